What follows belongs to an exercise in optimizing a design on an open flow for small area and a short achievable clock period; a production flow would make more cautious choices. The RTL was checked by simulation tests, not by an equivalence proof against the original design. Order is by start time. A run may have started before the one above it ended, and the first run may already hold edits. Not every run is shown, and edits may drop behaviour that the tests do not exercise. Power and IR drop assume default switching activity.

==> design/flow/design.v <==
module adder8bit(input [7:0] a, input [7:0] b, input c0, input Binv,
					  output [7:0] Sum, output Carry);
wire [1:0] P;
wire [1:0] G;
wire Carry1;
wire Carry2;
adder4bit A40(.a(a[3:0]), .b(b[3:0]), .CI(c0), .Binv(Binv), .result(Sum[3:0]), .P_out(P[0]), .G_out(G[0]));
CarryIn1 C1(.g0(G[0]), .p0(P[0]), .c0(c0), .c1(Carry1));
adder4bit A41(.a(a[7:4]), .b(b[7:4]), .CI(Carry1), .Binv(Binv), .result(Sum[7:4]), .P_out(P[1]), .G_out(G[1]));
CarryIn2 C2(.g(G[1:0]), .p(P[1:0]), .c0(c0), .c2(Carry2));
assign Carry = Carry2;
endmodule
module adder4bit(input [3:0] a, input [3:0] b, input CI, input Binv,
					  output [3:0]result, output P_out, output G_out);
wire [3:0] bInv;					  
wire [3:0] net_g;
wire [3:0] net_p;
wire c1, c2, c3, c4;
wire [3:0] net_result;
wire netP, netG;
assign bInv = (Binv) ? ~b : b;
_generate _G0(.ai(a[0]), .bi(bInv[0]), .gi(net_g[0]));
_generate _G1(.ai(a[1]), .bi(bInv[1]), .gi(net_g[1]));
_generate _G2(.ai(a[2]), .bi(bInv[2]), .gi(net_g[2]));
_generate _G3(.ai(a[3]), .bi(bInv[3]), .gi(net_g[3]));
_propagate _P0(.ai(a[0]), .bi(bInv[0]), .pi(net_p[0]));
_propagate _P1(.ai(a[1]), .bi(bInv[1]), .pi(net_p[1]));
_propagate _P2(.ai(a[2]), .bi(bInv[2]), .pi(net_p[2]));
_propagate _P3(.ai(a[3]), .bi(bInv[3]), .pi(net_p[3]));
CarryIn1 _CI1(.g0(net_g[0]), .p0(net_p[0]), .c0(CI), .c1(c1));
CarryIn2 _CI2(.g(net_g[1:0]), .p(net_p[1:0]), .c0(CI), .c2(c2));
CarryIn3 _CI3(.g(net_g[2:0]), .p(net_p[2:0]), .c0(CI), .c3(c3));
Propagate P0(.p(net_p[3:0]), .P(netP));
Generate G0(.g(net_g[3:0]), .p(net_p[3:0]), .G(netG));
adder1bit A10(.a(a[0]), .b(bInv[0]), .ci(CI), .result(net_result[0]));
adder1bit A11(.a(a[1]), .b(bInv[1]), .ci(c1), .result(net_result[1]));
adder1bit A12(.a(a[2]), .b(bInv[2]), .ci(c2), .result(net_result[2]));
adder1bit A13(.a(a[3]), .b(bInv[3]), .ci(c3), .result(net_result[3]));
assign result = net_result; assign P_out = netP; assign G_out = netG;
endmodule
module _generate(input ai, input bi, output gi);
	assign gi = ai & bi;
endmodule
module _propagate(input ai, input bi, output pi);
	assign pi = ai | bi;
endmodule
module CarryIn1(input g0, input p0, input c0, output c1);
	assign c1 = g0 | (p0 & c0);
endmodule
module CarryIn2(input [1:0] g, input [1:0] p, input c0, output c2);
	assign c2 = g[1] | (p[1] & g[0]) | (p[1] & p[0] & c0);
endmodule
module CarryIn3(input [2:0] g, input [2:0] p, input c0, output c3);
	assign c3 = g[2] | (p[2] & g[1]) | (p[2] & p[1] & g[0]) | (p[2] & p[1] & p[0] & c0);
endmodule
module CarryIn4(input [3:0] g, input [3:0] p, input c0, output c4);
	assign c4 = g[3] | (p[3] & g[2]) | (p[3] & p[2] & g[1]) | (p[3] & p[2] & p[1] & g[0]) | (p[3] & p[2] & p[1] & p[0] & c0);
endmodule
module Propagate(input [3:0] p, output P);
	assign P = p[3] & p[2] & p[1] & p[0];
endmodule
module Generate(input [3:0] g, input [3:0] p, output G);
	assign G = g[3] | (p[3] & g[2]) | (p[3] & p[2] & g[1]) | (p[3] & p[2] & p[1] & g[0]);
endmodule
module adder1bit(input a, input b,  
					  input ci,
					  output result);
	assign result = a ^ b ^ ci;
endmodule
module Multiply(input [7:0] a_in, input [7:0] b_in, output [15:0] product);
wire [7:0] net00, net01, net10, net11, net20, net21, net30, net31;
wire [7:0] net40, net41, net50, net51, net60, net61, net70, net71;
wire check;
assign check = a_in[7] ^ b_in[7];
wire [7:0] a1, b1; 
wire [7:0] a2, b2; 
wire check_a, check_b;
wire [7:0] a, b;
assign a1 = ~a_in;
assign b1 = ~b_in;
assign check_a = a_in[7];
assign check_b = b_in[7];
adder8bit IN_TC0(.a(a1), .b(8'b00000001), .c0(1'b0), .Binv(1'b0), .Sum(a2), .Carry());
adder8bit IN_TC1(.a(b1), .b(8'b00000001), .c0(1'b0), .Binv(1'b0), .Sum(b2), .Carry());
assign a = (check_a) ? (a2) : a_in;
assign b = (check_b) ? (b2) : b_in;
assign net00[0] = a[0] & b[0];
assign net00[1] = a[1] & b[0];
assign net00[2] = a[2] & b[0];
assign net00[3] = a[3] & b[0];
assign net00[4] = a[4] & b[0];
assign net00[5] = a[5] & b[0];
assign net00[6] = a[6] & b[0];
assign net00[7] = a[7] & b[0];
assign net01[0] = a[7] & b[1];
assign net01[1] = a[7] & b[2];
assign net01[2] = a[7] & b[3];
assign net01[3] = a[7] & b[4];
assign net01[4] = a[7] & b[5];
assign net01[5] = a[7] & b[6];
assign net01[6] = a[7] & b[7];
assign net01[7] = 1'b0;
assign net10[0] = 1'b0;
assign net10[1] = a[0] & b[1];
assign net10[2] = a[1] & b[1];
assign net10[3] = a[2] & b[1];
assign net10[4] = a[3] & b[1];
assign net10[5] = a[4] & b[1];
assign net10[6] = a[5] & b[1];
assign net10[7] = a[6] & b[1];
assign net11[0] = a[6] & b[2];
assign net11[1] = a[6] & b[3];
assign net11[2] = a[6] & b[4];
assign net11[3] = a[6] & b[5];
assign net11[4] = a[6] & b[6];
assign net11[5] = a[6] & b[7];
assign net11[6] = 1'b0;
assign net11[7] = 1'b0;
assign net20[0] = 1'b0;
assign net20[1] = 1'b0;
assign net20[2] = a[0] & b[2];
assign net20[3] = a[1] & b[2];
assign net20[4] = a[2] & b[2];
assign net20[5] = a[3] & b[2];
assign net20[6] = a[4] & b[2];
assign net20[7] = a[5] & b[2];
assign net21[0] = a[5] & b[3];
assign net21[1] = a[5] & b[4];
assign net21[2] = a[5] & b[5];
assign net21[3] = a[5] & b[6];
assign net21[4] = a[5] & b[7];
assign net21[5] = 1'b0;
assign net21[6] = 1'b0;
assign net21[7] = 1'b0;
assign net30[0] = 1'b0;
assign net30[1] = 1'b0;
assign net30[2] = 1'b0;
assign net30[3] = a[0] & b[3];
assign net30[4] = a[1] & b[3];
assign net30[5] = a[2] & b[3];
assign net30[6] = a[3] & b[3];
assign net30[7] = a[4] & b[3];
assign net31[0] = a[4] & b[4];
assign net31[1] = a[4] & b[5];
assign net31[2] = a[4] & b[6];
assign net31[3] = a[4] & b[7];
assign net31[4] = 1'b0;
assign net31[5] = 1'b0;
assign net31[6] = 1'b0;
assign net31[7] = 1'b0;
assign net40[0] = 1'b0;
assign net40[1] = 1'b0;
assign net40[2] = 1'b0;
assign net40[3] = 1'b0;
assign net40[4] = a[0] & b[4];
assign net40[5] = a[1] & b[4];
assign net40[6] = a[2] & b[4];
assign net40[7] = a[3] & b[4];
assign net41[0] = a[3] & b[5];
assign net41[1] = a[3] & b[6];
assign net41[2] = a[3] & b[7];
assign net41[3] = 1'b0;
assign net41[4] = 1'b0;
assign net41[5] = 1'b0;
assign net41[6] = 1'b0;
assign net41[7] = 1'b0;
assign net50[0] = 1'b0;
assign net50[1] = 1'b0;
assign net50[2] = 1'b0;
assign net50[3] = 1'b0;
assign net50[4] = 1'b0;
assign net50[5] = a[0] & b[5];
assign net50[6] = a[1] & b[5];
assign net50[7] = a[2] & b[5];
assign net51[0] = a[2] & b[6];
assign net51[1] = a[2] & b[7];
assign net51[2] = 1'b0;
assign net51[3] = 1'b0;
assign net51[4] = 1'b0;
assign net51[5] = 1'b0;
assign net51[6] = 1'b0;
assign net51[7] = 1'b0;
assign net60[0] = 1'b0;
assign net60[1] = 1'b0;
assign net60[2] = 1'b0;
assign net60[3] = 1'b0;
assign net60[4] = 1'b0;
assign net60[5] = 1'b0;
assign net60[6] = a[0] & b[6];
assign net60[7] = a[1] & b[6];
assign net61[0] = a[1] & b[7];
assign net61[1] = 1'b0;
assign net61[2] = 1'b0;
assign net61[3] = 1'b0;
assign net61[4] = 1'b0;
assign net61[5] = 1'b0;
assign net61[6] = 1'b0;
assign net61[7] = 1'b0;
assign net70[0] = 1'b0;
assign net70[1] = 1'b0;
assign net70[2] = 1'b0;
assign net70[3] = 1'b0;
assign net70[4] = 1'b0;
assign net70[5] = 1'b0;
assign net70[6] = 1'b0;
assign net70[7] = a[0] & b[7];
assign net71[0] = 1'b0;
assign net71[1] = 1'b0;
assign net71[2] = 1'b0;
assign net71[3] = 1'b0;
assign net71[4] = 1'b0;
assign net71[5] = 1'b0;
assign net71[6] = 1'b0;
assign net71[7] = 1'b0;
wire [7:0] add0Result, add1Result, add2Result, add3Result, add4Result, add5Result, add6Result, add7Result;
wire [7:0] add8Result, add9Result, add10Result, add11Result, add12Result, add13Result;
wire carry0, carry1, carry2, carry3, carry4, carry5, carry6;
adder8bit ADD0(.a(net00), .b(net10), .c0(1'b0), .Binv(1'b0), .Sum(add0Result), .Carry(carry0));
adder8bit ADD1(.a(net20), .b(net30), .c0(1'b0), .Binv(1'b0), .Sum(add1Result), .Carry(carry1));
adder8bit ADD2(.a(net40), .b(net50), .c0(1'b0), .Binv(1'b0), .Sum(add2Result), .Carry(carry2));
adder8bit ADD3(.a(net60), .b(net70), .c0(1'b0), .Binv(1'b0), .Sum(add3Result), .Carry(carry3));
adder8bit ADD4(.a(net01), .b(net11), .c0(carry0), .Binv(1'b0), .Sum(add4Result), .Carry());
adder8bit ADD5(.a(net21), .b(net31), .c0(carry1), .Binv(1'b0), .Sum(add5Result), .Carry());
adder8bit ADD6(.a(net41), .b(net51), .c0(carry2), .Binv(1'b0), .Sum(add6Result), .Carry());
adder8bit ADD7(.a(net61), .b(net71), .c0(carry3), .Binv(1'b0), .Sum(add7Result), .Carry());
adder8bit ADD8(.a(add0Result), .b(add1Result), .c0(1'b0), .Binv(1'b0), .Sum(add8Result), .Carry(carry4));
adder8bit ADD9(.a(add2Result), .b(add3Result), .c0(1'b0), .Binv(1'b0), .Sum(add9Result), .Carry(carry5));
adder8bit ADD10(.a(add4Result), .b(add5Result), .c0(carry4), .Binv(1'b0), .Sum(add10Result), .Carry());
adder8bit ADD11(.a(add6Result), .b(add7Result), .c0(carry5), .Binv(1'b0), .Sum(add11Result), .Carry());
adder8bit ADD12(.a(add8Result), .b(add9Result), .c0(1'b0), .Binv(1'b0), .Sum(add12Result), .Carry(carry6));
adder8bit ADD13(.a(add10Result), .b(add11Result), .c0(carry6), .Binv(1'b0), .Sum(add13Result), .Carry());
wire [7:0] add12Result_1, add12Result_2;
wire [7:0] add13Result_1, add13Result_2;
wire carry7;
assign add12Result_1 = ~add12Result;
assign add13Result_1 = ~add13Result;
adder8bit OUT_TC0(.a(add12Result_1), .b(8'b00000001), .c0(1'b0), .Binv(1'b0), .Sum(add12Result_2), .Carry(carry7));
adder8bit OUT_TC1(.a(add13Result_1), .b(8'b0), .c0(carry7), .Binv(1'b0), .Sum(add13Result_2), .Carry());
assign product[7:0] = (check) ? add12Result_2 : add12Result;
assign product[15:8] = (check) ? add13Result_2 : add13Result;
endmodule
module Overflow(input Binv, input c0, input a, input b, input Sum, output OF);
wire a1, b1, Binv1, c01;
assign a1 = ~a; assign b1 = ~b; assign Binv1 = ~Binv; assign c01 = ~c0;
assign OF = (Sum & ((a1 & b1 & c01 & Binv1) | (a1 & b & c0 & Binv))) | (~Sum & ((a & b & c01 & Binv1) | (a & b1 & c0 & Binv)));
endmodule
module rotate_left(input [7:0] a, input [2:0] b, output [7:0] r);
assign r[7:0] = (b == 3'd0) ? a :
					 (b == 3'd1) ? {a[6:0], a[7]} :
			       (b == 3'd2) ? {a[5:0], a[7:6]} :
			       (b == 3'd3) ? {a[4:0], a[7:5]} :
			       (b == 3'd4) ? {a[3:0], a[7:4]} :
			       (b == 3'd5) ? {a[2:0], a[7:3]} :
			       (b == 3'd6) ? {a[1:0], a[7:2]} : {a[0], a[7:1]};
endmodule
module rotate_right(input [7:0] a, input [2:0] b, output [7:0] r);
assign r[7:0] = (b == 3'd0) ? a :
					 (b == 3'd1) ? {a[0], a[7:1]} :
					 (b == 3'd2) ? {a[1:0], a[7:2]} :
					 (b == 3'd3) ? {a[2:0], a[7:3]} :
					 (b == 3'd4) ? {a[3:0], a[7:4]} :
					 (b == 3'd5) ? {a[4:0], a[7:5]} :
					 (b == 3'd6) ? {a[5:0], a[7:6]} : {a[6:0], a[7]};
endmodule
module shift_left_arithmetic(input [7:0] a, input [7:0] b, output [7:0] r);
assign r[7:0] = (b == 8'd0) ? a : 
					 (b == 8'd1) ? {a[7], a[5:0], 1'b0} :
					 (b == 8'd2) ? {a[7], a[4:0], 2'b0} :
					 (b == 8'd3) ? {a[7], a[3:0], 3'b0} :
					 (b == 8'd4) ? {a[7], a[2:0], 4'b0} :
					 (b == 8'd5) ? {a[7], a[1:0], 5'b0} :
					 (b == 8'd6) ? {a[7], a[0], 6'b0} : {a[7], 7'b0};
endmodule
module shift_left_logic(input [7:0] a, input [7:0] b, output [7:0] r);
assign r[7:0] = (b == 8'd0) ? a : 
					 (b == 8'd1) ? {a[6:0], 1'b0} :
					 (b == 8'd2) ? {a[5:0], 2'b0} :
					 (b == 8'd3) ? {a[4:0], 3'b0} :
					 (b == 8'd4) ? {a[3:0], 4'b0} :
					 (b == 8'd5) ? {a[2:0], 5'b0} :
					 (b == 8'd6) ? {a[1:0], 6'b0} : 
					 (b == 8'd7) ? {a[0], 7'b0} : 8'b0;
endmodule
module shift_right_arithmetic(input [7:0] a, input [7:0] b, output [7:0] r);
assign r[7:0] = (b == 8'd0) ? a : 
					 (b == 8'd1) ? {a[7], a[7:1]} :
					 (b == 8'd2) ? {a[7], a[7], a[7:2]} :
					 (b == 8'd3) ? {a[7], a[7], a[7], a[7:3]} :
					 (b == 8'd4) ? {a[7], a[7], a[7], a[7], a[7:4]} :
					 (b == 8'd5) ? {a[7], a[7], a[7], a[7], a[7], a[7:5]} :
					 (b == 8'd6) ? {a[7], a[7], a[7], a[7], a[7], a[7], a[7:6]} : {a[7], a[7], a[7], a[7], a[7], a[7], a[7], a[7]};
endmodule
module shift_right_logic(input [7:0] a, input [7:0] b, output [7:0] r);
assign r[7:0] = (b == 8'd0) ? a : 
					 (b == 8'd1) ? {1'b0, a[7:1]} :
					 (b == 8'd2) ? {2'b0, a[7:2]} :
					 (b == 8'd3) ? {3'b0, a[7:3]} :
					 (b == 8'd4) ? {4'b0, a[7:4]} :
					 (b == 8'd5) ? {5'b0, a[7:5]} :
					 (b == 8'd6) ? {6'b0, a[7:6]} : 
					 (b == 8'd7) ? {7'b0, a[7]} : 8'b0;
endmodule
module ALU8bit(input clk, input [3:0] Op,
					input [7:0] a, input [7:0] b,
					output reg [7:0] result, output reg [15:0] product,
					output OF, output zero, output slt);
wire [7:0] invResult, andResult, orResult; 
wire [7:0] sll, srl, sla, sra, rl, rr;
wire [7:0] arithmetic; wire [15:0] netProduct;
wire Binv, c0, CarryOut;
assign Binv = (Op == 4'b1010) ? 1'b1 : 1'b0;
assign c0 = (Op == 4'b1010) ? 1'b1 : 1'b0;
assign invResult = ~a;
assign andResult = a & b;
assign orResult = a | b;
shift_left_logic SLL(.a(a), .b(b), .r(sll));
shift_right_logic SRL(.a(a), .b(b), .r(srl));
shift_left_arithmetic SLA(.a(a), .b(b), .r(sla));
shift_right_arithmetic SRA(.a(a), .b(b), .r(sra));
rotate_left RL(.a(a), .b(b[2:0]), .r(rl));
rotate_right RR(.a(a), .b(b[2:0]), .r(rr));
adder8bit A80(.a(a), .b(b), .c0(c0), .Binv(Binv), .Sum(arithmetic), .Carry(CarryOut));
Multiply M0(.a_in(a), .b_in(b), .product(netProduct));
Overflow OV(.Binv(Binv), .c0(c0), .a(a[7]), .b(b[7]), .Sum(arithmetic[7]), .OF(OF));
assign zero = ((result == 8'b0) && (!OF)) ? 1'b1 : 1'b0;
assign slt = result[7] & Binv & c0 & (~OF);
always @(posedge clk) begin
	case(Op)
		4'b0000:begin  
			result <= invResult;
			product <= 16'b0;
		end
		4'b0001:begin  
			result <= andResult;
			product <= 16'b0;
		end
		4'b0010:begin  
			result <= orResult;
			product <= 16'b0;
		end
		4'b0011:begin  
			result <= sll;
			product <= 16'b0;
		end
		4'b0100:begin  
			result <= srl;
			product <= 16'b0;
		end
		4'b0101:begin  
			result <= sla;
			product <= 16'b0;
		end
		4'b0110:begin  
			result <= sra;
			product <= 16'b0;
		end
		4'b0111:begin  
			result <= rl;
			product <= 16'b0;
		end
		4'b1000:begin  
			result <= rr;
			product <= 16'b0;
		end
		4'b1001:begin  
			result <= arithmetic;
			product <= 16'b0;
		end
		4'b1010:begin  
			result <= arithmetic;
			product <= 16'b0;
		end
		4'b1011:begin  
			product <= netProduct;
			result <= 8'b0;
		end
		default:begin  
			result <= 8'b0;
			product <= 16'b0;
		end
	endcase
end
endmodule
==> design/flow/run.sh <==
#!/bin/bash
# synth_recipe.tcl (not shown) runs the flow's synth.tcl, then flattens the netlist and writes it again
# the make line also repeats each setting of config.mk as NAME=value (left out here)
make -C /OpenROAD-flow-scripts/flow DESIGN_CONFIG=/design/flow/config.mk WORK_HOME=/design/flow/orfs CLKGATE_MAP_FILE= SYNTH_SCRIPT=/design/flow/synth_recipe.tcl finish
==> design/flow/config.mk <==
export PLATFORM = sky130hd
export DESIGN_NAME = ALU8bit
export DESIGN_NICKNAME = ALU8bit
export VERILOG_FILES = /design/flow/design.v
export SDC_FILE = /design/flow/constraint.sdc
export NUM_CORES = 4
export LEC_CHECK = 0
export CAP_MARGIN = 20
export CORE_MARGIN = 2
export CORE_UTILIZATION = 40
export SLEW_MARGIN = 20
==> design/flow/constraint.sdc <==
create_clock -name core_clock -period 8.0 [get_ports {clk}]
set_input_delay 1.6000 -clock core_clock [delete_from_list [all_inputs] [get_ports {clk}]]
set_output_delay 1.6000 -clock core_clock [all_outputs]
set_load 0.01 [all_outputs]
==> flow_summary.json, run 1 <==
{
  "placed_area_um2": 8728,
  "routedWlPerCell_um": 17.18,
  "async_reset_ff_frac": 0,
  "num_vias": 7723,
  "synth_edf_count": 0,
  "hold_viol": 0,
  "synth_top_area_cell": "ha_1",
  "drv_cap": 0,
  "period_minus_slack_ns": 7.648,
  "syn_area_um2": 7352,
  "path_clk_slew_ns": 0.06,
  "h-tree-depth": 1,
  "dieArea_um2": 19480,
  "crit_arrival_ns": 7.80,
  "ys_warn_count": 1,
  "nets": 1323,
  "antenna_found_initial": 1,
  "pre_cts_slack_ns": -0.4700,
  "ant_nets": 0,
  "place_congestion": 0.9918,
  "ys_ff_latch": 24,
  "syn_inst": 1045,
  "yosysSeqAreaShare": 0.06535,
  "cts-root-buf": "clkbuf_16",
  "grt_pass1_vias": 7356,
  "initial_core_util": 0.4079,
  "critPathRequiredTime_ns": 8.15,
  "critical-path-slowest-cell": "fa_2",
  "drc": 0,
  "num_antenna_cells": 0,
  "drt_first_iter_violations": 667,
  "p_int_mw": 0.7561,
  "drv_slew": 0,
  "switchingPower_mw": 0.6554,
  "syn_to_final_growth_pct": 22.92,
  "final_util": 0.5014,
  "ir_drop_v": 0.0001627,
  "dp.cells": 1378,
  "p_sw_frac": 0.4643,
  "dr.pass1.iters": 5,
  "power_frac_comb": 0.805,
  "design_area_um2": 9037,
  "regArea_um2": 480.5,
  "final-instance-count-excl-fill": 1384,
  "layout_setup_ws_ns": 0.3516,
  "cts_buffers": 3,
  "max_slew_margin": 0.3645,
  "grt_pass1_wl_um": 37780,
  "status": "complete, no violations",
  "clock_path_buffers": 2,
  "seqPwrFrac": 0.096,
  "p_per_area_nw_per_um2": 156.2,
  "die_w_um": 139.6,
  "clkSinkCount": 24,
  "vias_per_cell": 5.580,
  "syn_area_per_cell_um2": 7.035,
  "io_buffers": 47,
  "multi_input_area_um2": 6302,
  "num_rows": 49,
  "wl_um": 23770,
  "path_max_fanout": 4,
  "grtUsageTotal": 0.2364,
  "finalCritPeriodShare": 0.9560,
  "fillers": 1832,
  "timing.fmax_ghz": 0.1307,
  "setup_viol": 0,
  "worst_pin_slew_ns": 0.9513,
  "core_um2": 18020,
  "synthDistinctLibCells": 84,
  "cts_tree": "built",
  "grt_max_degree": 25,
  "synth_area_leaders": "ha_1 (22%), inv_1 (6.8%), dfxtp_1 (6.5%), a21oi_1 (5.9%), nor2_1 (5.7%)",
  "hpwl_um": 19080,
  "io_pins": 48,
  "yosys.area.top_type_share": 0.2178,
  "cp_slowest_stage_delay_ns": 0.55,
  "grt_overflow": 0,
  "start_kind": "input port",
  "hp-class": "input port to flop",
  "die_h_um": 139.6,
  "worstSetupPathType": "input port to flop",
  "p_clk_frac": 0.099,
  "drive_gt1_frac": 0.1636,
  "cp-end-kind": "flop",
  "leakagePower_nw": 4.487,
  "ys.flop_type": "dfxtp_1"
}
[cells by family (layout without fill, tap and decap cells)]
kind of cell / count (synthesis) / in the layout / synth area share
DFF: 24 / 24 / 0.06535
AOI/OAI and AO/OA: 263 / 263 / 0.2400
other: 2 / 3 / 0.001021
adders and majority gates: 147 / 147 / 0.2682
muxes: 9 / 9 / 0.01242
and+or+nand+nor: 330 / 330 / 0.2187
buffers and inverters: 194 / 303 / 0.1019
xor gates and xnor gates: 76 / 76 / 0.09241
[cells in the mapped netlist (6+ instances only)]
cell,count
a21o_1,11
a31oi_1,6
or2_2,8
nand3_1,13
o21ai_0,36
nand2b_1,22
nor2b_1,12
a21oi_1,87
mux2i_1,8
xnor2_1,42
inv_1,133
o221ai_1,22
nor2_1,111
a221oi_1,8
nor4_1,7
o22ai_1,6
nor3_1,11
o21bai_1,10
clkbuf_1,42
xor2_1,33
buf_1,6
or3_1,7
nand2_1,102
a211oi_1,11
and3_1,7
a211o_1,7
dfxtp_1,24
o211ai_1,7
fa_1,18
ha_1,128
[power by group through the flow]
| stage | sequential (mW) | combinational (mW) | clock [mW] |
|---|---|---|---|
| 6_report | 0.136 | 1.14 | 0.140 |
| 2_1_floorplan | 0.144 | 0.697 | 0 |
| 3_5_place_dp | 0.139 | 1.08 | 0 |
| 5_1_grt | 0.137 | 1.26 | 0.147 |
| 4_1_cts | 0.136 | 1.10 | 0.142 |
| 3_3_place_gp | 0.139 | 1.07 | 0 |
[cell type report]
cell class,count,area share
Clock buffer,3,0.008307
Inverter,138,0.05746
Timing Repair Buffer,161,0.1487
Sequential cell,24,0.05316
Multi-Input combinational cell,828,0.6974
Tap cell,229,0.03170
Clock inverter,1,0.003323
[worst max-delay path: cells and delay by family]
kind                     cells  cell delay, ns
AND/OR/NAND/NOR             11            1.53
XOR/XNOR                     1            0.16
adder cells (fa/ha/maj)      7            2.25
buffers and inverters        6            0.65
AO/OA/AOI/OAI                8            1.58
[layout by cell type (no fill, tap or decap), drive strengths merged, types with 22 or more instances in the layout]
master | netlist | final
o21ai | 41 | 41
nand2b | 22 | 22
a21oi | 87 | 87
dfxtp | 24 | 24
xnor2 | 42 | 42
xor2 | 33 | 33
ha | 128 | 128
clkdlybuf4s50 | 0 | 37
nand2 | 103 | 103
inv | 134 | 134
o221ai | 22 | 22
buf | 14 | 114
nor2 | 111 | 111
[per-stage QoR]
| step | total power [mW] | setup TNS, ns | hold slack [ns] |
|---|---|---|---|
| floorplan | 0.8419 | 0 | 1.845 |
| global placement | 1.208 | -0.5595 | 2.338 |
| detailed placement | 1.221 | -1.012 | 2.335 |
| CTS | 1.376 | 0 | 2.177 |
| global route | 1.546 | -0.03165 | 2.033 |
| finish | 1.412 | 0 | 2.033 |
[metal layers]
layer,GRT usage,wire [um],up-vias
met5,0,0,-
met4,0.04053,419,0
met3,0.02822,1856,43
met2,0.4087,11140,324
met1,0.3215,10360,3595
li1,-,-,3761
[state kept, by name (all words and copies together), names as in the netlist]
signal   count
result       8
product     16
[final timing paths]
| kind | start | to | slack, ns | cells after the start |
|---|---|---|---|---|
| worst max-delay path | b[0] | product[15] | 0.35 | 33 |
| worst min-delay path | a[0] | result[0] | 2.03 | 4 |
[what timing repair did]
item | 4_1_cts | 5_1_grt
setup buffers | 0 | 2
hold buffers | 0 | 0
pin swaps | 5 | 21
endpoints found under the setup margin | 2 | 4
gates resized for setup | 16 | 43
==> run 2, diff against run 1 <==
==> design/flow/design.v (replaced) <==
module mul8s(input [7:0] a, input [7:0] b, output [15:0] p);
wire pp_0_0 = a[0] & b[0];
wire pp_0_1 = a[1] & b[0];
wire pp_0_2 = a[2] & b[0];
wire pp_0_3 = a[3] & b[0];
wire pp_0_4 = a[4] & b[0];
wire pp_0_5 = a[5] & b[0];
wire pp_0_6 = a[6] & b[0];
wire pp_0_7 = ~(a[7] & b[0]);
wire pp_1_0 = a[0] & b[1];
wire pp_1_1 = a[1] & b[1];
wire pp_1_2 = a[2] & b[1];
wire pp_1_3 = a[3] & b[1];
wire pp_1_4 = a[4] & b[1];
wire pp_1_5 = a[5] & b[1];
wire pp_1_6 = a[6] & b[1];
wire pp_1_7 = ~(a[7] & b[1]);
wire pp_2_0 = a[0] & b[2];
wire pp_2_1 = a[1] & b[2];
wire pp_2_2 = a[2] & b[2];
wire pp_2_3 = a[3] & b[2];
wire pp_2_4 = a[4] & b[2];
wire pp_2_5 = a[5] & b[2];
wire pp_2_6 = a[6] & b[2];
wire pp_2_7 = ~(a[7] & b[2]);
wire pp_3_0 = a[0] & b[3];
wire pp_3_1 = a[1] & b[3];
wire pp_3_2 = a[2] & b[3];
wire pp_3_3 = a[3] & b[3];
wire pp_3_4 = a[4] & b[3];
wire pp_3_5 = a[5] & b[3];
wire pp_3_6 = a[6] & b[3];
wire pp_3_7 = ~(a[7] & b[3]);
wire pp_4_0 = a[0] & b[4];
wire pp_4_1 = a[1] & b[4];
wire pp_4_2 = a[2] & b[4];
wire pp_4_3 = a[3] & b[4];
wire pp_4_4 = a[4] & b[4];
wire pp_4_5 = a[5] & b[4];
wire pp_4_6 = a[6] & b[4];
wire pp_4_7 = ~(a[7] & b[4]);
wire pp_5_0 = a[0] & b[5];
wire pp_5_1 = a[1] & b[5];
wire pp_5_2 = a[2] & b[5];
wire pp_5_3 = a[3] & b[5];
wire pp_5_4 = a[4] & b[5];
wire pp_5_5 = a[5] & b[5];
wire pp_5_6 = a[6] & b[5];
wire pp_5_7 = ~(a[7] & b[5]);
wire pp_6_0 = a[0] & b[6];
wire pp_6_1 = a[1] & b[6];
wire pp_6_2 = a[2] & b[6];
wire pp_6_3 = a[3] & b[6];
wire pp_6_4 = a[4] & b[6];
wire pp_6_5 = a[5] & b[6];
wire pp_6_6 = a[6] & b[6];
wire pp_6_7 = ~(a[7] & b[6]);
wire pp_7_0 = ~(a[0] & b[7]);
wire pp_7_1 = ~(a[1] & b[7]);
wire pp_7_2 = ~(a[2] & b[7]);
wire pp_7_3 = ~(a[3] & b[7]);
wire pp_7_4 = ~(a[4] & b[7]);
wire pp_7_5 = ~(a[5] & b[7]);
wire pp_7_6 = ~(a[6] & b[7]);
wire pp_7_7 = a[7] & b[7];
wire s1, c2;
assign {c2, s1} = pp_0_6 + pp_1_5;
wire s3, c4;
assign {c4, s3} = pp_0_7 + pp_1_6 + pp_2_5;
wire s5, c6;
assign {c6, s5} = pp_3_4 + pp_4_3;
wire s7, c8;
assign {c8, s7} = pp_1_7 + pp_2_6 + pp_3_5;
wire s9, c10;
assign {c10, s9} = pp_4_4 + pp_5_3 + pp_6_2;
wire s11, c12;
assign {c12, s11} = pp_2_7 + pp_3_6 + pp_4_5;
wire s13, c14;
assign {c14, s13} = pp_0_4 + pp_1_3;
wire s15, c16;
assign {c16, s15} = pp_0_5 + pp_1_4 + pp_2_3;
wire s17, c18;
assign {c18, s17} = pp_3_2 + pp_4_1;
wire s19, c20;
assign {c20, s19} = s1 + pp_2_4 + pp_3_3;
wire s21, c22;
assign {c22, s21} = pp_4_2 + pp_5_1 + pp_6_0;
wire s23, c24;
assign {c24, s23} = c2 + s3 + s5;
wire s25, c26;
assign {c26, s25} = pp_5_2 + pp_6_1 + pp_7_0;
wire s27, c28;
assign {c28, s27} = c4 + c6 + s7;
wire s29, c30;
assign {c30, s29} = s9 + pp_7_1 + 1'b1;
wire s31, c32;
assign {c32, s31} = c8 + c10 + s11;
wire s33, c34;
assign {c34, s33} = pp_5_4 + pp_6_3 + pp_7_2;
wire s35, c36;
assign {c36, s35} = c12 + pp_3_7 + pp_4_6;
wire s37, c38;
assign {c38, s37} = pp_5_5 + pp_6_4 + pp_7_3;
wire s39, c40;
assign {c40, s39} = pp_4_7 + pp_5_6 + pp_6_5;
wire s41, c42;
assign {c42, s41} = pp_0_3 + pp_1_2;
wire s43, c44;
assign {c44, s43} = s13 + pp_2_2 + pp_3_1;
wire s45, c46;
assign {c46, s45} = c14 + s15 + s17;
wire s47, c48;
assign {c48, s47} = c16 + c18 + s19;
wire s49, c50;
assign {c50, s49} = c20 + c22 + s23;
wire s51, c52;
assign {c52, s51} = c24 + c26 + s27;
wire s53, c54;
assign {c54, s53} = c28 + c30 + s31;
wire s55, c56;
assign {c56, s55} = c32 + c34 + s35;
wire s57, c58;
assign {c58, s57} = c36 + c38 + s39;
wire s59, c60;
assign {c60, s59} = c40 + pp_5_7 + pp_6_6;
wire s61, c62;
assign {c62, s61} = pp_0_2 + pp_1_1;
wire s63, c64;
assign {c64, s63} = s41 + pp_2_1 + pp_3_0;
wire s65, c66;
assign {c66, s65} = c42 + s43 + pp_4_0;
wire s67, c68;
assign {c68, s67} = c44 + s45 + pp_5_0;
wire s69, c70;
assign {c70, s69} = c46 + s47 + s21;
wire s71, c72;
assign {c72, s71} = c48 + s49 + s25;
wire s73, c74;
assign {c74, s73} = c50 + s51 + s29;
wire s75, c76;
assign {c76, s75} = c52 + s53 + s33;
wire s77, c78;
assign {c78, s77} = c54 + s55 + s37;
wire s79, c80;
assign {c80, s79} = c56 + s57 + pp_7_4;
wire s81, c82;
assign {c82, s81} = c58 + s59 + pp_7_5;
wire s83, c84;
assign {c84, s83} = c60 + pp_6_7 + pp_7_6;
wire [15:0] x = {1'b1, c84, c82, c80, c78, c76, c74, c72, c70, c68, c66, c64, c62, s61, pp_0_1, pp_0_0};
wire [15:0] y = {1'b0, pp_7_7, s83, s81, s79, s77, s75, s73, s71, s69, s67, s65, s63, pp_2_0, pp_1_0, 1'b0};
assign p = x + y;
endmodule
module ALU8bit(input clk, input [3:0] Op,
               input [7:0] a, input [7:0] b,
               output reg [7:0] result, output reg [15:0] product,
               output OF, output zero, output slt);
wire sub = (Op == 4'd10);
function carry7(input [6:0] g, input [6:0] p);
  reg g10, p10, g32, p32, g54, p54, g30, g64, p64;
  begin
    g10 = g[1] | (p[1] & g[0]);
    g32 = g[3] | (p[3] & g[2]); p32 = p[3] & p[2];
    g54 = g[5] | (p[5] & g[4]); p54 = p[5] & p[4];
    g30 = g32 | (p32 & g10);
    g64 = g[6] | (p[6] & g54);  p64 = p[6] & p54;
    carry7 = g64 | (p64 & g30);
  end
endfunction
wire [6:0] bn = ~b[6:0];
wire c7a = carry7(a[6:0] & b[6:0], a[6:0] | b[6:0]);
wire c7s = carry7({a[6:1] & bn[6:1], a[0] | bn[0]}, a[6:0] | bn);
wire c7  = sub ? c7s : c7a;
wire b7x = b[7] ^ sub;
assign OF = c7 ? (~a[7] & ~b7x) : (a[7] & b7x);
assign zero = (result == 8'd0) & ~OF;
assign slt  = result[7] & sub & ~OF;
wire [7:0] arith = a + (b ^ {8{sub}}) + {7'd0, sub};
wire [2:0] s   = b[2:0];
wire big       = |b[7:3];
wire right     = (Op == 4'd4) | (Op == 4'd6) | (Op == 4'd8);
wire rot_op    = (Op == 4'd7) | (Op == 4'd8);
wire [2:0] L   = right ? (3'd0 - s) : s;
wire [7:0] r1  = L[0] ? {a[6:0], a[7]}    : a;
wire [7:0] r2  = L[1] ? {r1[5:0], r1[7:6]} : r1;
wire [7:0] rot = L[2] ? {r2[3:0], r2[7:4]} : r2;
wire [7:0] t;
genvar i;
generate for (i = 0; i < 8; i = i + 1) begin : g_t
  assign t[i] = (i >= s);
end endgenerate
wire [7:0] trev = {t[0], t[1], t[2], t[3], t[4], t[5], t[6], t[7]};
wire [7:0] keep = rot_op ? 8'hff : big ? 8'h00 : (right ? trev : t);
wire fill = (Op == 4'd6) & a[7];
wire [7:0] shres = (rot & keep) | ({8{fill}} & ~keep);
wire [15:0] mul;
mul8s M0(.a(a), .b(b), .p(mul));
always @(posedge clk) begin
  case (Op)
    4'd0: result <= ~a;
    4'd1: result <= a & b;
    4'd2: result <= a | b;
    4'd3, 4'd4, 4'd6, 4'd7, 4'd8: result <= shres;
    4'd5: result <= {a[7], shres[6:0]};
    4'd9, 4'd10: result <= arith;
    default: result <= 8'd0;
  endcase
  product <= (Op == 4'd11) ? mul : 16'd0;
end
endmodule
==> design/flow/flow/run.sh (new file) <==
#!/bin/bash
# Own layout flow: the standard ORFS flow (standard.sh), run unchanged for
# synthesis, then for the layout with these changes to how it is made:
#  - port buffers are sky130_fd_sc_hd__buf_1 (ORFS otherwise picks a delay cell);
#  - clock tree built from small clock buffers, without dummy loads.
# Each make call writes its full output to its own log file in this folder.
set -euo pipefail
bash standard.sh synth > flow_synth.log 2>&1
bash standard.sh \
  "BUFFER_PORTS_ARGS=-buffer_cell sky130_fd_sc_hd__buf_1" \
  "CTS_ARGS=-sink_clustering_enable -repair_clock_nets -dont_use_dummy_load -buf_list {sky130_fd_sc_hd__clkbuf_2 sky130_fd_sc_hd__clkbuf_4 sky130_fd_sc_hd__clkbuf_8}" \
  finish > flow_layout.log 2>&1
==> design/flow/standard.sh (new file) <==
#!/bin/bash
# synth_recipe.tcl (not shown) runs the flow's synth.tcl, then flattens the netlist and writes it again
# the make line also repeats each setting of config.mk as NAME=value (left out here)
make -C /OpenROAD-flow-scripts/flow DESIGN_CONFIG=/design/flow/config.mk WORK_HOME=/design/flow/orfs CLKGATE_MAP_FILE= SYNTH_SCRIPT=/design/flow/synth_recipe.tcl "${@:-finish}"
--- a/design/flow/config.mk
+++ b/design/flow/config.mk
@@ -9,3 +9,4 @@
 export CORE_MARGIN = 2
-export CORE_UTILIZATION = 40
+export CORE_UTILIZATION = 70
+export SETUP_SLACK_MARGIN = 2
 export SLEW_MARGIN = 20
removed: design/flow/run.sh
==> flow_summary.json, run 2 <==
{
  "num_vias": 3923,
  "core_um2": 5608,
  "finalCritPeriodShare": 0.7152,
  "drt_first_iter_violations": 403,
  "grt_pass1_vias": 3724,
  "final-instance-count-excl-fill": 619,
  "syn_area_per_cell_um2": 7.940,
  "yosysSeqAreaShare": 0.1164,
  "drive_gt1_frac": 0.05119,
  "cp_top_family": "buffers and inverters",
  "fin_tns_setup_ns": 0,
  "syn_to_final_growth_pct": 5.848,
  "grt_pass1_wl_um": 17930,
  "grt_max_degree": 28,
  "synth_area_leaders": "fa_1 (18%), dfxtp_1 (12%), ha_1 (11%), nand2_1 (5.6%), inv_1 (5.5%)",
  "start_kind": "input port",
  "io_pins": 48,
  "synthDistinctLibCells": 56,
  "synth-xor-area-share": 0.05939,
  "p_clk_frac": 0.103,
  "drv_slew": 0,
  "crit_buf_inv": 3,
  "routedWlPerCell_um": 17.53,
  "setup_viol": 0,
  "period_minus_slack_ns": 5.722,
  "hold_viol": 0,
  "status": "complete, no violations",
  "critical-path-slowest-cell": "buf_1",
  "worst_pin_slew_ns": 0.8452,
  "grt_overflow": 0,
  "place_congestion": 0.9595,
  "yosys.area.top_type_share": 0.1794,
  "hp-class": "input port to flop",
  "clock_path_buffers": 2,
  "initial_core_util": 0.7363,
  "io_buffers": 47,
  "p_int_mw": 0.4003,
  "cp-end-kind": "primary output",
  "ir_drop_v": 0.0002628,
  "vias_per_cell": 6.338,
  "final_common_cell": "nand2_1",
  "dieArea_um2": 6529,
  "synth_compound_area_frac": 0.1918,
  "synth_top_area_cell": "fa_1",
  "hpwl_um": 8272,
  "synth-simple-area-share": 0.1836,
  "seqPwrFrac": 0.175,
  "wl_um": 10850,
  "die_h_um": 80.80,
  "ys_warn_count": 1,
  "crit_chain": "buf_1, inv_1, ha_1, nor2_1, o21ai_0, a21oi_1, o2111ai_1, a31oi_1, mux2_2, nor2_1, buf_1",
  "synth_edf_count": 0,
  "synthMostInstantiatedCell": "nand2_1",
  "ys.flop_type": "dfxtp_1",
  "crit_arrival_ns": 4.12,
  "syn_inst": 520,
  "dp.cells": 616,
  "power_frac_comb": 0.722,
  "path_clk_slew_ns": 0.10,
  "timing.fmax_ghz": 0.1748,
  "synth_fa_ha_area_frac": 0.2909,
  "netlist_top_cells_count": "nand2_1 (62), inv_1 (61), nor2_1 (45), fa_1 (37), ha_1 (36)",
  "cts-root-buf": "clkbuf_8",
  "ys_ff_latch": 24,
  "drc": 0,
  "drv_cap": 0,
  "path_max_fanout": 14,
  "cts_hold_buf": 0,
  "clkSinkCount": 24,
  "fillers": 431,
  "ant_nets": 0,
  "num_antenna_cells": 0,
  "critPathRequiredTime_ns": 6.40,
  "grtUsageTotal": 0.3555,
  "cts_buffers": 3,
  "nets": 643,
  "async_reset_ff_frac": 0,
  "num_rows": 27,
  "cp_slowest_stage_delay_ns": 0.50,
  "reg_top3": "product: 16 flops, result: 8 flops",
  "max_slew_margin": 0.4285,
  "h-tree-depth": 1,
  "dr.pass1.iters": 7,
  "antenna_found_initial": 0,
  "leakagePower_nw": 1.999,
  "syn_area_um2": 4129,
  "rsz0062_at_grt": "no",
  "worstSetupPathType": "input port to primary output",
  "cts_tree": "built",
  "p_per_area_nw_per_um2": 177.8,
  "regMostFlops": "product",
  "synth_mux_area_frac": 0.07030,
  "largest_register_ffs": 16,
  "die_w_um": 80.80,
  "synth_top_family_by_area": "adder cells",
  "switchingPower_mw": 0.3768,
  "p_sw_frac": 0.4849,
  "final_cell_mix": "nand2_1 (62), inv_1 (61), nor2_1 (45)",
  "post_cts_buffers": 0
}
-- run 2: through the flow --
step	worst slack [ns]	power, mW	util	instance area [um^2]	hold slack, ns
floorplan	2.420	0.5768	-	4129	1.896
global placement	1.860	0.6690	0.7706	4322	1.986
detailed placement	1.570	0.6916	0.7706	4322	1.984
CTS	2.018	0.7687	0.7782	4364	1.918
global route	2.069	0.8552	0.7793	4370	1.968
finish	2.278	0.7771	0.7793	4370	1.927
-- run 2: worst min-delay path, cell delays in order --
cell     delay (ns)
buf_1          0.23
o22ai_1        0.21
a211o_1        0.13
-- run 2: worst paths after layout --
path	from	to	slack (ns)	cells past startpoint
min	Op[3]	result[7]	1.93	3
max	a[0]	zero	2.28	11
-- run 2: cell families after synthesis --
family                     Yosys count
muxes                               17
xor gates and xnor gates            28
DFF                                 24
AOI/OAI and AO/OA                  121
adders and majority gates           74
buffers and inverters               92
and+or+nand+nor                    164
-- run 2: layout make-up --
cell class | instances | area, um^2 | area share
sequential | 24 | 480.5 | 0.1099
clock buffer | 3 | 41.29 | 0.009447
inverter | 63 | 239.0 | 0.05468
timing repair buffer | 53 | 225.2 | 0.05153
multi-input combinational | 404 | 3294 | 0.7538
tap | 72 | 90.09 | 0.02061
-- run 2: repair_timing --
action / CTS / global route
hold endpoints to repair: 0 / 0
gates resized for setup: 1 / 5
endpoints found under the setup margin: 4 / 7
-- run 2: power groups by stage --
stage,Combinational (mW),Sequential (mW),Clock (mW)
after floorplan,0.433,0.144,0
after global routing,0.635,0.137,0.0833
after detailed placement,0.553,0.138,0
after global placement,0.531,0.138,0
final,0.561,0.136,0.0801
after CTS,0.555,0.136,0.0776
-- run 2: layer usage --
layer / vias to the layer above / share of wire / track usage
li1: 1820 / - / -
met1: 1844 / 0.42 / 0.4907
met2: 221 / 0.45 / 0.5678
met3: 38 / 0.10 / 0.07556
met4: 0 / 0.028 / 0.1000
met5: - / 0 / 0
==> run 3, diff against run 2 <==
--- a/design/flow/design.v
+++ b/design/flow/design.v
@@ -149,6 +149,376 @@
 assign {c84, s83} = c60 + pp_6_7 + pp_7_6;
-wire [15:0] x = {1'b1, c84, c82, c80, c78, c76, c74, c72, c70, c68, c66, c64, c62, s61, pp_0_1, pp_0_0};
-wire [15:0] y = {1'b0, pp_7_7, s83, s81, s79, s77, s75, s73, s71, s69, s67, s65, s63, pp_2_0, pp_1_0, 1'b0};
-assign p = x + y;
+assign p[0] = pp_0_0;
+wire mw1;
+c_nand2 mu1 (.a(pp_0_1), .b(pp_1_0), .y(mw1));
+wire mw2;
+c_nor2 mu2 (.a(pp_0_1), .b(pp_1_0), .y(mw2));
+wire mw3;
+c_xor2 mu3 (.a(pp_0_1), .b(pp_1_0), .y(mw3));
+wire mw4;
+c_nand2 mu4 (.a(s61), .b(pp_2_0), .y(mw4));
+wire mw5;
+c_nor2 mu5 (.a(s61), .b(pp_2_0), .y(mw5));
+wire mw6;
+c_xor2 mu6 (.a(s61), .b(pp_2_0), .y(mw6));
+wire mw7;
+c_nand2 mu7 (.a(c62), .b(s63), .y(mw7));
+wire mw8;
+c_nor2 mu8 (.a(c62), .b(s63), .y(mw8));
+wire mw9;
+c_xor2 mu9 (.a(c62), .b(s63), .y(mw9));
+wire mw10;
+c_nand2 mu10 (.a(c64), .b(s65), .y(mw10));
+wire mw11;
+c_nor2 mu11 (.a(c64), .b(s65), .y(mw11));
+wire mw12;
+c_xor2 mu12 (.a(c64), .b(s65), .y(mw12));
+wire mw13;
+c_nand2 mu13 (.a(c66), .b(s67), .y(mw13));
+wire mw14;
+c_nor2 mu14 (.a(c66), .b(s67), .y(mw14));
+wire mw15;
+c_xor2 mu15 (.a(c66), .b(s67), .y(mw15));
+wire mw16;
+c_nand2 mu16 (.a(c68), .b(s69), .y(mw16));
+wire mw17;
+c_nor2 mu17 (.a(c68), .b(s69), .y(mw17));
+wire mw18;
+c_xor2 mu18 (.a(c68), .b(s69), .y(mw18));
+wire mw19;
+c_nand2 mu19 (.a(c70), .b(s71), .y(mw19));
+wire mw20;
+c_nor2 mu20 (.a(c70), .b(s71), .y(mw20));
+wire mw21;
+c_xor2 mu21 (.a(c70), .b(s71), .y(mw21));
+wire mw22;
+c_nand2 mu22 (.a(c72), .b(s73), .y(mw22));
+wire mw23;
+c_nor2 mu23 (.a(c72), .b(s73), .y(mw23));
+wire mw24;
+c_xor2 mu24 (.a(c72), .b(s73), .y(mw24));
+wire mw25;
+c_nand2 mu25 (.a(c74), .b(s75), .y(mw25));
+wire mw26;
+c_nor2 mu26 (.a(c74), .b(s75), .y(mw26));
+wire mw27;
+c_xor2 mu27 (.a(c74), .b(s75), .y(mw27));
+wire mw28;
+c_nand2 mu28 (.a(c76), .b(s77), .y(mw28));
+wire mw29;
+c_nor2 mu29 (.a(c76), .b(s77), .y(mw29));
+wire mw30;
+c_xor2 mu30 (.a(c76), .b(s77), .y(mw30));
+wire mw31;
+c_nand2 mu31 (.a(c78), .b(s79), .y(mw31));
+wire mw32;
+c_nor2 mu32 (.a(c78), .b(s79), .y(mw32));
+wire mw33;
+c_xor2 mu33 (.a(c78), .b(s79), .y(mw33));
+wire mw34;
+c_nand2 mu34 (.a(c80), .b(s81), .y(mw34));
+wire mw35;
+c_nor2 mu35 (.a(c80), .b(s81), .y(mw35));
+wire mw36;
+c_xor2 mu36 (.a(c80), .b(s81), .y(mw36));
+wire mw37;
+c_nand2 mu37 (.a(c82), .b(s83), .y(mw37));
+wire mw38;
+c_nor2 mu38 (.a(c82), .b(s83), .y(mw38));
+wire mw39;
+c_xor2 mu39 (.a(c82), .b(s83), .y(mw39));
+wire mw40;
+c_nand2 mu40 (.a(c84), .b(pp_7_7), .y(mw40));
+wire mw41;
+c_nor2 mu41 (.a(c84), .b(pp_7_7), .y(mw41));
+wire mw42;
+c_xor2 mu42 (.a(c84), .b(pp_7_7), .y(mw42));
+wire mw43;
+c_oai21 mu43 (.a1(mw5), .a2(mw1), .b1(mw4), .y(mw43));
+wire mw44;
+c_oai21 mu44 (.a1(mw11), .a2(mw7), .b1(mw10), .y(mw44));
+wire mw45;
+c_nor2 mu45 (.a(mw11), .b(mw8), .y(mw45));
+wire mw46;
+c_oai21 mu46 (.a1(mw17), .a2(mw13), .b1(mw16), .y(mw46));
+wire mw47;
+c_nor2 mu47 (.a(mw17), .b(mw14), .y(mw47));
+wire mw48;
+c_oai21 mu48 (.a1(mw23), .a2(mw19), .b1(mw22), .y(mw48));
+wire mw49;
+c_nor2 mu49 (.a(mw23), .b(mw20), .y(mw49));
+wire mw50;
+c_oai21 mu50 (.a1(mw29), .a2(mw25), .b1(mw28), .y(mw50));
+wire mw51;
+c_nor2 mu51 (.a(mw29), .b(mw26), .y(mw51));
+wire mw52;
+c_oai21 mu52 (.a1(mw35), .a2(mw31), .b1(mw34), .y(mw52));
+wire mw53;
+c_nor2 mu53 (.a(mw35), .b(mw32), .y(mw53));
+wire mw54;
+c_oai21 mu54 (.a1(mw41), .a2(mw37), .b1(mw40), .y(mw54));
+wire mw55;
+c_nor2 mu55 (.a(mw41), .b(mw38), .y(mw55));
+wire mw56;
+c_inv mu56 (.a(mw43), .y(mw56));
+wire mw57;
+c_oai21 mu57 (.a1(mw8), .a2(mw56), .b1(mw7), .y(mw57));
+wire mw58;
+c_aoi21 mu58 (.a1(mw45), .a2(mw43), .b1(mw44), .y(mw58));
+wire mw59;
+c_inv mu59 (.a(mw46), .y(mw59));
+wire mw60;
+c_oai21 mu60 (.a1(mw20), .a2(mw59), .b1(mw19), .y(mw60));
+wire mw61;
+c_inv mu61 (.a(mw47), .y(mw61));
+wire mw62;
+c_nor2 mu62 (.a(mw20), .b(mw61), .y(mw62));
+wire mw63;
+c_aoi21 mu63 (.a1(mw49), .a2(mw46), .b1(mw48), .y(mw63));
+wire mw64;
+c_nand2 mu64 (.a(mw49), .b(mw47), .y(mw64));
+wire mw65;
+c_inv mu65 (.a(mw50), .y(mw65));
+wire mw66;
+c_oai21 mu66 (.a1(mw32), .a2(mw65), .b1(mw31), .y(mw66));
+wire mw67;
+c_inv mu67 (.a(mw51), .y(mw67));
+wire mw68;
+c_nor2 mu68 (.a(mw32), .b(mw67), .y(mw68));
+wire mw69;
+c_aoi21 mu69 (.a1(mw53), .a2(mw50), .b1(mw52), .y(mw69));
+wire mw70;
+c_nand2 mu70 (.a(mw53), .b(mw51), .y(mw70));
+wire mw71;
+c_oai21 mu71 (.a1(mw14), .a2(mw58), .b1(mw13), .y(mw71));
+wire mw72;
+c_inv mu72 (.a(mw58), .y(mw72));
+wire mw73;
+c_aoi21 mu73 (.a1(mw47), .a2(mw72), .b1(mw46), .y(mw73));
+wire mw74;
+c_aoi21 mu74 (.a1(mw62), .a2(mw72), .b1(mw60), .y(mw74));
+wire mw75;
+c_oai21 mu75 (.a1(mw64), .a2(mw58), .b1(mw63), .y(mw75));
+wire mw76;
+c_oai21 mu76 (.a1(mw38), .a2(mw69), .b1(mw37), .y(mw76));
+wire mw77;
+c_nor2 mu77 (.a(mw38), .b(mw70), .y(mw77));
+wire mw78;
+c_inv mu78 (.a(mw69), .y(mw78));
+wire mw79;
+c_aoi21 mu79 (.a1(mw55), .a2(mw78), .b1(mw54), .y(mw79));
+wire mw80;
+c_inv mu80 (.a(mw70), .y(mw80));
+wire mw81;
+c_nand2 mu81 (.a(mw55), .b(mw80), .y(mw81));
+wire mw82;
+c_inv mu82 (.a(mw75), .y(mw82));
+wire mw83;
+c_oai21 mu83 (.a1(mw26), .a2(mw82), .b1(mw25), .y(mw83));
+wire mw84;
+c_aoi21 mu84 (.a1(mw51), .a2(mw75), .b1(mw50), .y(mw84));
+wire mw85;
+c_aoi21 mu85 (.a1(mw68), .a2(mw75), .b1(mw66), .y(mw85));
+wire mw86;
+c_oai21 mu86 (.a1(mw70), .a2(mw82), .b1(mw69), .y(mw86));
+wire mw87;
+c_aoi21 mu87 (.a1(mw77), .a2(mw75), .b1(mw76), .y(mw87));
+wire mw88;
+c_oai21 mu88 (.a1(mw81), .a2(mw82), .b1(mw79), .y(mw88));
+wire mw89;
+c_xnor2 mu89 (.a(mw6), .b(mw1), .y(mw89));
+wire mw90;
+c_xor2 mu90 (.a(mw9), .b(mw43), .y(mw90));
+wire mw91;
+c_xor2 mu91 (.a(mw12), .b(mw57), .y(mw91));
+wire mw92;
+c_xnor2 mu92 (.a(mw15), .b(mw58), .y(mw92));
+wire mw93;
+c_xor2 mu93 (.a(mw18), .b(mw71), .y(mw93));
+wire mw94;
+c_xnor2 mu94 (.a(mw21), .b(mw73), .y(mw94));
+wire mw95;
+c_xnor2 mu95 (.a(mw24), .b(mw74), .y(mw95));
+wire mw96;
+c_xor2 mu96 (.a(mw27), .b(mw75), .y(mw96));
+wire mw97;
+c_xor2 mu97 (.a(mw30), .b(mw83), .y(mw97));
+wire mw98;
+c_xnor2 mu98 (.a(mw33), .b(mw84), .y(mw98));
+wire mw99;
+c_xnor2 mu99 (.a(mw36), .b(mw85), .y(mw99));
+wire mw100;
+c_xor2 mu100 (.a(mw39), .b(mw86), .y(mw100));
+wire mw101;
+c_xnor2 mu101 (.a(mw42), .b(mw87), .y(mw101));
+wire mw102;
+c_inv mu102 (.a(mw88), .y(mw102));
+assign p[1] = mw3;
+assign p[2] = mw89;
+assign p[3] = mw90;
+assign p[4] = mw91;
+assign p[5] = mw92;
+assign p[6] = mw93;
+assign p[7] = mw94;
+assign p[8] = mw95;
+assign p[9] = mw96;
+assign p[10] = mw97;
+assign p[11] = mw98;
+assign p[12] = mw99;
+assign p[13] = mw100;
+assign p[14] = mw101;
+assign p[15] = mw102;
 endmodule
+module alu_flags(input [3:0] Op, input [7:0] a, input [7:0] b, input rz, input r7,
+                 output OF, output zero, output slt);
+wire sub = (Op == 4'd10);
+wire ow1;
+c_nand2 ou1 (.a(a[0]), .b(b[0]), .y(ow1));
+wire ow2;
+c_nand2 ou2 (.a(a[1]), .b(b[1]), .y(ow2));
+wire ow3;
+c_nand2 ou3 (.a(a[2]), .b(b[2]), .y(ow3));
+wire ow4;
+c_nand2 ou4 (.a(a[3]), .b(b[3]), .y(ow4));
+wire ow5;
+c_nand2 ou5 (.a(a[4]), .b(b[4]), .y(ow5));
+wire ow6;
+c_nand2 ou6 (.a(a[5]), .b(b[5]), .y(ow6));
+wire ow7;
+c_nand2 ou7 (.a(a[6]), .b(b[6]), .y(ow7));
+wire ow8;
+c_nor2 ou8 (.a(a[0]), .b(b[0]), .y(ow8));
+wire ow9;
+c_nor2 ou9 (.a(a[1]), .b(b[1]), .y(ow9));
+wire ow10;
+c_nor2 ou10 (.a(a[2]), .b(b[2]), .y(ow10));
+wire ow11;
+c_nor2 ou11 (.a(a[3]), .b(b[3]), .y(ow11));
+wire ow12;
+c_nor2 ou12 (.a(a[4]), .b(b[4]), .y(ow12));
+wire ow13;
+c_nor2 ou13 (.a(a[5]), .b(b[5]), .y(ow13));
+wire ow14;
+c_nor2 ou14 (.a(a[6]), .b(b[6]), .y(ow14));
+wire ow15;
+c_inv ou15 (.a(b[0]), .y(ow15));
+wire ow16;
+c_inv ou16 (.a(b[1]), .y(ow16));
+wire ow17;
+c_inv ou17 (.a(b[2]), .y(ow17));
+wire ow18;
+c_inv ou18 (.a(b[3]), .y(ow18));
+wire ow19;
+c_inv ou19 (.a(b[4]), .y(ow19));
+wire ow20;
+c_inv ou20 (.a(b[5]), .y(ow20));
+wire ow21;
+c_inv ou21 (.a(b[6]), .y(ow21));
+wire ow22;
+c_nand2 ou22 (.a(a[1]), .b(ow16), .y(ow22));
+wire ow23;
+c_nand2 ou23 (.a(a[2]), .b(ow17), .y(ow23));
+wire ow24;
+c_nand2 ou24 (.a(a[3]), .b(ow18), .y(ow24));
+wire ow25;
+c_nand2 ou25 (.a(a[4]), .b(ow19), .y(ow25));
+wire ow26;
+c_nand2 ou26 (.a(a[5]), .b(ow20), .y(ow26));
+wire ow27;
+c_nand2 ou27 (.a(a[6]), .b(ow21), .y(ow27));
+wire ow28;
+c_nor2 ou28 (.a(a[0]), .b(ow15), .y(ow28));
+wire ow29;
+c_nor2 ou29 (.a(a[1]), .b(ow16), .y(ow29));
+wire ow30;
+c_nor2 ou30 (.a(a[2]), .b(ow17), .y(ow30));
+wire ow31;
+c_nor2 ou31 (.a(a[3]), .b(ow18), .y(ow31));
+wire ow32;
+c_nor2 ou32 (.a(a[4]), .b(ow19), .y(ow32));
+wire ow33;
+c_nor2 ou33 (.a(a[5]), .b(ow20), .y(ow33));
+wire ow34;
+c_nor2 ou34 (.a(a[6]), .b(ow21), .y(ow34));
+wire ow35;
+c_oai21 ou35 (.a1(ow9), .a2(ow1), .b1(ow2), .y(ow35));
+wire ow36;
+c_oai21 ou36 (.a1(ow11), .a2(ow3), .b1(ow4), .y(ow36));
+wire ow37;
+c_nor2 ou37 (.a(ow11), .b(ow10), .y(ow37));
+wire ow38;
+c_oai21 ou38 (.a1(ow13), .a2(ow5), .b1(ow6), .y(ow38));
+wire ow39;
+c_nor2 ou39 (.a(ow13), .b(ow12), .y(ow39));
+wire ow40;
+c_inv ou40 (.a(ow35), .y(ow40));
+wire ow41;
+c_oai21 ou41 (.a1(ow10), .a2(ow40), .b1(ow3), .y(ow41));
+wire ow42;
+c_aoi21 ou42 (.a1(ow37), .a2(ow35), .b1(ow36), .y(ow42));
+wire ow43;
+c_inv ou43 (.a(ow38), .y(ow43));
+wire ow44;
+c_oai21 ou44 (.a1(ow14), .a2(ow43), .b1(ow7), .y(ow44));
+wire ow45;
+c_inv ou45 (.a(ow39), .y(ow45));
+wire ow46;
+c_nor2 ou46 (.a(ow14), .b(ow45), .y(ow46));
+wire ow47;
+c_oai21 ou47 (.a1(ow12), .a2(ow42), .b1(ow5), .y(ow47));
+wire ow48;
+c_inv ou48 (.a(ow42), .y(ow48));
+wire ow49;
+c_aoi21 ou49 (.a1(ow39), .a2(ow48), .b1(ow38), .y(ow49));
+wire ow50;
+c_aoi21 ou50 (.a1(ow46), .a2(ow48), .b1(ow44), .y(ow50));
+wire ow51;
+c_oai21 ou51 (.a1(ow29), .a2(ow28), .b1(ow22), .y(ow51));
+wire ow52;
+c_oai21 ou52 (.a1(ow31), .a2(ow23), .b1(ow24), .y(ow52));
+wire ow53;
+c_nor2 ou53 (.a(ow31), .b(ow30), .y(ow53));
+wire ow54;
+c_oai21 ou54 (.a1(ow33), .a2(ow25), .b1(ow26), .y(ow54));
+wire ow55;
+c_nor2 ou55 (.a(ow33), .b(ow32), .y(ow55));
+wire ow56;
+c_inv ou56 (.a(ow51), .y(ow56));
+wire ow57;
+c_oai21 ou57 (.a1(ow30), .a2(ow56), .b1(ow23), .y(ow57));
+wire ow58;
+c_aoi21 ou58 (.a1(ow53), .a2(ow51), .b1(ow52), .y(ow58));
+wire ow59;
+c_inv ou59 (.a(ow54), .y(ow59));
+wire ow60;
+c_oai21 ou60 (.a1(ow34), .a2(ow59), .b1(ow27), .y(ow60));
+wire ow61;
+c_inv ou61 (.a(ow55), .y(ow61));
+wire ow62;
+c_nor2 ou62 (.a(ow34), .b(ow61), .y(ow62));
+wire ow63;
+c_oai21 ou63 (.a1(ow32), .a2(ow58), .b1(ow25), .y(ow63));
+wire ow64;
+c_inv ou64 (.a(ow58), .y(ow64));
+wire ow65;
+c_aoi21 ou65 (.a1(ow55), .a2(ow64), .b1(ow54), .y(ow65));
+wire ow66;
+c_aoi21 ou66 (.a1(ow62), .a2(ow64), .b1(ow60), .y(ow66));
+wire c7 = sub ? ow66 : ow50;   
+wire b7x = b[7] ^ sub;
+wire of1 = ~a[7] & ~b7x;
+wire of0 = a[7] & b7x;
+c_mux2 f_of (.a1(of0), .a0(of1), .s(c7), .y(OF));
+c_mux2 f_zero (.a1(rz & ~of0), .a0(rz & ~of1), .s(c7), .y(zero));
+c_mux2 f_slt (.a1(r7 & sub & ~of0), .a0(r7 & sub & ~of1), .s(c7), .y(slt));
+endmodule
+module c_nand2(input a, input b, output y); assign y = ~(a & b); endmodule
+module c_nor2(input a, input b, output y); assign y = ~(a | b); endmodule
+module c_inv(input a, output y); assign y = ~a; endmodule
+module c_xor2(input a, input b, output y); assign y = a ^ b; endmodule
+module c_xnor2(input a, input b, output y); assign y = ~(a ^ b); endmodule
+module c_aoi21(input a1, input a2, input b1, output y); assign y = ~((a1 & a2) | b1); endmodule
+module c_oai21(input a1, input a2, input b1, output y); assign y = ~((a1 | a2) & b1); endmodule
+module c_nand2b(input an, input b, output y); assign y = ~(~an & b); endmodule
+module c_nor2b(input a, input bn, output y); assign y = ~(a | ~bn); endmodule
+module c_mux2(input a0, input a1, input s, output y); assign y = s ? a1 : a0; endmodule
 module ALU8bit(input clk, input [3:0] Op,
@@ -158,22 +528,6 @@
 wire sub = (Op == 4'd10);
-function carry7(input [6:0] g, input [6:0] p);
-  reg g10, p10, g32, p32, g54, p54, g30, g64, p64;
-  begin
-    g10 = g[1] | (p[1] & g[0]);
-    g32 = g[3] | (p[3] & g[2]); p32 = p[3] & p[2];
-    g54 = g[5] | (p[5] & g[4]); p54 = p[5] & p[4];
-    g30 = g32 | (p32 & g10);
-    g64 = g[6] | (p[6] & g54);  p64 = p[6] & p54;
-    carry7 = g64 | (p64 & g30);
-  end
-endfunction
-wire [6:0] bn = ~b[6:0];
-wire c7a = carry7(a[6:0] & b[6:0], a[6:0] | b[6:0]);
-wire c7s = carry7({a[6:1] & bn[6:1], a[0] | bn[0]}, a[6:0] | bn);
-wire c7  = sub ? c7s : c7a;
-wire b7x = b[7] ^ sub;
-assign OF = c7 ? (~a[7] & ~b7x) : (a[7] & b7x);
-assign zero = (result == 8'd0) & ~OF;
-assign slt  = result[7] & sub & ~OF;
+alu_flags FL(.Op(Op), .a(a), .b(b), .rz(result == 8'd0), .r7(result[7]),
+             .OF(OF), .zero(zero), .slt(slt));
 wire [7:0] arith = a + (b ^ {8{sub}}) + {7'd0, sub};
+wire [7:0] shres;
 wire [2:0] s   = b[2:0];
@@ -194,3 +548,3 @@
 wire fill = (Op == 4'd6) & a[7];
-wire [7:0] shres = (rot & keep) | ({8{fill}} & ~keep);
+assign shres = (rot & keep) | ({8{fill}} & ~keep);
 wire [15:0] mul;
--- a/design/flow/flow/run.sh
+++ b/design/flow/flow/run.sh
@@ -3,3 +3,3 @@
 # synthesis, then for the layout with these changes to how it is made:
-#  - port buffers are sky130_fd_sc_hd__buf_1 (ORFS otherwise picks a delay cell);
+#  - port buffers are sky130_fd_sc_hd__buf_2 (ORFS otherwise picks a delay cell);
 #  - clock tree built from small clock buffers, without dummy loads.
@@ -9,3 +9,3 @@
 bash standard.sh \
-  "BUFFER_PORTS_ARGS=-buffer_cell sky130_fd_sc_hd__buf_1" \
+  "BUFFER_PORTS_ARGS=-buffer_cell sky130_fd_sc_hd__buf_2" \
   "CTS_ARGS=-sink_clustering_enable -repair_clock_nets -dont_use_dummy_load -buf_list {sky130_fd_sc_hd__clkbuf_2 sky130_fd_sc_hd__clkbuf_4 sky130_fd_sc_hd__clkbuf_8}" \
--- a/design/flow/config.mk
+++ b/design/flow/config.mk
@@ -10,3 +10,4 @@
 export CORE_UTILIZATION = 70
-export SETUP_SLACK_MARGIN = 2
+export SETUP_SLACK_MARGIN = 2.8
 export SLEW_MARGIN = 20
+export SYNTH_HIERARCHICAL = 1
==> flow_summary.json, run 3 <==
{
  "finalCritPeriodShare": 0.6232,
  "syn_inst": 595,
  "ys_warn_count": 7,
  "ys.flop_type": "dfxtp_1",
  "synth_top_area_cell": "fa_1",
  "place_congestion": 0.9707,
  "ys_ff_latch": 24,
  "die_h_um": 84.09,
  "grt_pass1_wl_um": 18270,
  "cts_buffers": 3,
  "vias_per_cell": 5.904,
  "grt_overflow": 0,
  "yosysSeqAreaShare": 0.1070,
  "clkSinkCount": 24,
  "hpwl_um": 8005,
  "layout_setup_ws_ns": 3.015,
  "critical-path-slowest-cell": "fa_1",
  "hp-class": "input port to flop",
  "syn_area_per_cell_um2": 7.545,
  "placed_area_um2": 4654,
  "hold_end": "product[0]",
  "worstSetupPathType": "input port to flop",
  "grt_pass1_vias": 4029,
  "path_clk_slew_ns": 0.08,
  "ant_nets": 0,
  "syn_area_um2": 4489,
  "regMostFlops": "product",
  "num_vias": 4109,
  "synth_area_leaders": "fa_1 (16%), dfxtp_1 (11%), and2_1 (8.1%), inv_1 (6.5%), nand2_1 (5.6%)",
  "drt_first_iter_violations": 267,
  "largest_register_ffs": 16,
  "crit_arrival_ns": 5.20,
  "drv_cap": 0,
  "dieArea_um2": 7070,
  "antenna_found_initial": 0,
  "period_minus_slack_ns": 4.985,
  "hold-path-cell-count": 3,
  "drc": 0,
  "worst_path_most_repeated_cell": "fa_1",
  "num_antenna_cells": 0,
  "wl_um": 10670,
  "grtUsageTotal": 0.3141,
  "worst_pin_slew_ns": 0.8777,
  "yosys.area.top_type_share": 0.1605,
  "io_buffers": 47,
  "rsz0062_at_grt": "no",
  "num_rows": 29,
  "p_per_area_nw_per_um2": 167.5,
  "cts_hold_buf": 0,
  "status": "complete, no violations",
  "design_area_um2": 4732,
  "syn_to_final_growth_pct": 5.407,
  "drv_slew": 0,
  "ir_drop_v": 0.0002215,
  "h-tree-depth": 1,
  "leakagePower_nw": 2.244,
  "nets": 698,
  "synth_edf_count": 0,
  "fin_tns_setup_ns": 0,
  "netlist_top_cells_count": "inv_1 (78), nand2_1 (67), and2_1 (58), nor2_1 (57), fa_1 (36)",
  "synthDistinctLibCells": 58,
  "setup_viol": 0,
  "cp_slowest_stage_delay_ns": 0.55,
  "final_cell_mix": "inv_1 (78), nand2_1 (67), and2_1 (58)",
  "cp-end-kind": "flop",
  "crit_chain": "buf_2, and2_1, fa_1, fa_1, fa_1, fa_1, inv_1, nor2_1, nor2_2, a21oi_2, o21ai_4, buf_4, a21oi_2, xnor2_1, and2_1",
  "max_slew_margin": 0.4127,
  "core_um2": 6277,
  "hold_viol": 0,
  "grt_max_degree": 26,
  "cts-root-buf": "clkbuf_8",
  "dr.pass1.iters": 6,
  "initial_core_util": 0.7152,
  "pre_cts_slack_ns": 2.403,
  "die_w_um": 84.09,
  "drive_gt1_frac": 0.1470,
  "power_mw": 0.7924,
  "critPathRequiredTime_ns": 8.22,
  "routedWlPerCell_um": 15.33,
  "synthMostInstantiatedCell": "inv_1",
  "cts_tree": "built",
  "async_reset_ff_frac": 0,
  "reg_top3": "product: 16 flops, result: 8 flops",
  "final_common_cell": "inv_1",
  "clock_path_buffers": 2,
  "path_max_fanout": 21,
  "io_pins": 48,
  "start_kind": "input port",
  "timing.fmax_ghz": 0.2006,
  "worstHoldStart": "b[0]"
}
==> run 3: critical path, delay by kind of cell <==
| kind | cells | cell delay (ns) |
|---|---|---|
| xor+xnor | 1 | 0.12 |
| buf+inv | 3 | 0.45 |
| compound gates | 3 | 0.39 |
| fa+ha+maj | 4 | 1.98 |
| simple gates | 4 | 0.64 |
==> run 3: power breakdown <==
part	switching, mW	internal [mW]
combinational	0.337	0.248
sequential	0.00380	0.131
clock	0.0395	0.0338
total	0.380	0.412
==> run 3: logic make-up (layout without fill, tap and decap cells) <==
kind of cell    count (synthesis)  in the layout  share of synthesized area
mux                            18             18                    0.06159
flops                          24             24                     0.1070
xor+xnor                       40             40                    0.07971
compound gates                132            132                     0.1901
fa+ha+maj                      56             56                     0.2163
simple gates                  216            216                     0.2397
buf+inv                       109            133                     0.1056
==> run 3: final cells by class <==
| cell class | count | area (um^2) |
|---|---|---|
| timing repair buffer | 50 | 262.8 |
| fill | 489 | 1545 |
| sequential | 24 | 480.5 |
| clock buffer | 3 | 41.29 |
| tap | 77 | 96.34 |
| multi-input combinational | 462 | 3551 |
| inverter | 80 | 300.3 |
==> run 3: modules after synthesis, one instance, submodules excluded <==
module	cell area (um^2)	flip-flops and latches	times used
ALU8bit	2120	24	1
alu_flags	86.33	0	1
c_aoi21	8.758	0	13
c_inv	3.754	0	23
c_mux2	15.01	0	3
c_nand2	3.754	0	30
c_nor2	3.754	0	41
c_oai21	5.005	0	24
c_xnor2	8.758	0	7
c_xor2	8.758	0	20
mul8s	1415	0	1
==> run 3: routing by layer <==
metal,GRT usage,vias up,share of wire
met1,0.3913,1905,0.42
li1,-,2003,-
met2,0.5548,164,0.49
met4,0.1378,0,0.033
met5,0,-,0
met3,0.02275,37,0.061
==> run 3: metrics by stage <==
stage,hold WS (ns),util,cells
floorplan,1.904,-,595
global placement,1.993,0.7415,691
detailed placement,1.994,0.7415,691
CTS,1.884,0.7487,694
global route,1.926,0.7538,696
finish,1.881,0.7538,696
==> run 3: timing repair <==
| item | CTS | global route |
|---|---|---|
| resized for setup | 1 | 5 |
| setup endpoints to repair | 3 | 4 |
| pin swaps | 0 | 1 |
| buffers inserted | 0 | 2 |
==> run 3: worst max path at each step <==
stage	from	to	slack [ns]	depth (start not counted)
2_1_floorplan	a[7]	product[13]	2.90	15
3_3_place_gp	b[2]	product[13]	2.59	15
3_5_place_dp	a[7]	product[10]	2.40	15
4_1_cts	b[2]	product[10]	2.87	15
5_1_grt	a[7]	product[12]	2.80	15
6_report	a[7]	product[14]	3.01	15
==> run 4, diff against run 3 <==
--- a/design/flow/design.v
+++ b/design/flow/design.v
@@ -1,2 +1,2 @@
-module mul8s(input [7:0] a, input [7:0] b, output [15:0] p);
+module mul8s(input [7:0] a, input [7:0] b, input en, output [15:0] p);
 wire pp_0_0 = a[0] & b[0];
@@ -149,5 +149,5 @@
 assign {c84, s83} = c60 + pp_6_7 + pp_7_6;
-assign p[0] = pp_0_0;
+assign p[0] = en & pp_0_0;
 wire mw1;
-c_nand2 mu1 (.a(pp_0_1), .b(pp_1_0), .y(mw1));
+c_nand3 mu1 (.a(pp_0_1), .b(pp_1_0), .c(en), .y(mw1));
 wire mw2;
@@ -155,5 +155,5 @@
 wire mw3;
-c_xor2 mu3 (.a(pp_0_1), .b(pp_1_0), .y(mw3));
+c_xora mu3 (.a(pp_0_1), .b(pp_1_0), .e(en), .y(mw3));
 wire mw4;
-c_nand2 mu4 (.a(s61), .b(pp_2_0), .y(mw4));
+c_nand3 mu4 (.a(s61), .b(pp_2_0), .c(en), .y(mw4));
 wire mw5;
@@ -161,5 +161,5 @@
 wire mw6;
-c_xor2 mu6 (.a(s61), .b(pp_2_0), .y(mw6));
+c_xora mu6 (.a(s61), .b(pp_2_0), .e(en), .y(mw6));
 wire mw7;
-c_nand2 mu7 (.a(c62), .b(s63), .y(mw7));
+c_nand3 mu7 (.a(c62), .b(s63), .c(en), .y(mw7));
 wire mw8;
@@ -167,5 +167,5 @@
 wire mw9;
-c_xor2 mu9 (.a(c62), .b(s63), .y(mw9));
+c_xora mu9 (.a(c62), .b(s63), .e(en), .y(mw9));
 wire mw10;
-c_nand2 mu10 (.a(c64), .b(s65), .y(mw10));
+c_nand3 mu10 (.a(c64), .b(s65), .c(en), .y(mw10));
 wire mw11;
@@ -173,5 +173,5 @@
 wire mw12;
-c_xor2 mu12 (.a(c64), .b(s65), .y(mw12));
+c_xora mu12 (.a(c64), .b(s65), .e(en), .y(mw12));
 wire mw13;
-c_nand2 mu13 (.a(c66), .b(s67), .y(mw13));
+c_nand3 mu13 (.a(c66), .b(s67), .c(en), .y(mw13));
 wire mw14;
@@ -179,5 +179,5 @@
 wire mw15;
-c_xor2 mu15 (.a(c66), .b(s67), .y(mw15));
+c_xora mu15 (.a(c66), .b(s67), .e(en), .y(mw15));
 wire mw16;
-c_nand2 mu16 (.a(c68), .b(s69), .y(mw16));
+c_nand3 mu16 (.a(c68), .b(s69), .c(en), .y(mw16));
 wire mw17;
@@ -185,5 +185,5 @@
 wire mw18;
-c_xor2 mu18 (.a(c68), .b(s69), .y(mw18));
+c_xora mu18 (.a(c68), .b(s69), .e(en), .y(mw18));
 wire mw19;
-c_nand2 mu19 (.a(c70), .b(s71), .y(mw19));
+c_nand3 mu19 (.a(c70), .b(s71), .c(en), .y(mw19));
 wire mw20;
@@ -191,5 +191,5 @@
 wire mw21;
-c_xor2 mu21 (.a(c70), .b(s71), .y(mw21));
+c_xora mu21 (.a(c70), .b(s71), .e(en), .y(mw21));
 wire mw22;
-c_nand2 mu22 (.a(c72), .b(s73), .y(mw22));
+c_nand3 mu22 (.a(c72), .b(s73), .c(en), .y(mw22));
 wire mw23;
@@ -197,5 +197,5 @@
 wire mw24;
-c_xor2 mu24 (.a(c72), .b(s73), .y(mw24));
+c_xora mu24 (.a(c72), .b(s73), .e(en), .y(mw24));
 wire mw25;
-c_nand2 mu25 (.a(c74), .b(s75), .y(mw25));
+c_nand3 mu25 (.a(c74), .b(s75), .c(en), .y(mw25));
 wire mw26;
@@ -203,5 +203,5 @@
 wire mw27;
-c_xor2 mu27 (.a(c74), .b(s75), .y(mw27));
+c_xora mu27 (.a(c74), .b(s75), .e(en), .y(mw27));
 wire mw28;
-c_nand2 mu28 (.a(c76), .b(s77), .y(mw28));
+c_nand3 mu28 (.a(c76), .b(s77), .c(en), .y(mw28));
 wire mw29;
@@ -209,5 +209,5 @@
 wire mw30;
-c_xor2 mu30 (.a(c76), .b(s77), .y(mw30));
+c_xora mu30 (.a(c76), .b(s77), .e(en), .y(mw30));
 wire mw31;
-c_nand2 mu31 (.a(c78), .b(s79), .y(mw31));
+c_nand3 mu31 (.a(c78), .b(s79), .c(en), .y(mw31));
 wire mw32;
@@ -215,5 +215,5 @@
 wire mw33;
-c_xor2 mu33 (.a(c78), .b(s79), .y(mw33));
+c_xora mu33 (.a(c78), .b(s79), .e(en), .y(mw33));
 wire mw34;
-c_nand2 mu34 (.a(c80), .b(s81), .y(mw34));
+c_nand3 mu34 (.a(c80), .b(s81), .c(en), .y(mw34));
 wire mw35;
@@ -221,5 +221,5 @@
 wire mw36;
-c_xor2 mu36 (.a(c80), .b(s81), .y(mw36));
+c_xora mu36 (.a(c80), .b(s81), .e(en), .y(mw36));
 wire mw37;
-c_nand2 mu37 (.a(c82), .b(s83), .y(mw37));
+c_nand3 mu37 (.a(c82), .b(s83), .c(en), .y(mw37));
 wire mw38;
@@ -227,5 +227,5 @@
 wire mw39;
-c_xor2 mu39 (.a(c82), .b(s83), .y(mw39));
+c_xora mu39 (.a(c82), .b(s83), .e(en), .y(mw39));
 wire mw40;
-c_nand2 mu40 (.a(c84), .b(pp_7_7), .y(mw40));
+c_nand3 mu40 (.a(c84), .b(pp_7_7), .c(en), .y(mw40));
 wire mw41;
@@ -233,3 +233,3 @@
 wire mw42;
-c_xor2 mu42 (.a(c84), .b(pp_7_7), .y(mw42));
+c_xora mu42 (.a(c84), .b(pp_7_7), .e(en), .y(mw42));
 wire mw43;
@@ -352,4 +352,2 @@
 c_xnor2 mu101 (.a(mw42), .b(mw87), .y(mw101));
-wire mw102;
-c_inv mu102 (.a(mw88), .y(mw102));
 assign p[1] = mw3;
@@ -368,3 +366,3 @@
 assign p[14] = mw101;
-assign p[15] = mw102;
+assign p[15] = (en & ~mw88);
 endmodule
@@ -523,2 +521,8 @@
 module c_mux2(input a0, input a1, input s, output y); assign y = s ? a1 : a0; endmodule
+module c_mux2i(input a0, input a1, input s, output y); assign y = ~(s ? a1 : a0); endmodule
+module c_a21o(input a1, input a2, input b1, output y); assign y = (a1 & a2) | b1; endmodule
+module c_nand3b(input an, input b, input c, output y); assign y = ~(~an & b & c); endmodule
+module c_o21a(input a1, input a2, input b1, output y); assign y = (a1 | a2) & b1; endmodule
+module c_nand3(input a, input b, input c, output y); assign y = ~(a & b & c); endmodule
+module c_xora(input a, input b, input e, output y); assign y = (a ^ b) & e; endmodule
 module ALU8bit(input clk, input [3:0] Op,
@@ -550,3 +554,3 @@
 wire [15:0] mul;
-mul8s M0(.a(a), .b(b), .p(mul));
+mul8s M0(.a(a), .b(b), .en(Op == 4'd11), .p(mul));
 always @(posedge clk) begin
@@ -561,3 +565,3 @@
   endcase
-  product <= (Op == 4'd11) ? mul : 16'd0;
+  product <= mul;
 end
--- a/design/flow/config.mk
+++ b/design/flow/config.mk
@@ -10,3 +10,3 @@
 export CORE_UTILIZATION = 70
-export SETUP_SLACK_MARGIN = 2.8
+export SETUP_SLACK_MARGIN = 3.0
 export SLEW_MARGIN = 20
==> flow_summary.json, run 4 <==
{
  "met1_usage": 0.4446,
  "syn_inst": 576,
  "ant_nets": 0,
  "max_slew_margin": 0.5110,
  "rsz0062_at_grt": "no",
  "worstHoldStart": "b[0]",
  "core_um2": 6241,
  "ys.flop_type": "dfxtp_1",
  "routedWlPerCell_um": 15.90,
  "drc": 0,
  "timing.fmax_ghz": 0.2031,
  "ys_warn_count": 7,
  "grt_overflow": 0,
  "cts_hold_buf": 0,
  "io_buffers": 47,
  "grt_max_degree": 31,
  "setup_viol": 0,
  "design_area_um2": 4775,
  "path_clk_slew_ns": 0.10,
  "period_minus_slack_ns": 4.924,
  "critPathLaunch": "a[7]",
  "synth_area_leaders": "fa_1 (16%), dfxtp_1 (11%), and2_1 (8.0%), inv_1 (6.3%), ha_1 (5.6%)",
  "dr.pass1.iters": 7,
  "grt_pass1_wl_um": 18310,
  "cp_slowest_stage_delay_ns": 0.55,
  "worstSetupPathType": "input port to flop",
  "cts-root-buf": "clkbuf_8",
  "busiest_layer": "met2",
  "hpwl_um": 8031,
  "crit_arrival_ns": 5.14,
  "placed_area_um2": 4658,
  "ys_ff_latch": 24,
  "hp-class": "input port to flop",
  "dieArea_um2": 7028,
  "final_util": 0.7650,
  "hold_ws_ns": 1.713,
  "yosysSeqAreaShare": 0.1077,
  "netlist_top_cells_count": "inv_1 (75), nor2_1 (62), and2_1 (57), nand2_1 (50), fa_1 (36)",
  "p_per_area_nw_per_um2": 135.0,
  "multi_input_area_um2": 3576,
  "worst_path_most_repeated_cell": "fa_1",
  "clkSinkCount": 24,
  "drt_first_iter_violations": 351,
  "syn_to_final_growth_pct": 7.011,
  "critical-path-slowest-cell": "fa_1",
  "synth_top_area_cell": "fa_1",
  "wl_um": 10860,
  "initial_core_util": 0.7149,
  "async_reset_ff_frac": 0,
  "grt_util_met3": 0.04253,
  "nets": 685,
  "yosys.area.top_type_share": 0.1615,
  "grt_pass1_vias": 3958,
  "drv_cap": 0,
  "place_congestion": 0.9403,
  "cts_tree": "built",
  "final_cell_mix": "inv_1 (74), nor2_1 (59), and2_1 (57)",
  "synth_edf_count": 0,
  "reg_top3": "product: 16 flops, result: 8 flops",
  "cp-end-kind": "flop",
  "fillers": 483,
  "leakagePower_nw": 2.278,
  "fin_tns_setup_ns": 0,
  "syn_area_per_cell_um2": 7.746,
  "vias_per_cell": 6.041,
  "worst_pin_slew_ns": 0.7259,
  "regMostFlops": "product",
  "start_kind": "input port",
  "num_vias": 4126,
  "h-tree-depth": 1,
  "drv_slew": 0,
  "syn_area_um2": 4462,
  "num_antenna_cells": 0,
  "path_max_fanout": 24,
  "io_pins": 48,
  "status": "complete, no violations",
  "num_rows": 29,
  "ir_drop_v": 0.0001431,
  "synthDistinctLibCells": 58,
  "grtUsageTotal": 0.3187,
  "largest_register_ffs": 16,
  "clock_path_buffers": 2,
  "hold_viol": 0,
  "final_common_cell": "inv_1",
  "crit_chain": "buf_4, and2_1, fa_1, fa_1, fa_1, fa_1, inv_1, nor2_1, nor2_2, a21oi_2, o21ai_4, buf_4, a21oi_2, xnor2_1",
  "synthMostInstantiatedCell": "inv_1",
  "cts_buffers": 3,
  "die_h_um": 83.84,
  "critPathRequiredTime_ns": 8.21,
  "finalCritPeriodShare": 0.6155,
  "antenna_found_initial": 1,
  "regArea_um2": 480.5,
  "drive_gt1_frac": 0.1535,
  "use_met2": 0.5338,
  "die_w_um": 83.84
}
==> run 4: metrics by stage <==
| step | std cells | total power, mW | worst slack [ns] |
|---|---|---|---|
| detailed placement | 676 | 0.5464 | 2.469 |
| global route | 683 | 0.7052 | 2.953 |
| CTS | 679 | 0.6254 | 3.024 |
| floorplan | 576 | 0.4587 | 3.018 |
| finish | 683 | 0.6444 | 3.076 |
| global placement | 676 | 0.5276 | 2.641 |
==> run 4: path summary, 6_finish.rpt <==
kind / to / slack (ns) / depth (start not counted)
setup / recovery: product[14] / 3.08 / 14
hold / removal: product[0] / 1.71 / 2
==> run 4: power breakdown <==
group	switching, mW	internal (mW)	leakage (nW)
logic	0.263	0.165	2.06
registers	0.00459	0.133	0.196
clock network	0.0450	0.0339	0.0216
total	0.313	0.332	2.28
==> run 4: kinds of logic (layout without fill, tap and decap cells) <==
| kind of cell | after synthesis | count (layout) | share of synthesized area |
|---|---|---|---|
| muxes | 22 | 22 | 0.08441 |
| adders and majority gates | 56 | 56 | 0.2176 |
| xor gates and xnor gates | 40 | 40 | 0.08020 |
| buffers and inverters | 102 | 132 | 0.1001 |
| DFF | 24 | 24 | 0.1077 |
| and+or+nand+nor | 213 | 213 | 0.2364 |
| AOI/OAI and AO/OA | 119 | 119 | 0.1736 |
==> run 4: critical path: cells and delay by family <==
kind	cells	cell delay [ns]
AO/OA/AOI/OAI	3	0.45
AND/OR/NAND/NOR	3	0.57
buffers and inverters	3	0.42
XOR/XNOR	1	0.13
adder cells (fa/ha/maj)	4	1.96
==> run 4: metal layers <==
metal	vias up	wire, um
met5	-	0
li1	1972	-
met2	162	5262
met3	8	795
met1	1984	4702
met4	0	97
==> run 4: Yosys stat by module, one instance, submodules excluded <==
module | copies in the design | area (um^2) | flip-flops and latches
ALU8bit | 1 | 1999 | 24
alu_flags | 1 | 86.33 | 0
c_mux2 | 3 | 15.01 | 0
c_xor2 | 6 | 8.758 | 0
c_nand2 | 16 | 3.754 | 0
c_aoi21 | 13 | 8.758 | 0
c_nor2 | 41 | 3.754 | 0
c_xnor2 | 7 | 8.758 | 0
mul8s | 1 | 1406 | 0
c_inv | 22 | 3.754 | 0
c_nand3 | 14 | 5.005 | 0
c_xora | 14 | 15.01 | 0
c_oai21 | 24 | 5.005 | 0
==> run 4: what timing repair did <==
action	in CTS	in global routing
hold endpoints to repair	0	0
pin swaps	0	3
setup buffers	0	4
resized for setup	4	13
setup endpoints to repair	6	6
==> run 4: final cells by class <==
cell class	count	share of cell area
well taps	77	0.02018
multi-input cells	450	0.7490
clock buffers	3	0.008648
inverters	76	0.05975
repair buffers	53	0.06184
flip-flops and latches	24	0.1006

port drivers added, routing unchanged:
Ports are ideal in the flow. The routed layouts listed here were re-timed in OpenROAD.
Step 1 (the two cells are an assumption about what drives the block):
set clk [get_ports {clk}]
set_driving_cell -lib_cell sky130_fd_sc_hd__clkbuf_16 $clk
set_driving_cell -lib_cell sky130_fd_sc_hd__buf_2 [delete_from_list [all_inputs] $clk]
Step 2 moves the port delays by t, midway between the first and last clock arrival at a register: inputs arrive t later, outputs are due t later. That takes back most of the time a late clock gives input paths.
Slacks: ideal / step 1 / step 2; pairs: ideal / step 1.
| run | shift t [ns] | setup slack, ns | clock arrival spread, ns | worst slew at a driven data input, ns | cell pins on the clock port's net |
|---|---|---|---|---|---|
| run 1 | 0.282 | 0.352 / 0.362 / 0.080 | 0.002 / 0.001 | 0.05 | 1 |
| run 2 | 0.306 | 2.278 / 2.253 / 2.027 | 0.005 / 0.006 | 0.04 | 1 |
| run 3 | 0.294 | 3.015 / 3.018 / 2.723 | 0.003 / 0.003 | 0.03 | 1 |
| run 4 | 0.307 | 3.076 / 3.085 / 2.778 | 0.004 / 0.004 | 0.03 | 1 |
After both steps every run listed still meets setup and hold. For run 4, which loses most, drivers alone change the setup slack by +0.009 ns; drivers and shift together by -0.298 ns.
